Context: an optimization exercise on an open-source flow, tuned for small area and a short achievable clock period. The choices shown serve that exercise and are no tape-out recipe.
The RTL was checked by simulation tests, not by an equivalence proof against the original design.
The runs stand in the order in which they began. Some may have run side by side, so a run need not build on the results above it, and the first need not be the original design.
The series may have gaps, and a smaller design here may also do less where the tests do not look.
No activity file was given, so power comes from the tool's default toggle rates.

File: flow/config.mk
export PLATFORM = sky130hd
export DESIGN_NAME = rv32_core
export DESIGN_NICKNAME = rv32_core
export VERILOG_FILES = /design/flow/design.v
export SDC_FILE = /design/flow/constraint.sdc
export NUM_CORES = 4
export LEC_CHECK = 0
export CAP_MARGIN = 20
export CORE_MARGIN = 2
export CORE_UTILIZATION = 40
export SETUP_SLACK_MARGIN = 5
export SLEW_MARGIN = 20
File: flow/constraint.sdc
create_clock -name core_clock -period 11.0 [get_ports {clk}]
set_input_delay 2.2000 -clock core_clock [delete_from_list [all_inputs] [get_ports {clk}]]
set_output_delay 2.2000 -clock core_clock [all_outputs]
set_load 0.01 [all_outputs]
File: flow/design.v
module rv32_core(
	input clk,
	input reset,
	output [31:2] imem_addr,
	input [31:0] imem_rdata,
	output [31:2] dmem_addr,
	output dmem_we,
	output io_we,
	output [3:0] dmem_be,
	output [31:0] dmem_wdata,
	input [31:0] dmem_rdata,
	input [31:0] io_rdata,
	output rf_we,
	output [4:0] rf_waddr,
	output [31:0] rf_wdata
	);
	reg [31:0] pc;			 
	reg [31:0] d_pc;		 
	reg [31:0] d_opa;		 
	reg [31:0] d_opb;		 
	reg d_cin;			 
	reg d_s_sum, d_s_lts, d_s_ltu, d_s_xor, d_s_or, d_s_and, d_s_sll, d_s_srl;
	reg [31:0] d_rs2;		 
	reg [4:0] d_wbreg;
	reg d_wben;
	reg d_st;			 
	reg d_isS, d_isLD;
	reg [2:0] d_f3;
	reg ebrk;			 
	reg jdet;			 
	reg [31:0] e_alu;
	reg [31:0] e_rs2;
	reg [4:0] e_wbreg;
	reg e_wben;
	reg e_st;
	reg e_isS, e_isLD;
	reg [2:0] e_f3;
	reg [31:0] m_aluv;		 
	reg [4:0] m_wbreg;
	reg m_wben;
	reg [3:0] m_lo [0:1];
	reg [2:0] m_mid [0:1];
	reg m_hi [0:1];
	reg [3:0] m_sxb [0:1];
	reg [3:0] m_sxh [0:1];
	wire [63:0] ldx = {io_rdata, dmem_rdata};
	reg [31:0] wb_data;
	integer j, q;
	always @(*) begin
		wb_data = m_aluv;
		for (q = 0; q < 2; q = q + 1) begin
			for (j = 0; j < 8; j = j + 1)
				wb_data[j] = wb_data[j]
					| (m_lo[q][0] & ldx[q*32 + j]) | (m_lo[q][1] & ldx[q*32 + j + 8])
					| (m_lo[q][2] & ldx[q*32 + j + 16]) | (m_lo[q][3] & ldx[q*32 + j + 24]);
			for (j = 8; j < 16; j = j + 1)
				wb_data[j] = wb_data[j]
					| (m_mid[q][0] & ldx[q*32 + j]) | (m_mid[q][1] & ldx[q*32 + j + 8])
					| (m_mid[q][2] & ldx[q*32 + j + 16])
					| (m_sxb[q][3] & ldx[q*32 + 31]) | (m_sxb[q][2] & ldx[q*32 + 23])
					| (m_sxb[q][1] & ldx[q*32 + 15]) | (m_sxb[q][0] & ldx[q*32 + 7]);
			for (j = 16; j < 32; j = j + 1)
				wb_data[j] = wb_data[j]
					| (m_hi[q] & ldx[q*32 + j])
					| (m_sxh[q][3] & ldx[q*32 + 31]) | (m_sxh[q][2] & ldx[q*32 + 23])
					| (m_sxh[q][1] & ldx[q*32 + 15]) | (m_sxh[q][0] & ldx[q*32 + 7]);
		end
	end
	assign rf_we = m_wben;
	assign rf_waddr = m_wbreg;
	assign rf_wdata = wb_data;
	wire m_fok = m_wben & (m_wbreg != 5'd0);
	wire [31:0] rf_d = wb_data & {32{~reset}};
	reg [31:0] rf [1:31];
	genvar gi;
	generate
		for (gi = 1; gi < 32; gi = gi + 1) begin : g_rf
			always @(posedge clk)
				if (reset | (m_fok & (m_wbreg == gi)))
					rf[gi] <= rf_d;
		end
	endgenerate
	wire [31:0] iw = imem_rdata;
	wire [6:0] op = iw[6:0];
	wire [2:0] f3 = iw[14:12];
	wire [4:0] rd = iw[11:7];
	wire [4:0] r1 = iw[19:15];
	wire [4:0] r2 = iw[24:20];
	wire isR     = (op == 7'b0110011);
	wire isB     = (op == 7'b1100011);
	wire isS     = (op == 7'b0100011);
	wire isLD    = (op == 7'b0000011);
	wire isOPI   = (op == 7'b0010011);
	wire isJAL   = (op == 7'b1101111);
	wire isJALR  = (op == 7'b1100111);
	wire isLUI   = (op == 7'b0110111);
	wire isAUIPC = (op == 7'b0010111);
	wire isEBRK  = (iw == 32'h00100073);
	wire [31:0] alu;
	wire d_fok = d_wben & (d_wbreg != 5'd0);
	wire e_fok = e_wben & (e_wbreg != 5'd0);
	wire f1e = d_fok & (r1 == d_wbreg);
	wire f1m = e_fok & (r1 == e_wbreg);
	wire f1w = m_fok & (r1 == m_wbreg);
	wire f2e = d_fok & (r2 == d_wbreg);
	wire f2m = e_fok & (r2 == e_wbreg);
	wire f2w = m_fok & (r2 == m_wbreg);
	reg [31:0] rf1, rf2;
	integer k;
	always @(*) begin
		rf1 = 32'h0;
		rf2 = 32'h0;
		for (k = 1; k < 32; k = k + 1) begin
			rf1 = rf1 | (rf[k] & {32{r1 == k}});
			rf2 = rf2 | (rf[k] & {32{r2 == k}});
		end
	end
	wire [31:0] v1 = f1e ? alu : f1m ? e_alu : f1w ? wb_data : rf1;
	wire [31:0] v2 = f2e ? alu : f2m ? e_alu : f2w ? wb_data : rf2;
	wire b_eq = (v1 == v2);
	wire b_ltu = (v1 < v2);
	wire b_lt = ($signed(v1) < $signed(v2));
	reg b_cond;
	always @(*) begin
		case (f3)
			3'b000: b_cond = b_eq;
			3'b001: b_cond = ~b_eq;
			3'b100: b_cond = b_lt;
			3'b101: b_cond = ~b_lt;
			3'b110: b_cond = b_ltu;
			3'b111: b_cond = ~b_ltu;
			default: b_cond = 1'b0;
		endcase
	end
	wire jump = ~ebrk & (isJAL | isJALR | (isB & b_cond));
	wire [31:0] imm_b = {{20{iw[31]}}, iw[7], iw[30:25], iw[11:8], 1'b0};
	wire [31:0] imm_j = {{12{iw[31]}}, iw[19:12], iw[20], iw[30:21], 1'b0};
	wire [31:0] tgt_pc = d_pc + (isB ? imm_b : imm_j);
	wire [31:0] tgt_jalr = e_alu + {20'h0, iw[31:20]};
	wire [31:0] tgt = isJALR ? tgt_jalr : tgt_pc;
	wire [31:0] imm_i = {{20{iw[31]}}, iw[31:20]};
	wire [31:0] imm_s = {{20{iw[31]}}, iw[31:25], iw[11:7]};
	wire [31:0] imm_u = {iw[31:12], 12'h0};
	reg n_sum, n_lts, n_ltu, n_xor, n_or, n_and, n_sll, n_srl, n_sub;
	reg [31:0] n_b;
	always @(*) begin
		n_sum = 1'b0; n_lts = 1'b0; n_ltu = 1'b0; n_xor = 1'b0;
		n_or = 1'b0; n_and = 1'b0; n_sll = 1'b0; n_srl = 1'b0; n_sub = 1'b0;
		n_b = imm_i;
		if (isR) begin
			n_b = v2;
			case (f3)
				3'b000: begin n_sum = 1'b1; n_sub = (iw[31:25] != 7'b0); end
				3'b001: n_sll = 1'b1;
				3'b010: begin n_lts = 1'b1; n_sub = 1'b1; end
				3'b100: n_xor = 1'b1;
				3'b101: n_srl = 1'b1;
				3'b110: n_or = 1'b1;
				3'b111: n_and = 1'b1;
				default: ;
			endcase
		end
		else if (isOPI) begin
			case (f3)
				3'b000: n_sum = 1'b1;
				3'b001: n_sll = 1'b1;
				3'b010: begin n_lts = 1'b1; n_sub = 1'b1; end
				3'b011: begin n_ltu = 1'b1; n_sub = 1'b1; end
				3'b100: n_xor = 1'b1;
				3'b101: n_srl = 1'b1;
				3'b110: n_or = 1'b1;
				3'b111: n_and = 1'b1;
			endcase
		end
		else if (isLD) begin
			n_sum = (f3 != 3'b011) && (f3 != 3'b110) && (f3 != 3'b111);
		end
		else if (isS) begin
			n_b = imm_s;
			n_sum = (f3 == 3'b000) || (f3 == 3'b001) || (f3 == 3'b010);
		end
		else if (isLUI | isAUIPC) begin
			n_b = imm_u;
			n_sum = 1'b1;
		end
		else if (isJAL | isJALR) begin
			n_b = 32'd4;
			n_sum = 1'b1;
		end
	end
	wire n_apc = isAUIPC | isJAL | isJALR;
	reg [31:0] v1_rev;
	integer t;
	always @(*)
		for (t = 0; t < 32; t = t + 1)
			v1_rev[t] = v1[31 - t];
	wire halt = ebrk | isEBRK;
	wire kill = jdet & ~jump;
	wire kill_nj = jdet & ~(isB | isJAL | isJALR);
	wire wb_upd = isR | isJALR | isLD | isOPI | isLUI | isAUIPC | isJAL | isS | isB;
	wire wb_rd = isR | isJALR | isLD | isOPI | isLUI | isAUIPC | isJAL;
	always @(posedge clk) begin
		if (reset) begin
			ebrk <= 1'b0;
			jdet <= 1'b0;
			d_pc <= 32'h0;
			d_opa <= 32'h0;
			d_opb <= 32'h0;
			d_cin <= 1'b0;
			{d_s_sum, d_s_lts, d_s_ltu, d_s_xor, d_s_or, d_s_and, d_s_sll, d_s_srl} <= 8'b10000000;
			d_rs2 <= 32'h0;
			d_wbreg <= 5'h0;
			d_wben <= 1'b0;
			d_st <= 1'b0;
			d_isS <= 1'b0;
			d_isLD <= 1'b0;
			d_f3 <= 3'h0;
		end
		else if (halt) begin
			ebrk <= 1'b1;
			d_pc <= 32'h0;
			d_opa <= 32'h0;
			d_opb <= 32'h0;
			d_cin <= 1'b0;
			{d_s_sum, d_s_lts, d_s_ltu, d_s_xor, d_s_or, d_s_and, d_s_sll, d_s_srl} <= 8'b10000000;
			d_rs2 <= 32'h0;
			d_wbreg <= 5'h0;
			d_wben <= 1'b1;
			d_isS <= 1'b0;
			d_isLD <= 1'b0;
			d_f3 <= 3'h0;
		end
		else begin
			jdet <= jump;
			d_pc <= pc;
			d_rs2 <= v2;
			d_st <= isS;
			if (wb_upd) begin
				d_wbreg <= wb_rd ? rd : 5'h0;
				d_wben <= ~isB;
			end
			if (kill_nj | isB) begin
				d_opa <= v1;
				d_opb <= 32'h0;
				d_cin <= 1'b0;
				{d_s_sum, d_s_lts, d_s_ltu, d_s_xor, d_s_or, d_s_and, d_s_sll, d_s_srl} <= {kill, 7'b0};
				d_isS <= 1'b0;
				d_isLD <= 1'b0;
				d_f3 <= 3'h0;
			end
			else begin
				d_opa <= n_apc ? pc : isLUI ? 32'h0 : n_sll ? v1_rev : v1;
				d_opb <= n_sub ? ~n_b : n_b;
				d_cin <= n_sub;
				{d_s_sum, d_s_lts, d_s_ltu, d_s_xor, d_s_or, d_s_and, d_s_sll, d_s_srl} <=
					{n_sum, n_lts, n_ltu, n_xor, n_or, n_and, n_sll, n_srl};
				d_isS <= isS;
				d_isLD <= isLD;
				d_f3 <= f3;
			end
		end
	end
	wire [32:0] sum = {1'b0, d_opa} + {1'b0, d_opb} + {32'h0, d_cin};
	wire lts = (d_opa[31] == d_opb[31]) ? d_opa[31] : sum[31];
	wire ltu = ~sum[32];
	wire [31:0] shr = d_opa >> d_opb[4:0];
	reg [31:0] shl;
	integer u;
	always @(*)
		for (u = 0; u < 32; u = u + 1)
			shl[u] = shr[31 - u];
	assign alu = ({32{d_s_sum}} & sum[31:0])
		| {31'h0, d_s_lts & lts}
		| {31'h0, d_s_ltu & ltu}
		| ({32{d_s_xor}} & (d_opa ^ d_opb))
		| ({32{d_s_or}} & (d_opa | d_opb))
		| ({32{d_s_and}} & (d_opa & d_opb))
		| ({32{d_s_sll}} & shl)
		| ({32{d_s_srl}} & shr);
	always @(posedge clk) begin
		if (reset) begin
			e_alu <= 32'h0;
			e_rs2 <= 32'h0;
			e_wbreg <= 5'h0;
			e_wben <= 1'b0;
			e_st <= 1'b0;
			e_isS <= 1'b0;
			e_isLD <= 1'b0;
			e_f3 <= 3'h0;
		end
		else begin
			e_alu <= alu;
			e_rs2 <= d_rs2;
			e_wbreg <= d_wbreg;
			e_wben <= d_wben;
			e_st <= d_st;
			e_isS <= d_isS;
			e_isLD <= d_isLD;
			e_f3 <= d_f3;
		end
	end
	wire [1:0] e_w = e_f3[1:0];
	wire [1:0] e_a = e_alu[1:0];
	wire st_w = (e_w == 2'b10);
	wire st_h = (e_w == 2'b01);
	wire st_b = (e_w == 2'b00);
	wire [3:0] be =
		{4{e_isS}} & (
		  ({4{st_w}} & 4'b1111)
		| ({4{st_h & (e_a == 2'b00)}} & 4'b0011)
		| ({4{st_h & (e_a == 2'b01)}} & 4'b0110)
		| ({4{st_h & (e_a == 2'b10)}} & 4'b1100)
		| ({4{st_b}} & (4'b0001 << e_a)));
	wire [7:0] lane0 = e_rs2[7:0];
	wire [7:0] lane1 = (st_w | (st_h & (e_a == 2'b00))) ? e_rs2[15:8] : e_rs2[7:0];
	wire [7:0] lane2 = st_w ? e_rs2[23:16] : (st_h & (e_a == 2'b01)) ? e_rs2[15:8] : e_rs2[7:0];
	wire [7:0] lane3 = st_w ? e_rs2[31:24] : st_h ? e_rs2[15:8] : e_rs2[7:0];
	assign dmem_be = be;
	assign dmem_wdata = {lane3 & {8{be[3]}}, lane2 & {8{be[2]}}, lane1 & {8{be[1]}}, lane0 & {8{be[0]}}};
	assign dmem_addr = e_alu[31:2] & {30{e_st | e_isLD}};
	assign dmem_we = e_st & ~e_alu[31];
	assign io_we = e_st & e_alu[31];
	wire ld_w = e_isLD & (e_w == 2'b10);
	wire [2:0] ld_h = {3{e_isLD & (e_w == 2'b01)}} & {e_a == 2'b10, e_a == 2'b01, e_a == 2'b00};
	wire [3:0] ld_b = {4{e_isLD & (e_w == 2'b00)}} & {e_a == 2'b11, e_a == 2'b10, e_a == 2'b01, e_a == 2'b00};
	wire ld_sgn = ~e_f3[2];
	wire [1:0] ld_src = {e_alu[31], ~e_alu[31]};
	integer p;
	always @(posedge clk) begin
		if (reset) begin
			m_aluv <= 32'h0;
			m_wbreg <= 5'h0;
			m_wben <= 1'b0;
			for (p = 0; p < 2; p = p + 1) begin
				m_lo[p] <= 4'h0;
				m_mid[p] <= 3'h0;
				m_hi[p] <= 1'b0;
				m_sxb[p] <= 4'h0;
				m_sxh[p] <= 4'h0;
			end
		end
		else begin
			m_aluv <= e_isLD ? 32'h0 : e_alu;
			m_wbreg <= e_wbreg;
			m_wben <= e_wben;
			for (p = 0; p < 2; p = p + 1) begin
				m_lo[p] <= {4{ld_src[p]}} & {ld_b[0], ld_h[0] | ld_b[1], ld_h[1] | ld_b[2], ld_w | ld_h[2] | ld_b[3]};
				m_mid[p] <= {3{ld_src[p]}} & {ld_h[0], ld_h[1], ld_w | ld_h[2]};
				m_hi[p] <= ld_src[p] & ld_w;
				m_sxb[p] <= {4{ld_src[p] & ld_sgn}} & {ld_b[0], ld_b[1], ld_b[2], ld_b[3]};
				m_sxh[p] <= {4{ld_src[p] & ld_sgn}} & {ld_h[0] | ld_b[0], ld_h[1] | ld_b[1], ld_h[2] | ld_b[2], ld_b[3]};
			end
		end
	end
	always @(posedge clk) begin
		if (reset)
			pc <= 32'h0;
		else
			pc <= jump ? tgt : pc + 32'd4;
	end
	assign imem_addr = pc[31:2];
endmodule
File: flow/run.sh
#!/bin/bash
# synth_recipe.tcl (not shown) runs the flow's synth.tcl, then flattens the netlist and writes it again
# the make line also repeats each setting of config.mk as NAME=value (left out here)
make -C /OpenROAD-flow-scripts/flow DESIGN_CONFIG=/design/flow/config.mk WORK_HOME=/design/flow/orfs CLKGATE_MAP_FILE= SYNTH_SCRIPT=/design/flow/synth_recipe.tcl finish
==> results.tsv, run 1 <==
metric	value	unit
Syn. warnings	7	
mapped cell area	65810	um2
top cell type's share of synthesized area	45.26	%
Area growth syn-to-layout	27.04	%
CP top delay family	compound AO/OA/AOI/OAI gates	
Top-Level Pins	234	
gr ovfl total	0	
Leak	31.13	nW
Period Utilization, post-route	61.43	%
Core ar.	163100	um2
largest net degree at the start of global routing	102	
peak per-stage delay on the critical path	0.42	ns
pwr dens	154.1	nW/um2
kind of critical path	input pin to register	
min-delay worst type	register to register	
dpl hpwl	247300	um
Fmax achieved	0.1480	GHz
Buffers on Ports	233	
Post-Layout Cell Count	8874	
status	no timing/DRC/antenna violations	
grt met1 use	51.33	%
Clock H-tree levels	4	
routing usage on met2	62.56	%
GR peak layer	met2	
most frequent cells in the layout	edfxtp_1, a22oi_1, buf_4	
setup-violating endpoint count in the final report	0	
drc violations	0	
asr flop ratio synth	0	%
Max IR drop VDD	0.1708	mV
Design Power	0.01288	W
commonest non-fill, non-tap cell in the layout	edfxtp_1	
sequential share of the synthesized area	55.21	%
die area	167800	um2
Vias/cell	7.356	
GRT Total Usage	44.42	%
fraction of layout cells with a size suffix above 1	22.25	%
Worst EP arrival	7.48	ns
# rows	148	
Nets	6795	
crit end category	register	
Synth area leaders	edfxtp_1, a22oi_1, dfxtp_1	
clk latency of the worst-skew pair	0.85	ns
relative slew slack	21.14	%
Final WS setup	4.242	ns
die span in x	409.6	um
initial drt markers	14670	
worst-margin pin slew	1.183	ns
Mapped Cells	5951	
CP Data Required Time	11.72	ns
max_cap viols	0	
RSZ-0062 raised after global routing	true	
max-slew violation count	0	
syn nets	6192	
Clock Path Buffers	3	
Clock Tree Root	clkbuf_16	
Most common cell on crit path	nor2_4	
Post-CTS Hold Fix Bufs	0	
Yosys reg bits	1319	
RePlAce Congestion	1.075	
vias in the first global route	60390	
number of synthesized flops with an enable pin	992	
skew final	0.07319	ns
cell at the slowest stage of the critical path	nor2_4	
antenna-violating nets left	0	
CTS tree	done	
antenna violations before repair	36	
via count of the routed design	65280	
Initial Util	40.34	%
min cycle time layout	6.758	ns
crit path launch type	input pin	
met3 Use GR	20.49	%
worst-path maximum fanout	9	
first-pass GRT wire length	513100	um
final WL	387000	um
final hold vios	0	
distinct cell type count after synthesis	105	
Setup TNS	0	ns
ys flop type	edfxtp_1	
final hold slack	0.4443	ns
Detailed Routing Iterations Pass 1	17	
die height	409.6	um
Worst-path clk slew	0.06	ns
Clock Sinks	1319	
pre-CTS setup slack	1.049	ns
syn avg cell area	11.06	um2
Post-Place Cells	8195	
WL per Instance	43.61	um
Num CTS Buffers	145	
post-synth top area cell	edfxtp_1	
buffers and inverters on the worst path	7	
[worst paths after layout]
check	end	slack, ns	cells past startpoint	start
setup / recovery	pc[16]$_SDFF_PP0_	4.24	25	imem_rdata[20]
hold / removal	e_rs2[17]$_SDFF_PP0_	0.44	1	d_rs2[17]$_SDFF_PP0_
setup reg to reg	pc[16]$_SDFF_PP0_	4.56	27	d_opb[0]$_SDFF_PP0_
hold reg to reg	e_rs2[17]$_SDFF_PP0_	0.44	1	d_rs2[17]$_SDFF_PP0_
[synth_stat cells (all sizes together) (38+ instances only)]
cell    number
o21ai      168
edfxtp     992
nand3      184
a22o        41
dfxtp      327
xnor2       77
nor3       108
ha         139
buf        188
nand4      132
nor4        38
clkbuf     285
a222oi      71
and3        40
nor2b      125
a22oi      874
a221oi      96
nand2      477
a21o        56
xor2        58
a211oi      83
and2        71
nor2       425
inv        118
mux2i       78
a21oi      277
[kinds of logic after synthesis]
group	Yosys count	synth area share, %
AO/OA/AOI/OAI	1917	21.21
AND/OR/NAND/NOR	1715	12.52
flip-flops	1319	55.21
buffers and inverters	591	3.869
adder cells (fa/ha/maj)	143	2.764
XOR/XNOR	135	1.797
multiplexers	131	2.631
[worst reg2reg max path, delay by kind of cell (launching register included)]
| family | cells | cell delay, ns |
|---|---|---|
| AO/OA/AOI/OAI | 10 | 2.83 |
| adder cells (fa/ha/maj) | 3 | 1.01 |
| buffers and inverters | 5 | 0.76 |
| flip-flops | 1 | 0.34 |
| multiplexers | 1 | 0.33 |
| AND/OR/NAND/NOR | 8 | 1.12 |
[layout make-up]
type | instances | area (um2)
timing repair inverter | 1 | 5.005
multi-input combinational | 4042 | 29970
inverter | 118 | 450.4
clock buffer | 178 | 3882
tap | 2175 | 2721
clock inverter | 85 | 953.4
timing repair buffer | 927 | 9209
fill | 14260 | 79540
sequential | 1319 | 36340
antenna | 29 | 72.57
[timing repair]
action / in CTS / in global routing
endpoints found under the setup margin: 130 / 71
gates resized for setup: 558 / 121
setup buffers: 339 / 36
gates cloned: 12 / 0
pin swaps: 164 / 76
[stage by stage]
step | area [um2] | util [%]
finish | 83610 | 51.25
global route | 83540 | 51.21
CTS | 82610 | 50.64
detailed placement | 72430 | 44.40
global placement | 72320 | 44.33
floorplan | 66400 | -
[registers in the layout, indices dropped and copies added, names as in the netlist, 2 cells and up]
| name | count |
|---|---|
| rf | 992 |
| e_alu | 32 |
| d_wbreg | 5 |
| m_mid | 6 |
| e_rs2 | 32 |
| d_rs2 | 32 |
| e_wbreg | 5 |
| m_lo | 8 |
| d_pc | 32 |
| pc | 32 |
| d_f3 | 3 |
| d_opa | 32 |
| e_f3 | 3 |
| d_opb | 32 |
| m_sxh | 6 |
| m_aluv | 32 |
| m_hi | 2 |
| m_sxb | 8 |
| m_wbreg | 5 |
[where the power goes]
part	leakage [nW]	switching, W	internal (W)	total [W]
sequential	12.9	0.000259	0.00562	0.00588
clock	2.37	0.00217	0.00291	0.00508
combinational	15.9	0.00132	0.000612	0.00193
total	31.1	0.00375	0.00913	0.0129
[per-layer routing]
metal	wire [um]	part of all wire, %	vias to the layer above
li1	-	-	24520
met1	128400	33	31130
met2	153400	40	7029
met3	60580	16	2557
met4	43300	11	46
met5	1330	0.34	-
==> run 2: changes to the inputs <==
--- a/flow/config.mk
+++ b/flow/config.mk
@@ -9,4 +9,6 @@
 export CORE_MARGIN = 2
 export CORE_UTILIZATION = 40
+export CTS_CLUSTER_DIAMETER = 90
+export CTS_CLUSTER_SIZE = 20
 export SETUP_SLACK_MARGIN = 5
 export SLEW_MARGIN = 20
==> results.tsv, run 2 <==
metric	value	unit	change
status	no timing/DRC/antenna violations		
top cell type's share of synthesized area	45.26	%	unchanged
first-pass GRT wire length	508100	um	-0.97%
cell at the slowest stage of the critical path	or4b_4		
Sequential Area	36340	um2	unchanged
kind of critical path	input pin to register		
clk latency of the worst-skew pair	0.79	ns	-0.06 ns
fraction of layout cells with a size suffix above 1	21.15	%	-1.1 points
pre-CTS setup slack	1.049	ns	unchanged
Synth area leaders	edfxtp_1, a22oi_1, dfxtp_1		
number of synthesized flops with an enable pin	992		unchanged
Min-Delay Startpoint	d_rs2[17]$_SDFF_PP0_		
antenna-violating nets left	0		unchanged
WL per Instance	43.98	um	+0.85%
vias in the first global route	59310		-1.8%
CTS tree	done		
CP top delay family	simple AND/OR/NAND/NOR gates		
Design Power	0.01110	W	-14%
top-count cell post-synth	edfxtp_1		
skew final	0.06845	ns	-0.004738 ns
RR Endpoint	pc[30]$_SDFF_PP0_		
# rows	148		unchanged
distinct cell type count after synthesis	105		unchanged
antenna violations before repair	31		-14%
syn nets	6192		unchanged
relative slew slack	20.57	%	-0.57 points
die area	167800	um2	unchanged
min-delay worst type	register to register		
via count of the routed design	64570		-1.1%
Initial Util	40.34	%	unchanged
Min-Delay Path Depth	1		unchanged
Worst-path clk slew	0.08	ns	+0.02 ns
worst-margin pin slew	1.188	ns	+0.005453 ns
Top-Level Pins	234		unchanged
most frequent cells in the layout	edfxtp_1, a22oi_1, buf_4		
Worst EP arrival	7.57	ns	+0.09 ns
min cycle time layout	6.902	ns	+0.1450 ns
Clock Path Buffers	3		unchanged
syn avg cell area	11.06	um2	unchanged
GRT Total Usage	43.88	%	-0.54 points
design area	81020	um2	-3.1%
FILL cells	14480		+1.5%
peak per-stage delay on the critical path	0.57	ns	+0.15 ns
Final WS setup	4.098	ns	-0.1450 ns
NetSw	0.003383	W	-9.7%
buffers and inverters on the worst path	4		-3
dpl hpwl	247300	um	unchanged
R2R setup slack	4.41	ns	-0.15 ns
synth cell count leaders	edfxtp_1, a22oi_1, nand2_1		
ys flop type	edfxtp_1		
Clock Sinks	1319		unchanged
final hold vios	0		unchanged
max_cap viols	0		unchanged
clock power share	29.9	%	-9.5 points
RePlAce Congestion	1.075		unchanged
initial drt markers	13970		-4.7%
gr ovfl total	0		unchanged
crit path launch type	input pin		
largest net degree at the start of global routing	102		unchanged
Multi-input gate area	29990	um2	about the same
pwr dens	137.0	nW/um2	-11%
sw frac	30.48	%	+1.4 points
Comb pwr share	17.2	%	+2.2 points
Max IR drop VDD	0.1233	mV	-28%
Yosys reg bits	1319		unchanged
register name with the most flops	rf		
Num CTS Buffers	82		-43%
commonest non-fill, non-tap cell in the layout	edfxtp_1		
post-synth top area cell	edfxtp_1		
sink of the worst hold path	e_rs2[17]$_SDFF_PP0_		
Leak	29.89	nW	-4.0%
Vias/cell	7.410		+0.74%
Nets	6717		-1.1%
setup-violating endpoint count in the final report	0		unchanged
Area growth syn-to-layout	23.10	%	
CP Data Required Time	11.67	ns	-0.05 ns
Largest register FFs	992		unchanged
Core ar.	163100	um2	unchanged
Critical R2R Launch	d_opb[1]$_SDFF_PP0_		
worst-path maximum fanout	9		unchanged
Mapped Cells	5951		unchanged
Detailed Routing Iterations Pass 1	15		-2
Flop pwr share	52.8	%	+7.2 points
die span in x	409.6	um	unchanged
internal power	0.007718	W	-16%
asr flop ratio synth	0	%	unchanged
max-slew violation count	0		unchanged
RSZ-0062 raised after global routing	true		
dpl cell area	72430	um2	unchanged
final WL	383200	um	-0.97%
Clock H-tree levels	3		-1
crit end category	register		
Syn. warnings	7		unchanged
Fmax achieved	0.1449	GHz	-2.1%
Buffers on Ports	233		unchanged
Setup TNS	0	ns	unchanged
Clock Tree Root	clkbuf_16		
Period Utilization, post-route	62.75	%	+1.3 points
mapped cell area	65810	um2	unchanged
sequential share of the synthesized area	55.21	%	unchanged
Worst R2R Path Depth	26		-3.7%
drc violations	0		unchanged
die height	409.6	um	unchanged
==> run 2: cell counts after synthesis <==
No cell type changed its count.
==> run 2: worst max path at each step <==
stage / cells past startpoint / slack, ns / startpoint / end
2_1_floorplan: 26 / 4.57 / imem_rdata[16] / pc[30]$_SDFF_PP0_
3_3_place_gp: 20 / 1.01 / imem_rdata[18] / pc[30]$_SDFF_PP0_
3_5_place_dp: 20 / 1.05 / imem_rdata[18] / pc[30]$_SDFF_PP0_
4_1_cts: 27 / 4.36 / imem_rdata[19] / pc[30]$_SDFF_PP0_
5_1_grt: 27 / 4.15 / imem_rdata[19] / pc[30]$_SDFF_PP0_
6_report: 25 / 4.10 / imem_rdata[20] / pc[30]$_SDFF_PP0_
==> run 2: final cells by class <==
class | count | area share [%]
inverter | 118 | 0.5606
antenna | 27 | 0.08340
clock buffer | 101 | 2.724
multi-input combinational | 4042 | 37.02
tap | 2175 | 3.359
clock inverter | 19 | 0.3614
timing repair buffer | 912 | 11.03
timing repair inverter | 1 | 0.006178
sequential | 1319 | 44.85
==> run 2: timing repair <==
| action | 4_1_cts | 5_1_grt |
|---|---|---|
| gates cloned | 10 | 3 |
| endpoints found under the setup margin | 139 | 72 |
| pin swaps | 145 | 104 |
| resized for setup | 535 | 168 |
| setup buffers | 297 | 61 |
| endpoints found under the hold margin | 0 | 0 |
| hold buffers | 0 | 0 |
==> run 2: cells by family after synthesis <==
| logic type | share of synthesized area [%] |
|---|---|
| AOI/OAI and AO/OA | 21.21 |
| xor gates and xnor gates | 1.797 |
| adders and majority gates | 2.764 |
| buffers and inverters | 3.869 |
| DFF | 55.21 |
| muxes | 2.631 |
| and+or+nand+nor | 12.52 |
==> run 2: power groups by stage <==
| stage | Sequential, W | Combinational [W] | Clock [W] |
|---|---|---|---|
| 2_1_floorplan | 0.00582 | 0.000791 | 0 |
| 5_1_grt | 0.00587 | 0.00192 | 0.00346 |
| 3_3_place_gp | 0.00596 | 0.00157 | 0 |
| 3_5_place_dp | 0.00595 | 0.00157 | 0 |
| 4_1_cts | 0.00584 | 0.00173 | 0.00330 |
| 6_report | 0.00587 | 0.00191 | 0.00332 |
==> run 2: metal layers <==
metal	share of wire (%)	global-route usage, %	wire, um
met5	0.17	2.241	662
met4	11	33.89	41420
met3	16	19.78	60540
met2	40	62.54	153100
met1	33	51.10	127500
==> run 2: through the flow <==
step | utilization, % | cells | hold WS [ns]
after global routing | 49.63 | 8696 | 0.4618
after detailed placement | 44.40 | 8195 | 0.4277
after floorplan | - | 5951 | 0.4138
after CTS | 48.81 | 8622 | 0.4461
final | 49.66 | 8714 | 0.4493
after global placement | 44.33 | 8190 | 0.4174
==> run 3: changes to the inputs <==
--- a/flow/design.v
+++ b/flow/design.v
@@ -15,5 +15,10 @@
 	output [31:0] rf_wdata
 	);
-	reg [31:0] pc;			 
+	reg [31:0] pc_tgt;
+	reg [31:0] pc_seq;
+	reg j_jal;			 
+	reg j_br;			 
+	reg [2:0] j_f3;			 
+	reg d_kb;			 
 	reg [31:0] d_pc;		 
 	reg [31:0] d_opa;		 
@@ -28,5 +33,4 @@
 	reg [2:0] d_f3;
 	reg ebrk;			 
-	reg jdet;			 
 	reg [31:0] e_alu;
 	reg [31:0] e_rs2;
@@ -118,10 +122,10 @@
 	wire [31:0] v1 = f1e ? alu : f1m ? e_alu : f1w ? wb_data : rf1;
 	wire [31:0] v2 = f2e ? alu : f2m ? e_alu : f2w ? wb_data : rf2;
-	wire b_eq = (v1 == v2);
-	wire b_ltu = (v1 < v2);
-	wire b_lt = ($signed(v1) < $signed(v2));
+	wire b_eq = (d_opa == d_rs2);
+	wire b_ltu = (d_opa < d_rs2);
+	wire b_lt = ($signed(d_opa) < $signed(d_rs2));
 	reg b_cond;
 	always @(*) begin
-		case (f3)
+		case (j_f3)
 			3'b000: b_cond = b_eq;
 			3'b001: b_cond = ~b_eq;
@@ -133,10 +137,14 @@
 		endcase
 	end
-	wire jump = ~ebrk & (isJAL | isJALR | (isB & b_cond));
+	wire jump = j_jal | (j_br & b_cond);	 
+	wire jdet = jump;
+	wire [31:0] pc = jump ? pc_tgt : pc_seq;
 	wire [31:0] imm_b = {{20{iw[31]}}, iw[7], iw[30:25], iw[11:8], 1'b0};
 	wire [31:0] imm_j = {{12{iw[31]}}, iw[19:12], iw[20], iw[30:21], 1'b0};
-	wire [31:0] tgt_pc = d_pc + (isB ? imm_b : imm_j);
+	wire [31:0] tgt_b = d_pc + imm_b;
+	wire [31:0] tgt_j = d_pc + imm_j;
 	wire [31:0] tgt_jalr = e_alu + {20'h0, iw[31:20]};
-	wire [31:0] tgt = isJALR ? tgt_jalr : tgt_pc;
+	wire [31:0] tgt = ({32{isB}} & tgt_b) | ({32{isJALR}} & tgt_jalr)
+		| ({32{~isB & ~isJALR}} & tgt_j);
 	wire [31:0] imm_i = {{20{iw[31]}}, iw[31:20]};
 	wire [31:0] imm_s = {{20{iw[31]}}, iw[31:25], iw[11:7]};
@@ -196,5 +204,4 @@
 			v1_rev[t] = v1[31 - t];
 	wire halt = ebrk | isEBRK;
-	wire kill = jdet & ~jump;
 	wire kill_nj = jdet & ~(isB | isJAL | isJALR);
 	wire wb_upd = isR | isJALR | isLD | isOPI | isLUI | isAUIPC | isJAL | isS | isB;
@@ -203,5 +210,5 @@
 		if (reset) begin
 			ebrk <= 1'b0;
-			jdet <= 1'b0;
+			d_kb <= 1'b0;
 			d_pc <= 32'h0;
 			d_opa <= 32'h0;
@@ -219,4 +226,5 @@
 		else if (halt) begin
 			ebrk <= 1'b1;
+			d_kb <= 1'b0;
 			d_pc <= 32'h0;
 			d_opa <= 32'h0;
@@ -232,5 +240,5 @@
 		end
 		else begin
-			jdet <= jump;
+			d_kb <= isB & jdet;
 			d_pc <= pc;
 			d_rs2 <= v2;
@@ -244,5 +252,5 @@
 				d_opb <= 32'h0;
 				d_cin <= 1'b0;
-				{d_s_sum, d_s_lts, d_s_ltu, d_s_xor, d_s_or, d_s_and, d_s_sll, d_s_srl} <= {kill, 7'b0};
+				{d_s_sum, d_s_lts, d_s_ltu, d_s_xor, d_s_or, d_s_and, d_s_sll, d_s_srl} <= {kill_nj, 7'b0};
 				d_isS <= 1'b0;
 				d_isLD <= 1'b0;
@@ -270,5 +278,6 @@
 		for (u = 0; u < 32; u = u + 1)
 			shl[u] = shr[31 - u];
-	assign alu = ({32{d_s_sum}} & sum[31:0])
+	wire s_sum = d_s_sum | (d_kb & ~jump);
+	assign alu = ({32{s_sum}} & sum[31:0])
 		| {31'h0, d_s_lts & lts}
 		| {31'h0, d_s_ltu & ltu}
@@ -355,7 +364,21 @@
 	always @(posedge clk) begin
 		if (reset)
-			pc <= 32'h0;
+			pc_seq <= 32'h0;
 		else
-			pc <= jump ? tgt : pc + 32'd4;
+			pc_seq <= pc + 32'd4;
+	end
+	always @(posedge clk)
+		pc_tgt <= tgt;
+	always @(posedge clk) begin
+		if (reset) begin
+			j_jal <= 1'b0;
+			j_br <= 1'b0;
+			j_f3 <= 3'h0;
+		end
+		else begin
+			j_jal <= ~ebrk & (isJAL | isJALR);
+			j_br <= ~ebrk & isB;
+			j_f3 <= f3;
+		end
 	end
 	assign imem_addr = pc[31:2];
--- a/flow/config.mk
+++ b/flow/config.mk
@@ -9,6 +9,4 @@
 export CORE_MARGIN = 2
 export CORE_UTILIZATION = 40
-export CTS_CLUSTER_DIAMETER = 90
-export CTS_CLUSTER_SIZE = 20
 export SETUP_SLACK_MARGIN = 5
 export SLEW_MARGIN = 20
==> results.tsv, run 3 <==
metric	value	unit	change
sw frac	28.98	%	-1.5 points
asr flop ratio synth	0	%	unchanged
synth cell count leaders	edfxtp_1, a22oi_1, nand2_1		
Clock Tree Root	clkbuf_16		
Fmax achieved	0.1580	GHz	+9.0%
NetSw	0.003758	W	+11%
met3 Use GR	17.50	%	-2.3 points
Yosys reg bits	1356		+2.8%
number of synthesized flops with an enable pin	992		unchanged
max-slew violation count	0		unchanged
crit end category	register		
Flop pwr share	46.0	%	-6.8 points
vias in the first global route	61760		+4.1%
routing usage on met2	60.39	%	-2.2 points
kind of critical path	input pin to register		
skew final	0.06149	ns	-0.006966 ns
post-synth top area cell	edfxtp_1		
die height	419.6	um	+2.4%
WL per Instance	41.76	um	-5.1%
grt met1 use	48.49	%	-2.6 points
pwr dens	156.7	nW/um2	+14%
max_cap viols	0		unchanged
via count of the routed design	66900		+3.6%
fraction of layout cells with a size suffix above 1	16.95	%	-4.2 points
clock power share	40.7	%	+11 points
first-pass GRT wire length	510500	um	+0.47%
Clock Path Buffers	3		unchanged
initial drt markers	15230		+9.0%
Setup TNS	0	ns	unchanged
status	no timing/DRC/antenna violations		
CP Data Required Time	11.63	ns	-0.04 ns
Largest register FFs	992		unchanged
RSZ-0062 raised after global routing	true		
Clock Sinks	1356		+2.8%
Mapped Cells	6384		+7.3%
crit path launch type	input pin		
Initial Util	40.28	%	-0.063 points
antenna violations before repair	30		-3.2%
top cell type's share of synthesized area	43.11	%	-2.1 points
commonest non-fill, non-tap cell in the layout	edfxtp_1		
Period Utilization, post-route	57.55	%	-5.2 points
min-delay worst type	register to register		
worst-path maximum fanout	24		+15
# rows	152		+2.7%
FILL cells	15490		+7.0%
Synth area leaders	edfxtp_1, dfxtp_1, a22oi_1		
Clock H-tree levels	4		+1
Top-Level Pins	234		unchanged
Max IR drop VDD	0.1787	mV	+45%
Multi-input gate area	31140	um2	+3.8%
drc violations	0		unchanged
internal power	0.009211	W	+19%
syn avg cell area	10.82	um2	-2.1%
die span in x	419.6	um	+2.4%
min cycle time layout	6.331	ns	-0.5720 ns
Core ar.	171500	um2	+5.2%
Nets	6938		+3.3%
Worst-path clk slew	0.07	ns	about the same
Worst EP arrival	6.96	ns	-0.61 ns
GRT Total Usage	41.88	%	-2.0 points
mapped cell area	69100	um2	+5.0%
Leak	31.41	nW	+5.1%
final hold vios	0		unchanged
most frequent cells in the layout	edfxtp_1, a22oi_1, nand2_1		
clk latency of the worst-skew pair	0.84	ns	+0.05 ns
top-count cell post-synth	edfxtp_1		
setup-violating endpoint count in the final report	0		unchanged
Buffers on Ports	233		unchanged
Syn. warnings	7		unchanged
Area growth syn-to-layout	19.75	%	
Vias/cell	7.321		-1.2%
CTS tree	done		
final WL	381600	um	-0.43%
dpl hpwl	236900	um	-4.2%
register name with the most flops	rf		
largest net degree at the start of global routing	66		-35%
Num CTS Buffers	149		+82%
GR peak layer	met2		
gr ovfl total	0		unchanged
Detailed Routing Iterations Pass 1	15		unchanged
Comb pwr share	13.2	%	-4.0 points
RePlAce Congestion	1.072		-0.28%
ys flop type	edfxtp_1		
syn nets	6639		+7.2%
design area	82740	um2	+2.1%
worst-margin pin slew	1.245	ns	+0.05665 ns
die area	176100	um2	+4.9%
Sequential Area	37150	um2	+2.2%
distinct cell type count after synthesis	106		+0.95%
sequential share of the synthesized area	53.66	%	-1.6 points
antenna-violating nets left	0		unchanged
relative slew slack	16.62	%	-4.0 points
dpl cell area	74770	um2	+3.2%
==> run 3: metrics by stage <==
step / cells / utilization [%] / hold WS [ns] / setup WS (ns) / total power [W]
floorplan: 6384 / - / 0.3989 / 5.315 / 0.006704
global placement: 8665 / 43.54 / 0.4220 / 3.207 / 0.007542
global route: 9125 / 48.21 / 0.4426 / 4.764 / 0.01314
finish: 9138 / 48.23 / 0.4095 / 4.670 / 0.01297
CTS: 9077 / 47.87 / 0.3999 / 4.900 / 0.01275
detailed placement: 8667 / 43.59 / 0.4213 / 3.647 / 0.007538
==> run 3: timing repair <==
action | 4_1_cts | 5_1_grt
gates resized for setup | 384 | 143
cloned | 5 | 1
pin swaps | 70 | 27
endpoints found under the hold margin | 0 | 0
setup buffers | 130 | 38
setup endpoints to repair | 89 | 101
hold buffers | 0 | 0
==> run 3: critical path, stage by stage <==
cell,delay [ns]
clkdlybuf4s50_1,0.45
buf_4,0.37
nand3b_1,0.44
nor2_4,0.17
buf_4,0.37
a222oi_1,0.41
nor4bb_1,0.40
nand3_1,0.42
a221oi_1,0.86
a2111oi_0,0.15
a31oi_1,0.27
nor2_1,0.10
a2bb2oi_2,0.28
==> run 3: routing by layer <==
metal  up-vias  wire (um)
met5         -        699
met4        40      42080
li1      25490          -
met1     32000     124400
met2      7068     156100
met3      2303      58210
==> run 3: final timing paths <==
path	start	endpoint	slack, ns	depth (start not counted)
max	imem_rdata[19]	d_opa[23]$_SDFF_PP0_	4.67	13
min	d_pc[0]$_SDFF_PP0_	pc_tgt[0]$_DFF_P_	0.41	2
max reg2reg	d_opb[3]$_SDFF_PP0_	d_opa[13]$_SDFF_PP0_	5.46	13
min reg2reg	d_pc[0]$_SDFF_PP0_	pc_tgt[0]$_DFF_P_	0.41	2
==> run 3: cells by family (layout without fill, tap and decap cells) <==
group	after synthesis	count (layout)	synth area share [%]
simple gates	1962	1963	14.24
compound gates	1916	1916	20.22
flops	1356	1356	53.66
buf+inv	683	1105	4.074
mux	176	176	3.218
fa+ha+maj	158	158	2.912
xor+xnor	133	133	1.686
other cells	0	21	0
==> run 3: area by class of cell <==
type                    count  area share [%]
clock buffers             180           4.744
diodes                     21         0.06351
clock inverters            95           1.440
multi-input cells        4346           37.63
repair buffers            655           6.914
inverters                 175          0.8151
well taps                2310           3.493
flip-flops and latches   1356           44.90
==> run 3: power groups by stage <==
stage               Combinational (W)  Sequential, W  Clock, W
global route                  0.00171        0.00597   0.00545
detailed placement            0.00149        0.00605         0
floorplan                    0.000755        0.00595         0
global placement              0.00149        0.00605         0
CTS                           0.00156        0.00595   0.00524
finish                        0.00172        0.00597   0.00528
==> run 4: changes to the inputs <==
--- a/flow/config.mk
+++ b/flow/config.mk
@@ -9,4 +9,6 @@
 export CORE_MARGIN = 2
 export CORE_UTILIZATION = 40
+export CTS_CLUSTER_DIAMETER = 90
+export CTS_CLUSTER_SIZE = 20
 export SETUP_SLACK_MARGIN = 5
 export SLEW_MARGIN = 20
==> results.tsv, run 4 <==
metric	value	unit	change
status	no timing/DRC/antenna violations		
Setup TNS	0	ns	unchanged
Largest register FFs	992		unchanged
Nets	6862		-1.1%
GRT Total Usage	41.54	%	-0.34 points
origin of the worst setup path	imem_rdata[20]		
Worst-path clk slew	0.10	ns	+0.03 ns
# rows	152		unchanged
via count of the routed design	66080		-1.2%
max-slew violation count	0		unchanged
Fmax achieved	0.1621	GHz	+2.6%
synth cell count leaders	edfxtp_1, a22oi_1, nand2_1		
top cell type's share of synthesized area	43.11	%	unchanged
Initial Util	40.28	%	unchanged
Core ar.	171500	um2	unchanged
syn avg cell area	10.82	um2	unchanged
sink of the worst hold path	e_f3[1]$_SDFF_PP0_		
Sequential Area	37130	um2	about the same
design area	79890	um2	-3.4%
dpl cell area	74770	um2	unchanged
mapped cell area	69100	um2	unchanged
CTS tree	done		
Area growth syn-to-layout	15.63	%	
Critical R2R Launch	d_opa[4]$_SDFF_PP0_		
die span in x	419.6	um	unchanged
vias in the first global route	61090		-1.1%
final WL	379200	um	-0.61%
crit end category	register		
gr ovfl total	0		unchanged
Detailed Routing Iterations Pass 1	17		+2
sequential share of the synthesized area	53.66	%	unchanged
Syn. warnings	7		unchanged
Clock Sinks	1356		unchanged
antenna violations before repair	33		+10%
RePlAce Congestion	1.072		unchanged
Final Core Density	46.57	%	-1.7 points
die height	419.6	um	unchanged
Clock H-tree levels	3		-1
largest net degree at the start of global routing	66		unchanged
antenna-violating nets left	0		unchanged
Worst EP arrival	6.82	ns	-0.14 ns
distinct cell type count after synthesis	106		unchanged
crit path launch type	input pin		
pwr dens	137.4	nW/um2	-12%
WL per Instance	42.30	um	+1.3%
first-pass GRT wire length	506600	um	-0.77%
register name with the most flops	rf		
drc violations	0		unchanged
Max IR drop VDD	0.1383	mV	-23%
skew final	0.07092	ns	+0.009436 ns
Leak	30.06	nW	-4.3%
Mapped Cells	6384		unchanged
top-count cell post-synth	edfxtp_1		
Multi-input gate area	31070	um2	-0.23%
syn nets	6639		unchanged
pre-CTS setup slack	3.647	ns	unchanged
Min-Delay Path Depth	1		-1
post-synth top area cell	edfxtp_1		
Yosys reg bits	1356		unchanged
ys flop type	edfxtp_1		
R2R setup slack	5.54	ns	+0.08 ns
fraction of layout cells with a size suffix above 1	15.11	%	-1.8 points
asr flop ratio synth	0	%	unchanged
min cycle time layout	6.169	ns	-0.1615 ns
relative slew slack	18.32	%	+1.7 points
dpl hpwl	236900	um	unchanged
Clock Tree Root	clkbuf_16		
RSZ-0062 raised after global routing	true		
commonest non-fill, non-tap cell in the layout	edfxtp_1		
worst-path maximum fanout	65		+170%
CP Data Required Time	11.65	ns	+0.02 ns
most frequent cells in the layout	edfxtp_1, a22oi_1, nand2_1		
Buffers on Ports	233		unchanged
Post-CTS Hold Fix Bufs	0		unchanged
Top-Level Pins	234		unchanged
RR Endpoint	d_opa[13]$_SDFF_PP0_		
Vias/cell	7.371		+0.68%
number of synthesized flops with an enable pin	992		unchanged
setup-violating endpoint count in the final report	0		unchanged
Worst R2R Path Depth	11		-2
Clock Path Buffers	3		unchanged
kind of critical path	input pin to register		
max_cap viols	0		unchanged
Min-Delay Startpoint	d_f3[1]$_SDFF_PP0_		
FILL cells	15770		+1.8%
Final WS setup	4.831	ns	+0.1615 ns
min-delay worst type	register to register		
Synth area leaders	edfxtp_1, dfxtp_1, a22oi_1		
clk latency of the worst-skew pair	0.80	ns	-0.04 ns
final hold vios	0		unchanged
Period Utilization, post-route	56.08	%	-1.5 points
Design Power	0.01098	W	-15%
die area	176100	um2	unchanged
initial drt markers	14750		-3.1%
Num CTS Buffers	84		-44%
worst-margin pin slew	1.217	ns	-0.02806 ns
## run 4: cell counts after synthesis
No cell type changed its count.
## run 4: worst max-delay path by stage
stage	end	cells after the start
4_1_cts	rf_wdata[2]	4
6_report	d_opa[14]$_SDFF_PP0_	11
3_5_place_dp	d_opa[12]$_SDFF_PP0_	13
2_1_floorplan	rf_wdata[17]	6
3_3_place_gp	d_opa[12]$_SDFF_PP0_	13
5_1_grt	imem_addr[15]	14
## run 4: report_power, final
part	switching [W]	internal, W
Sequential	0.000227	0.00574
Clock	0.00188	0.00143
Combinational	0.00122	0.000485
## run 4: logic make-up after synthesis
family / synth area share (%)
simple gates: 14.24
compound gates: 20.22
flops: 53.66
buf+inv: 4.074
mux: 3.218
fa+ha+maj: 2.912
xor+xnor: 1.686
## run 4: timing repair
item | CTS | global route
buffers inserted | 126 | 30
setup endpoints to repair | 90 | 111
hold endpoints to repair | 0 | 0
gates resized for setup | 389 | 154
cloned | 5 | 1
pin swaps | 68 | 33
## run 4: worst max-delay path, cell delays in order
cell,delay (ns)
clkdlybuf4s50_1,0.45
buf_4,0.31
nor2b_2,0.20
buf_4,0.55
nand2_1,0.23
nor4_1,0.68
or3_2,0.27
buf_4,0.74
nor2_1,0.49
a22oi_2,0.43
o21ai_0,0.16
## run 4: final cells by class
class                   instances  share of cell area, %
flip-flops and latches       1356                  46.47
multi-input cells            4346                  38.88
repair buffers                644                  7.033
well taps                    2310                  3.618
clock buffers                  92                  2.669
inverters                     175                 0.8441
clock inverters                23                 0.4197
diodes                         19                0.05951
## run 4: routing by layer
metal / routed length, um / vias to the layer above / track usage (%) / share of wire (%)
li1: - / 25210 / - / -
met1: 123800 / 31680 / 47.87 / 33
met2: 155700 / 6846 / 60.65 / 41
met3: 57700 / 2305 / 17.22 / 15
met4: 41760 / 34 / 33.08 / 11
met5: 275 / - / 0.1667 / 0.073
## run 4: stage by stage
stage	std cells	hold slack (ns)
5_1_grt	8949	0.4583
2_1_floorplan	6384	0.3989
3_3_place_gp	8665	0.4220
6_report	8965	0.4426
4_1_cts	8913	0.4418
3_5_place_dp	8667	0.4213
==> run 5: changes to the inputs <==
--- a/flow/design.v
+++ b/flow/design.v
@@ -16,8 +16,7 @@
 	);
 	reg [31:0] pc_tgt;
-	reg [31:0] pc_seq;
+	reg pc_rst;			 
 	reg j_jal;			 
 	reg j_br;			 
-	reg [2:0] j_f3;			 
 	reg d_kb;			 
 	reg [31:0] d_pc;		 
@@ -127,5 +126,5 @@
 	reg b_cond;
 	always @(*) begin
-		case (j_f3)
+		case (d_f3)
 			3'b000: b_cond = b_eq;
 			3'b001: b_cond = ~b_eq;
@@ -139,4 +138,5 @@
 	wire jump = j_jal | (j_br & b_cond);	 
 	wire jdet = jump;
+	wire [31:0] pc_seq = (d_pc + 32'd4) & {32{~pc_rst}};
 	wire [31:0] pc = jump ? pc_tgt : pc_seq;
 	wire [31:0] imm_b = {{20{iw[31]}}, iw[7], iw[30:25], iw[11:8], 1'b0};
@@ -227,5 +227,5 @@
 			ebrk <= 1'b1;
 			d_kb <= 1'b0;
-			d_pc <= 32'h0;
+			d_pc <= pc;	 
 			d_opa <= 32'h0;
 			d_opb <= 32'h0;
@@ -255,5 +255,5 @@
 				d_isS <= 1'b0;
 				d_isLD <= 1'b0;
-				d_f3 <= 3'h0;
+				d_f3 <= isB ? f3 : 3'h0;
 			end
 			else begin
@@ -362,10 +362,6 @@
 		end
 	end
-	always @(posedge clk) begin
-		if (reset)
-			pc_seq <= 32'h0;
-		else
-			pc_seq <= pc + 32'd4;
-	end
+	always @(posedge clk)
+		pc_rst <= reset;
 	always @(posedge clk)
 		pc_tgt <= tgt;
@@ -374,10 +370,8 @@
 			j_jal <= 1'b0;
 			j_br <= 1'b0;
-			j_f3 <= 3'h0;
 		end
 		else begin
 			j_jal <= ~ebrk & (isJAL | isJALR);
 			j_br <= ~ebrk & isB;
-			j_f3 <= f3;
 		end
 	end
==> results.tsv, run 5 <==
metric	value	unit	change
status	no timing/DRC/antenna violations		
RR Endpoint	d_opa[29]$_SDFF_PP0_		
Clock Tree Root	clkbuf_16		
Synth area leaders	edfxtp_1, dfxtp_1, a22oi_1		
# rows	150		-1.3%
worst-path maximum fanout	25		-62%
Most common cell on crit path	buf_4		
WL per Instance	43.13	um	+1.9%
drc violations	0		unchanged
relative slew slack	19.98	%	+1.7 points
worst-margin pin slew	1.195	ns	-0.02220 ns
Largest register FFs	992		unchanged
vias in the first global route	60250		-1.4%
setup-violating endpoint count in the final report	0		unchanged
Core ar.	167600	um2	-2.3%
max-slew violation count	0		unchanged
syn avg cell area	10.88	um2	+0.55%
top-count cell post-synth	edfxtp_1		
asr flop ratio synth	0	%	unchanged
Min-Delay Path Depth	1		unchanged
antenna violations before repair	28		-15%
clk latency of the worst-skew pair	0.78	ns	-0.02 ns
distinct cell type count after synthesis	104		-1.9%
CP top delay family	simple AND/OR/NAND/NOR gates		
Area growth syn-to-layout	15.97	%	
Clock Path Buffers	3		unchanged
RSZ-0062 raised after global routing	true		
Worst R2R Path Depth	14		+3
Top-Level Pins	234		unchanged
largest net degree at the start of global routing	103		+56%
crit path launch type	input pin		
die height	415.2	um	-1.1%
worst-path cell chain	clkdlybuf4s50_1, buf_4, and3b_1, and2_2, buf_4, a22oi_1, nand4_1, nor2_1, nand3_1, o211ai_1, a211oi_1		
RePlAce Congestion	1.065		-0.65%
Fmax achieved	0.1572	GHz	-3.0%
synth cell count leaders	edfxtp_1, a22oi_1, nand2_1		
Clock Sinks	1322		-2.5%
top cell type's share of synthesized area	44.05	%	+0.94 points
Clock H-tree levels	3		unchanged
dpl hpwl	232400	um	-1.9%
crit end category	register		
sink of the worst hold path	e_isLD$_SDFF_PP0_		
gr ovfl total	0		unchanged
Detailed Routing Iterations Pass 1	14		-3
via count of the routed design	65090		-1.5%
Mapped Cells	6214		-2.7%
ys flop type	edfxtp_1		
Vias/cell	7.473		+1.4%
Critical R2R Launch	d_opb[3]$_SDFF_PP0_		
min-delay worst type	register to register		
final hold vios	0		unchanged
max_cap viols	0		unchanged
antenna-violating nets left	0		unchanged
cell at the slowest stage of the critical path	and3b_1		
syn nets	6469		-2.6%
Max IR drop VDD	0.1248	mV	-9.7%
initial drt markers	14910		+1.1%
Post-Place Cells	8417		-2.9%
peak per-stage delay on the critical path	0.88	ns	+0.14 ns
Worst-path clk slew	0.09	ns	about the same
Nets	6702		-2.3%
Worst EP arrival	6.93	ns	+0.11 ns
Initial Util	40.35	%	+0.073 points
mapped cell area	67630	um2	-2.1%
kind of critical path	input pin to register		
Period Utilization, post-route	57.83	%	+1.7 points
die span in x	415.2	um	-1.1%
Yosys reg bits	1322		-2.5%
CP Data Required Time	11.57	ns	-0.08 ns
Num CTS Buffers	81		-3.6%
R2R setup slack	5.53	ns	about the same
die area	172400	um2	-2.1%
number of synthesized flops with an enable pin	992		unchanged
CTS tree	done		
first-pass GRT wire length	503800	um	-0.55%
commonest non-fill, non-tap cell in the layout	edfxtp_1		
Post-Layout Cell Count	8709		-2.9%
GRT Total Usage	41.93	%	+0.39 points
most frequent cells in the layout	edfxtp_1, a22oi_1, nand2_1		
sequential share of the synthesized area	53.82	%	+0.16 points
buffers and inverters on the worst path	3		-1
skew final	0.05107	ns	-0.01985 ns
final WL	375600	um	-0.96%
min cycle time layout	6.361	ns	+0.1925 ns
register name with the most flops	rf		
fraction of layout cells with a size suffix above 1	15.25	%	+0.13 points
Buffers on Ports	233		unchanged
post-synth top area cell	edfxtp_1		
Setup TNS	0	ns	unchanged
pwr dens	136.3	nW/um2	-0.81%
Syn. warnings	7		unchanged
Leak	29.43	nW	-2.1%
Min-Delay Startpoint	d_isLD$_SDFF_PP0_		
## run 5: cell types whose count changed after synthesis, sizes merged, moves of 34 or more
cell    before  now
a221oi     112   71
a222oi      59   95
nand3      305  210
dfxtp      364  330
a22oi      743  845
mux2i      117   68
## run 5: logic make-up after synthesis
group	after synthesis	share of synthesized area, %
compound gates	2007	21.69
simple gates	1789	13.21
flops	1322	53.82
buf+inv	673	4.091
fa+ha+maj	158	2.975
xor+xnor	148	1.917
mux	117	2.305
## run 5: layer usage
layer / vias up / part of all wire, % / track usage [%] / wire length (um)
met5: - / 0.088 / 0 / 330
met4: 24 / 11 / 34.78 / 41240
met3: 2256 / 15 / 17.73 / 58030
met2: 6775 / 41 / 60.17 / 153500
met1: 31280 / 33 / 48.52 / 122500
li1: 24750 / - / - / -
## run 5: how the worst max path moves through the flow
| stage | startpoint | endpoint | slack, ns | cells past startpoint |
|---|---|---|---|---|
| 2_1_floorplan | dmem_rdata[7] | rf_wdata[18] | 5.17 | 6 |
| 3_3_place_gp | imem_rdata[17] | d_opa[19]$_SDFF_PP0_ | 3.56 | 12 |
| 3_5_place_dp | imem_rdata[16] | d_opa[19]$_SDFF_PP0_ | 3.47 | 12 |
| 4_1_cts | d_rs2[4]$_SDFF_PP0_ | imem_addr[20] | 4.83 | 14 |
| 5_1_grt | d_rs2[10]$_SDFF_PP0_ | imem_addr[13] | 4.77 | 16 |
| 6_report | imem_rdata[24] | d_rs2[19]$_SDFF_PP0_ | 4.64 | 11 |
## run 5: where the power goes
group	leakage [nW]	switching, W	internal [W]
sequential	13.0	0.000225	0.00560
clock	1.16	0.00181	0.00143
combinational	15.3	0.00116	0.000460
## run 5: what timing repair did
action | 4_1_cts | 5_1_grt
buffers inserted | 97 | 41
endpoints found under the setup margin | 81 | 85
resized for setup | 403 | 165
gates cloned | 9 | 2
endpoints found under the hold margin | 0 | 0
pin swaps | 53 | 62
hold buffers | 0 | 0
## run 5: final cells by class
type	instances	area [um2]
diodes	31	77.57
clock buffers	90	2113
clock inverters	20	291.5
fillers	15210	89170
inverters	185	703.2
multi-input cells	4222	30400
flip-flops and latches	1322	36470
well taps	2204	2758
repair buffers	635	5610
## run 5: stage by stage
step	util [%]	setup slack, ns	hold slack, ns	area [um2]	power [W]
6_report	46.79	4.639	0.4359	78430	0.01069
5_1_grt	46.75	4.771	0.4359	78350	0.01084
4_1_cts	46.21	4.828	0.4304	77450	0.01049
3_5_place_dp	43.68	3.471	0.4329	73210	0.007336
3_3_place_gp	43.65	3.559	0.4206	73160	0.007339
2_1_floorplan	-	5.173	0.4138	67630	0.006537
## run 5: worst register-to-register path, cell delays in order (launching register included)
cell      delay, ns
dfxtp_1        0.34
buf_4          0.47
inv_1          0.50
ha_1           0.58
o211ai_1       0.15
o211ai_1       0.32
o21ai_0        0.30
o311ai_1       0.31
buf_4          0.25
nand2_1        0.09
a211oi_1       0.47
a31oi_1        0.33
o21ai_0        0.64
a21oi_1        0.12
nor3_2         0.43
==> run 6: changes to the inputs <==
--- a/flow/config.mk
+++ b/flow/config.mk
@@ -11,4 +11,5 @@
 export CTS_CLUSTER_DIAMETER = 90
 export CTS_CLUSTER_SIZE = 20
+export PLACE_DENSITY = 0.68
 export SETUP_SLACK_MARGIN = 5
 export SLEW_MARGIN = 20
==> results.tsv, run 6 <==
metric	value	unit	change
relative slew slack	11.18	%	-8.8 points
top-count cell post-synth	edfxtp_1		
peak per-stage delay on the critical path	1.01	ns	+0.13 ns
crit path launch type	input pin		
status	no timing/DRC/antenna violations		
mapped cell area	67630	um2	unchanged
commonest non-fill, non-tap cell in the layout	edfxtp_1		
Yosys reg bits	1322		unchanged
register name with the most flops	rf		
Multi-input gate area	30220	um2	-0.60%
WL per Instance	41.90	um	-2.8%
skew final	0.03652	ns	-0.01455 ns
CP Data Required Time	11.65	ns	+0.08 ns
Largest register FFs	992		unchanged
Core ar.	167600	um2	unchanged
worst-margin pin slew	1.318	ns	+0.1236 ns
max-slew violation count	0		unchanged
Synth area leaders	edfxtp_1, dfxtp_1, a22oi_1		
buffers and inverters on the worst path	3		unchanged
GRT Total Usage	40.43	%	-1.5 points
fraction of layout cells with a size suffix above 1	14.04	%	-1.2 points
kind of critical path	input pin to register		
first-pass GRT wire length	488600	um	-3.0%
Sequential Area	36470	um2	about the same
FILL cells	15220		+0.026%
Worst-path clk slew	0.09	ns	about the same
Leak	29.19	nW	-0.82%
Area growth syn-to-layout	15.27	%	
Top-Level Pins	234		unchanged
Clock H-tree levels	3		unchanged
Worst EP arrival	6.89	ns	-0.04 ns
most frequent cells in the layout	edfxtp_1, a22oi_1, nand2_1		
Detailed Routing Iterations Pass 1	13		-1
setup-violating endpoint count in the final report	0		unchanged
pwr dens	136.3	nW/um2	about the same
syn avg cell area	10.88	um2	unchanged
worst-path maximum fanout	18		-28%
Clock Tree Root	clkbuf_16		
Buffers on Ports	233		unchanged
ys flop type	edfxtp_1		
top cell type's share of synthesized area	44.05	%	unchanged
number of synthesized flops with an enable pin	992		unchanged
gr ovfl total	0		unchanged
antenna violations before repair	34		+21%
Period Utilization, post-route	56.71	%	-1.1 points
distinct cell type count after synthesis	104		unchanged
via count of the routed design	65430		+0.52%
clk latency of the worst-skew pair	0.79	ns	about the same
drc violations	0		unchanged
RePlAce Congestion	1.039		-2.4%
pre-CTS setup slack	3.772	ns	+0.3010 ns
Setup TNS	0	ns	unchanged
max_cap viols	0		unchanged
die height	415.2	um	unchanged
Clock Sinks	1322		unchanged
die area	172400	um2	unchanged
final WL	363500	um	-3.2%
crit end category	register		
Max IR drop VDD	0.1459	mV	+17%
die span in x	415.2	um	unchanged
min cycle time layout	6.238	ns	-0.1235 ns
Initial Util	40.35	%	unchanged
Mapped Cells	6214		unchanged
syn nets	6469		unchanged
final hold vios	0		unchanged
Num CTS Buffers	81		unchanged
post-synth top area cell	edfxtp_1		
initial drt markers	15420		+3.4%
# rows	150		unchanged
worst-path cell chain	clkdlybuf4s50_1, buf_4, and3b_1, and2_2, buf_4, a22o_1, nor4_1, and3_1, o21ai_0, o21a_1, mux2i_1, a211oi_1		
Fmax achieved	0.1603	GHz	+2.0%
CP top delay family	simple AND/OR/NAND/NOR gates		
Syn. warnings	7		unchanged
antenna-violating nets left	0		unchanged
Vias/cell	7.541		+0.90%
Final WS setup	4.762	ns	+0.1235 ns
vias in the first global route	59900		-0.58%
synth cell count leaders	edfxtp_1, a22oi_1, nand2_1		
cell at the slowest stage of the critical path	and2_2		
asr flop ratio synth	0	%	unchanged
Post-CTS Hold Fix Bufs	0		unchanged
min-delay worst type	register to register		
dpl hpwl	225200	um	-3.1%
Clock Path Buffers	3		unchanged
sequential share of the synthesized area	53.82	%	unchanged
largest net degree at the start of global routing	85		-17%
Nets	6666		-0.54%
RSZ-0062 raised after global routing	true		
CTS tree	done		
Most common cell on crit path	buf_4		
[run 6: cell counts after synthesis]
No cell type changed its count.
[run 6: final timing paths]
path | from | to | slack (ns) | cells past startpoint
max | imem_rdata[22] | d_opb[6]$_SDFF_PP0_ | 4.76 | 12
min | d_isLD$_SDFF_PP0_ | e_isLD$_SDFF_PP0_ | 0.45 | 1
min reg2reg | d_isLD$_SDFF_PP0_ | e_isLD$_SDFF_PP0_ | 0.45 | 1
max reg2reg | d_opb[3]$_SDFF_PP0_ | d_opb[22]$_SDFF_PP0_ | 5.58 | 13
[run 6: logic make-up (layout without fill, tap and decap cells)]
family,Yosys count,after routing,synth area share [%]
AO/OA/AOI/OAI,2007,2007,21.69
XOR/XNOR,148,148,1.917
adder cells (fa/ha/maj),158,158,2.975
buffers and inverters,673,900,4.091
flip-flops,1322,1322,53.82
multiplexers,117,117,2.305
other,0,31,0
AND/OR/NAND/NOR,1789,1789,13.21
[run 6: area by class of cell]
type	count	area share (%)
Timing Repair Buffer	602	6.857
Clock buffer	93	2.685
Tap cell	2204	3.538
Inverter	185	0.9165
Sequential cell	1322	46.78
Clock inverter	20	0.3627
Antenna cell	31	0.09951
Multi-Input combinational cell	4219	38.76
[run 6: worst reg2reg max path, cell delays in order, from the launching register on]
cell and delay, ns:
dfxtp_1 0.34, buf_4 0.47, inv_1 0.48, ha_1 0.54, o211ai_1 0.12, a21oi_1 0.52
o211ai_1 0.31, nand2_1 0.23, nand2_1 0.07, a21boi_0 0.48, xor2_1 0.16, a221oi_2 0.99
a221oi_1 0.32, mux2i_1 0.20
[run 6: stage by stage]
stage          util, %  total power (W)  hold slack, ns  cell area [um2]  cells
2_1_floorplan        -         0.006537          0.4138            67630   6214
3_3_place_gp     43.61         0.007295          0.4210            73080   8403
3_5_place_dp     43.63         0.007304          0.4352            73120   8404
4_1_cts          46.21          0.01043          0.4463            77450   8626
5_1_grt          46.47          0.01075          0.4641            77890   8649
6_report         46.51          0.01062          0.4454            77950   8676
[run 6: report_power, final]
part,switching (W),internal [W]
sequential,0.000226,0.00560
combinational,0.00113,0.000449
clock,0.00181,0.00141
[run 6: layer usage]
layer  vias up  routed length [um]  track usage (%)
met4        34               41840            33.74
met1     31140              116400            45.60
met2      7071              147000            57.78
li1      24650                   -                -
met5         -                 518            1.445
met3      2522               57780            18.96
[run 6: repair_timing]
action                                 in CTS  in global routing
setup endpoints to repair                  79                 62
buffers inserted                          102                 16
pin swaps                                  73                 28
endpoints found under the hold margin       0                  0
resized for setup                         413                 83
cloned                                      7                  0
==> run 7: changes to the inputs <==
--- a/flow/config.mk
+++ b/flow/config.mk
@@ -8,8 +8,7 @@
 export CAP_MARGIN = 20
 export CORE_MARGIN = 2
-export CORE_UTILIZATION = 40
+export CORE_UTILIZATION = 45
 export CTS_CLUSTER_DIAMETER = 90
 export CTS_CLUSTER_SIZE = 20
-export PLACE_DENSITY = 0.68
 export SETUP_SLACK_MARGIN = 5
 export SLEW_MARGIN = 20
==> results.tsv, run 7 <==
metric	value	unit	change
WL per Instance	46.13	um	+10%
Mapped Cells	6214		unchanged
largest net degree at the start of global routing	84		-1.2%
Max IR drop VDD	0.1591	mV	+9.1%
Period Utilization, post-route	56.73	%	about the same
die span in x	391.7	um	-5.7%
Area growth syn-to-layout	15.88	%	
Yosys reg bits	1322		unchanged
Design Power	0.01073	W	+1.0%
crit end category	register		
origin of the worst setup path	imem_rdata[21]		
Min-Delay Startpoint	d_pc[0]$_SDFF_PP0_		
first-pass GRT wire length	517700	um	+6.0%
commonest non-fill, non-tap cell in the layout	edfxtp_1		
antenna-violating nets left	0		unchanged
Worst-path clk slew	0.10	ns	about the same
relative slew slack	15.31	%	+4.1 points
RSZ-0062 raised after global routing	true		
asr flop ratio synth	0	%	unchanged
Top-Level Pins	234		unchanged
post-synth top area cell	edfxtp_1		
Nets	6729		+0.95%
gr ovfl total	0		unchanged
Leak	29.55	nW	+1.2%
Num CTS Buffers	81		unchanged
Detailed Routing Iterations Pass 1	14		+1
sequential share of the synthesized area	53.82	%	unchanged
initial drt markers	13720		-11%
kind of critical path	input pin to register		
final WL	393600	um	+8.3%
most frequent cells in the layout	edfxtp_1, a22oi_1, nand2_1		
die area	153400	um2	-11%
Clock Path Buffers	3		unchanged
ys flop type	edfxtp_1		
setup-violating endpoint count in the final report	0		unchanged
worst-margin pin slew	1.270	ns	-0.04798 ns
drc violations	0		unchanged
Largest register FFs	992		unchanged
Buffers on Ports	233		unchanged
# rows	142		-5.3%
Final WS setup	4.760	ns	-0.002380 ns
distinct cell type count after synthesis	104		unchanged
min cycle time layout	6.240	ns	+0.002380 ns
Clock Tree Root	clkbuf_16		
Initial Util	45.21	%	+4.9 points
mapped cell area	67630	um2	unchanged
Clock Sinks	1322		unchanged
clk latency of the worst-skew pair	0.77	ns	-0.02 ns
vias in the first global route	60060		+0.27%
synth cell count leaders	edfxtp_1, a22oi_1, nand2_1		
FILL cells	13310		-13%
antenna violations before repair	36		+5.9%
Clock H-tree levels	3		unchanged
Core ar.	149600	um2	-11%
max-slew violation count	0		unchanged
Synth area leaders	edfxtp_1, dfxtp_1, a22oi_1		
pre-CTS setup slack	3.562	ns	-0.2098 ns
min-delay worst type	register to register		
crit path launch type	input pin		
Syn. warnings	7		unchanged
via count of the routed design	65230		-0.30%
dpl hpwl	246000	um	+9.2%
Worst EP arrival	6.83	ns	-0.06 ns
fraction of layout cells with a size suffix above 1	15.80	%	+1.8 points
final hold vios	0		unchanged
max_cap viols	0		unchanged
skew final	0.05473	ns	+0.01820 ns
syn nets	6469		unchanged
top cell type's share of synthesized area	44.05	%	unchanged
design area	78370	um2	+0.53%
status	no timing/DRC/antenna violations		
Critical R2R Launch	d_rs2[20]$_SDFF_PP0_		
top-count cell post-synth	edfxtp_1		
GRT Total Usage	49.69	%	+9.3 points
Setup TNS	0	ns	unchanged
pwr dens	136.9	nW/um2	+0.47%
RePlAce Congestion	1.031		-0.86%
CP Data Required Time	11.59	ns	-0.06 ns
number of synthesized flops with an enable pin	992		unchanged
dpl cell area	73050	um2	about the same
worst-path maximum fanout	28		+10
Fmax achieved	0.1602	GHz	about the same
die height	391.7	um	-5.7%
Sequential Area	36460	um2	about the same
CTS tree	done		
syn avg cell area	10.88	um2	unchanged
Vias/cell	7.645		+1.4%
Multi-input gate area	30500	um2	+0.94%
register name with the most flops	rf		
==> run 7: cell counts after synthesis <==
No cell type changed its count.
==> run 7: report_power, final <==
group	switching [W]	total [W]	internal [W]
clock	0.00182	0.00323	0.00141
sequential	0.000215	0.00582	0.00560
combinational	0.00121	0.00168	0.000473
==> run 7: cells by family after synthesis <==
group / share of synthesized area [%]
flip-flops: 53.82
buffers and inverters: 4.091
multiplexers: 2.305
AND/OR/NAND/NOR: 13.21
XOR/XNOR: 1.917
AO/OA/AOI/OAI: 21.69
adder cells (fa/ha/maj): 2.975
==> run 7: area by class of cell <==
cell class	instances	share of cell area, %
antenna	14	0.04470
clock buffer	90	2.657
clock inverter	21	0.3656
inverter	185	0.8941
multi-input combinational	4223	38.92
sequential	1322	46.52
tap	2016	3.219
timing repair buffer	661	7.376
==> run 7: through the flow <==
step | cells | hold WS (ns) | util (%)
2_1_floorplan | 6214 | 0.4138 | -
3_3_place_gp | 8232 | 0.4231 | 48.81
3_5_place_dp | 8233 | 0.4273 | 48.83
4_1_cts | 8468 | 0.4299 | 51.82
5_1_grt | 8519 | 0.4583 | 52.36
6_report | 8532 | 0.4511 | 52.39
==> run 7: path summary, 6_finish.rpt <==
kind | to | cells past startpoint | slack (ns)
worst min-delay path | pc_tgt[0]$_DFF_P_ | 2 | 0.45
worst min register to register | pc_tgt[0]$_DFF_P_ | 2 | 0.45
worst max-delay path | d_rs2[13]$_SDFF_PP0_ | 13 | 4.76
worst max register to register | d_opa[10]$_SDFF_PP0_ | 19 | 4.98
==> run 7: worst max-delay path, stage by stage <==
cell and delay, ns:
dlygate4sd2_1 0.87, nor2b_2 0.29, buf_4 0.34, and2_2 0.85, buf_4 0.55, a22oi_1 0.13
nand2_1 0.10, nor3_1 0.06, and3_1 0.33, nor2_1 0.28, a21oi_1 0.11, a21o_1 0.21
a21oi_1 0.43
==> run 7: timing repair <==
item | 4_1_cts | 5_1_grt
resized for setup | 446 | 150
setup buffers | 117 | 49
hold endpoints to repair | 0 | 0
cloned | 7 | 0
endpoints found under the setup margin | 113 | 80
pin swaps | 71 | 62
hold buffers | 0 | 0
==> run 7: layer usage <==
| metal | wire length, um | part of all wire, % | GRT usage, % | vias to the layer above |
|---|---|---|---|---|
| met2 | 161700 | 41 | 71.42 | 6756 |
| met5 | 273 | 0.069 | 0 | - |
| met4 | 42090 | 11 | 40.44 | 32 |
| met3 | 59920 | 15 | 19.64 | 2134 |
| li1 | - | - | - | 24800 |
| met1 | 129600 | 33 | 58.66 | 31510 |

-- separate check: timing with driven ports --
No port has a modelled driver above. Below, the same layouts with a new extraction and two added sets of constraints. Step 1, drivers: a clkbuf_16 drives clk and a buf_2 each remaining input, both assumed. Step 2 adds t to the input delays and takes it off the output delays; t is the mean of the earliest and latest rising clock arrival at the registers after step 1. Input paths then give back, and output paths get back, about the clock's delay inside the block. Three values: ideal ports, drivers, drivers and shift; two values: the first two.
| run | shift t [ns] | setup slack, ns | worst hold slack (ns) | worst setup path at the end | clock arrival spread, ns |
|---|---|---|---|---|---|
| run 1 | 0.895 | 4.242 / 4.169 / 3.274 | 0.444 / 0.444 / 0.444 | input to register | 0.075 / 0.075 |
| run 2 | 0.838 | 4.098 / 4.027 / 3.189 | 0.449 / 0.449 / 0.449 | input to register | 0.070 / 0.070 |
| run 3 | 0.896 | 4.669 / 4.725 / 3.829 | 0.409 / 0.409 / 0.409 | input to register | 0.064 / 0.064 |
| run 4 | 0.851 | 4.831 / 4.818 / 4.035 | 0.443 / 0.443 / 0.443 | input to register | 0.071 / 0.071 |
| run 5 | 0.833 | 4.639 / 4.668 / 3.835 | 0.436 / 0.436 / 0.436 | input to register | 0.051 / 0.051 |
| run 6 | 0.844 | 4.762 / 4.787 / 3.943 | 0.445 / 0.445 / 0.445 | input to register | 0.052 / 0.052 |
| run 7 | 0.823 | 4.760 / 4.688 / 3.995 | 0.451 / 0.451 / 0.451 | input to register | 0.054 / 0.054 |
After both steps setup and hold are still met in every run listed. For run 1, which loses most, drivers alone change the setup slack by -0.073 ns; drivers and shift together by -0.968 ns.
